Source: an optimization exercise on an open RTL-to-GDS flow (aim: small area and a short achievable clock period). Production flows keep margins and buffers that such runs may drop. Where RTL was checked, it was by simulation tests only, not by an equivalence proof against the original. Order is by start time. A run may have started before the one above it ended, and the first run may already hold edits. The series may have gaps, and a smaller design here may also do less where the tests do not look. No functional check of the RTL was part of runs 1 to 3. No activity file was given, so power comes from the tool's default toggle rates.

File: flow/config.mk
export PLATFORM = sky130hd
export DESIGN_NAME = sahinatilkan
export DESIGN_NICKNAME = sahinatilkan
export VERILOG_FILES = /design/flow/design.v
export SDC_FILE = /design/flow/constraint.sdc
export NUM_CORES = 4
export LEC_CHECK = 0
export CAP_MARGIN = 20
export CORE_MARGIN = 2
export CORE_UTILIZATION = 40
export SETUP_SLACK_MARGIN = 0.2
export SLEW_MARGIN = 20
File: flow/constraint.sdc
create_clock -name core_clock -period 12.0 [get_ports {clk}]
set_input_delay 2.4000 -clock core_clock [delete_from_list [all_inputs] [get_ports {clk}]]
set_output_delay 2.4000 -clock core_clock [all_outputs]
set_load 0.01 [all_outputs]
File: flow/design.v
module lab7_g7_p1(
    input  logic   [31:0]   komut,
    output logic    [6:0]   opcode,
    output logic    [3:0]   aluop,
    output logic    [4:0]   rs1, rs2, rd,
    output logic   [31:0]   imm,
    output logic            hata
);
parameter R = 7'b0000001;
parameter I = 7'b0000011;
parameter U = 7'b0000111;
parameter B = 7'b0001111;
logic [3:0] funct;
logic [6:0] code;
assign opcode = komut [6:0];
assign aluop   = funct;
always_comb begin
    case(opcode)
        R:
            begin
            rd      = komut [11: 7];
            rs1     = komut [19:15];
            rs2     = komut [24:20];
            imm     = 32'b0;
            {funct[3],funct[2:0]}   = {komut[30],komut [14:12]};
            hata      = 1'b0;
            end
        I:
            begin
            rd       = komut [11: 7] ;
            rs1      = komut [19:15] ;
            imm      = {20'b0,  komut [31:20]};
            {funct[3],funct [2:0]}    = {1'b0,komut[14:12]};
            rs2       = 5'b0;
            hata      = 1'b0;
            end
        U:
            begin
            rd        = komut [11: 7];
            imm       = komut [31:12];
            funct     = 4'b0;
            rs1       = 5'b0;
            rs2       = 5'b0;
            hata      = 1'b0;
            end
        B:
            begin
            {funct[3],funct [2:0]}       = {1'b0,komut[14:12]};
            rs1         = komut [19:15];
            rs2         = komut [24:20];
            imm         = {18'b0,komut [31:25],komut [11:7],1'b0};
            rd          = 5'b0;
            hata        = 1'b0;
            end
    default:
            begin
            funct       = 4'b0;
            rs1         = 5'b0;
            rs2         = 5'b0;
            imm         = 32'b0;
            rd          = 5'b0;
            hata        = 1'b1;
			end
endcase
end
endmodule
module lab7_g7_p2(input logic clk, reset,
input logic we,
input logic [4:0] waddr,
input logic [31:0] wbdata,
input logic [4:0] rs1,
input logic [4:0] rs2,
output logic [31:0] rs1_data,
output logic [31:0] rs2_data);
logic [31:0] mem[0:9];
integer i;
always_ff @(posedge clk)
    if(!reset)
    for (i=0; i<10; i=i+1)
    mem[i] <= 32'b0;
    else if(we && waddr < 5'd10)
        mem[waddr] <= wbdata;
always_comb begin
    rs1_data = (rs1 < 5'd10) ? mem[rs1] : 32'b0;
    rs2_data = (rs2 < 5'd10) ? mem[rs2] : 32'b0;
end
endmodule
module lab7_g7_p3(input logic clk, reset,
input logic [31:0] komut,
output logic [6:0] opcode,
output logic [3:0] aluop,
output logic [31:0] rs1_data,
output logic [31:0] rs2_data,
output logic [31:0] imm,
output logic hata,
input logic we,
input logic [31:0] rd_data);
logic [4:0] rd_kablo;
logic [4:0] rs1_kablo;
logic [4:0] rs2_kablo;
lab7_g7_p1 inst0(.komut(komut), .rd(rd_kablo), .rs1(rs1_kablo), .rs2(rs2_kablo),
.opcode(opcode), .aluop(aluop), .imm(imm), .hata(hata));
lab7_g7_p2 inst1(.clk(clk), .reset(reset), .we(we), .wbdata(rd_data),
.waddr(rd_kablo), .rs1(rs1_kablo), .rs2(rs2_kablo),.rs1_data(rs1_data),
.rs2_data(rs2_data));
endmodule
module lab8_g7_p1(input logic clk, reset, output logic [31:0]pc,
                  input logic pc_update, input logic [31:0] pc_new);
logic [31:0] pc1;
always_ff @(posedge clk) begin
if(!reset)
pc <= 32'b0;
else
pc <= pc1;
end
always_comb
begin
    if(pc_update)
    pc1 = pc_new;
    else
    pc1 = pc + 4;
end
endmodule
module lab8_g7_p3
(
input logic [31:0] rs1_data, rs2_data,
input logic [31:0] imm,
input logic [6:0] opcode,
input logic [3:0] func,
output logic [31:0] sonuc,
output logic pc_update,
output logic we,
output logic hata
);
parameter R = 7'b0000001;
parameter I = 7'b0000011;
parameter U = 7'b0000111;
parameter B = 7'b0001111;
always_comb begin
    case(opcode)
            R:
            begin
            if(func == 4'b0) begin
            sonuc = $signed(rs1_data) + $signed(rs2_data);
            hata = 0;
            pc_update = 0;
            we = 1;
            end
            else if(func == 4'b1000) begin
            sonuc = $signed(rs1_data) - $signed(rs2_data);
            hata = 0;
            pc_update = 0;
            we = 1;
            end
            else if(func == 4'b0111) begin
            sonuc = $signed(rs1_data) && $signed(rs2_data);
            hata = 0;
            pc_update = 0;
            we = 1;
            end
            else if(func == 4'b0110) begin
            sonuc = $signed(rs1_data) || $signed(rs2_data);
            hata = 0;
            pc_update = 0;
            we = 1;
            end
            else if(func == 4'b0100) begin
            sonuc = $signed(rs1_data) ^ $signed(rs2_data);
            hata = 0;
            pc_update = 0;
            we = 1;
            end
            else if(func == 4'b0001) begin
            sonuc = rs1_data << rs2_data;
            hata = 0;
            pc_update = 0;
            we = 1;
            end
            else if(func == 4'b0101) begin
            sonuc = $signed(rs1_data) >> $signed(rs2_data);
            hata = 0;
            pc_update = 0;
            we = 1;
            end
            else if(func == 4'b1101) begin
            sonuc = $signed(rs1_data) >>> $signed(rs2_data);
            hata = 0;
            pc_update = 0;
            we = 1;
            end
            else begin
            sonuc = 32'bx;
            hata = 1;
            pc_update = 0;
            we = 0;
            end
            end
            I:
            begin
            if(func == 4'b0) begin
            sonuc = $signed(rs1_data) + $signed(imm);
            hata = 0;
            pc_update = 0;
            we = 1;
            end
            else if(func == 4'b0111) begin
            sonuc = $signed(rs1_data) & $signed(imm);
            hata = 0;
            pc_update = 0;
            we = 1;
            end
            else if(func == 4'b0110) begin
            sonuc = $signed(rs1_data) | $signed(imm);
            hata = 0;
            pc_update = 0;
            we = 1;
            end
            else if(func == 4'b0100) begin
            sonuc = $signed(rs1_data) ^ $signed(imm);
            hata = 0;
            pc_update = 0;
            we = 1;
            end
            else if(func == 4'b0001) begin
            sonuc = rs1_data << imm;
            hata = 0;
            pc_update = 0;
            we = 1;
            end
            else if(func == 4'b0101) begin
            sonuc = rs1_data >> imm;
            hata = 0;
            pc_update = 0;
            we = 1;
            end
            else begin
            sonuc = 32'bx;
            hata = 1;
            pc_update = 0;
            we = 0;
            end
            end
            U:
            begin
            sonuc = imm;
            hata = 0;
            pc_update = 0;
            we = 1;
            end
            B:
            begin
            if(func == 4'b0011)begin
            pc_update = 1;
            sonuc = $signed(imm);
            hata = 0;
            we = 0;
            end
            else if(func == 4'b0000) begin
                if($signed(rs1_data) == $signed(rs2_data)) begin
                pc_update = 1;
                sonuc = $signed(imm);
                hata = 0;
                we = 0;
                end
                else begin
                pc_update = 0;
                sonuc = 32'bx;
                hata = 0;
                we = 0;
                end
            end
            else if(func == 4'b0001) begin
                if($signed(rs1_data) != $signed(rs2_data)) begin
                pc_update = 1;
                sonuc = $signed(imm);
                hata = 0;
                we = 0;
                end
                else begin
                pc_update = 0;
                sonuc = 32'bx;
                hata = 0;
                we = 0;
                end
            end
            else if(func == 4'b0100) begin
                if($signed(rs1_data) < $signed(rs2_data)) begin
                pc_update = 1;
                sonuc = $signed(imm);
                hata = 0;
                we = 0;
                end
                else begin
                pc_update = 0;
                sonuc = 32'bx;
                hata = 0;
                we = 0;
                end
            end
            else if(func == 4'b0101) begin
                if($signed(rs1_data) >= $signed(rs2_data)) begin
                pc_update = 1;
                sonuc = $signed(imm);
                hata = 0;
                we = 0;
                end
                else begin
                pc_update = 0;
                sonuc = 32'bx;
                hata = 0;
                we = 0;
                end
            end
            else if(func == 4'b0110) begin
                if(rs1_data < rs2_data) begin
                pc_update = 1;
                sonuc = imm;
                hata = 0;
                we = 0;
                end
                else begin
                pc_update = 0;
                sonuc = 32'bx;
                hata = 0;
                we = 0;
                end
            end
            else if(func == 4'b0111) begin
                if(rs1_data >= rs2_data) begin
                pc_update = 1;
                sonuc = imm;
                hata = 0;
                we = 0;
                end
                else begin
                pc_update = 0;
                sonuc = 32'bx;
                hata = 0;
                we = 0;
                end
            end
            else begin
            pc_update = 0;
            sonuc = 32'bx;
            hata = 1;
            we = 0;
            end
            end
            default: begin
            pc_update = 0;
            sonuc = 32'bx;
            hata = 1;
            we = 0;
            end
            endcase
end
endmodule
module sahinatilkan
(
input logic clk,reset,
input logic [31:0] komut,
output logic [31:0] pc,
output logic hata
);
logic [31:0]    rs1_data,rs2_data,imm;
logic [3:0]     aluop;
logic [6:0]     opcode;
logic           we,hataDecoder,hataExecute;
logic           pc_update;
logic [31:0]    pc_new;
lab7_g7_p3 Decoder(.clk(clk),.reset(reset),.komut(komut),.hata(hataDecoder),.rs1_data(rs1_data),
.rs2_data(rs2_data),.imm(imm),.aluop(aluop),.opcode(opcode),.rd_data(pc_new),.we(we));
lab8_g7_p3 Execute(.rs1_data(rs1_data),.rs2_data(rs2_data),.imm(imm),.func(aluop),.opcode(opcode),
.pc_update(pc_update),.sonuc(pc_new),.we(we),.hata(hataExecute));
lab8_g7_p1 Fetc(.clk(clk),.reset(reset),.pc(pc),.pc_update(pc_update),.pc_new(pc_new));
assign hata = hataDecoder | hataExecute;
endmodule
File: flow/run.sh
#!/bin/bash
# synth_recipe.tcl (not shown) runs the flow's synth.tcl, then flattens the netlist and writes it again
# the make line also repeats each setting of config.mk as NAME=value (left out here)
make -C /OpenROAD-flow-scripts/flow DESIGN_CONFIG=/design/flow/config.mk WORK_HOME=/design/flow/orfs CLKGATE_MAP_FILE= SYNTH_SCRIPT=/design/flow/synth_recipe.tcl finish
==> reports/results.tsv, run 1 <==
metric	value	unit
outcome	finished clean	
leakage	14.6	nW
criticalPathCategory	input port to flop	
vdd.ir_drop.worst	0.112	mV
postCtsSetupBuffers	0	
worstHoldPathType	flop to flop	
detail-route-antenna-nets	0	
yosys_most_used_dff	edfxtp_1	
drt_pass1_iterations	25	
grt_busiest_layer	met2	
drv_slew	0	
design_area	39900	um2
grt_pass1_wl	323000	um
core_area	88500	um2
synth-seq-cells	352	
fin_crit_sh	90.1	%
final.min_clock_period	10.82	ns
postRouteWirelength	236000	um
cts_tree	done	
ctsResizeCount	0	
num_rows	109	
grt_pass1_vias	39300	
antenna_found_initial	21	
rsz0062_at_grt	no	
synth_edf_count	320	
finalHoldViolations	0	
io_pins	67	
die_area	91700	um2
viasPerCell	7.54	
htreeDepth	2	
routedWlPerCell	41.5	um
grt_use_met1	63.6	%
fp.dieH	303	um
use_met3	19.3	%
globalplace.congestion	1.07	
cp_max_fo	14	
cp.required	12.28	ns
synth_common_cells	639 x nor2_1, 415 x a21oi_1, 381 x nand2_1	
grt.met2_usage	69.1	%
yosysSeqAreaShare	28.7	%
place_hpwl	176000	um
cts-root-buf	clkbuf_16	
grt.overflow.total	0	
yosys_warnings	4	
rr_worst_depth	23	
netlist_area	35700	um2
arrival	11.10	ns
setup_viol	0	
hold_buffers	0	
clk-insertion-delay-late	0.60	ns
synth_area_leaders	edfxtp_1 27%, nor2_1 6.7%, a21oi_1 5.8%, mux2i_1 4.1%, nand2_1 4.0%	
globalRouteTotalUtil	50.1	%
setup_tns	0	ns
io_buffers	66	
whs_path_depth	2	
syn-instance-count	4489	
clock-sinks	352	
start_util	40.4	%
syn_avg_cell_area	7.96	um2
synth_nets	4630	
clockBufferDepth	3	
synth_top_area_share	26.9	%
grt_max_degree	55	
synth_cell_types	106	
syn2layout_area_growth	11.7	%
max_cap_violations	0	
route.vias.total	42900	
clk_pin_slew	0.06	ns
detail_route.iter0.violations	8538	
yosysTopAreaCell	edfxtp_1	
dpl_cell_area	38600	um2
fmax	0.0924	GHz
fin_util	45.1	%
drive_gt1_share	12.9	%
worstSetupEndpointType	flop	
route.detailed.drc	0	
powerDensity	91.8	nW/um2
synthArstFlopShare	0	%
start_kind	input port	
die_w	303	um
post-synth-top-count-cell	nor2_1	
numCtsBuffers	37	
worstMarginPinSlew	1.34	ns
finish.net_count	4631	
max_slew_margin	10.1	%
reg2reg_slack	4.60	ns
skew	0.0328	ns
-- worst max-delay path, cell delays in order --
cell and delay [ns]:
clkdlybuf4s50_1 0.86, nand3_1 0.45, buf_4 0.32, buf_4 0.18, a2111oi_1 1.02, buf_4 0.30
o221ai_1 0.15, o311ai_1 0.16, buf_4 0.27, nand2_1 0.21, inv_1 0.29, ha_1 0.24
nand2b_1 0.12, a21oi_1 0.10, or3_1 0.36, a211o_1 0.32, a21oi_1 0.28, o21ai_0 0.26
a2111oi_0 0.44, buf_4 0.20, o21ai_0 0.17, a41oi_1 0.35, mux2i_1 0.22, o311ai_0 0.20
buf_4 0.21, a21oi_1 0.88, nor2_1 0.11
-- state kept, by name (all words and copies together) (netlist names) --
| signal | flops |
|---|---|
| Fetc.pc | 32 |
| Decoder.inst1.mem | 320 |
-- where the power goes --
group          switching [mW]  leakage (nW)  internal (mW)
Combinational           0.781          10.5          0.306
Clock                   0.532         0.565          0.642
Sequential             0.0294          3.56           1.37
Total                    1.34          14.6           2.32
-- path summary, 6_finish.rpt --
kind	start	endpoint
worst min-delay path	Fetc.pc[1]	Fetc.pc[1]
worst max register to register	Decoder.inst1.mem[1][2]	Decoder.inst1.mem[8][30]
worst max-delay path	komut[1]	Decoder.inst1.mem[8][30]
worst min register to register	Fetc.pc[1]	Fetc.pc[1]
-- cells by family (layout without fill, tap and decap cells) --
group | after synthesis | after routing | synth area share, %
xor gates and xnor gates | 71 | 71 | 1.74
buffers and inverters | 529 | 555 | 5.98
other | 0 | 8 | 0
adders and majority gates | 107 | 107 | 3.81
and+or+nand+nor | 1564 | 1564 | 19.9
DFF | 352 | 352 | 28.7
muxes | 269 | 269 | 8.82
AOI/OAI and AO/OA | 1597 | 1597 | 31.1
-- cell type report --
cell class,count,area (um2)
Clock buffer,48,967
Antenna cell,8,20.0
Clock inverter,16,203
Timing Repair Buffer,335,2700
Inverter,156,586
Fill cell,8902,48600
Tap cell,1165,1460
Multi-Input combinational cell,3608,23700
Sequential cell,352,10200
-- through the flow --
step           power [mW]  setup WS (ns)  std cells  hold slack [ns]
6_report             3.66           1.18       5688            0.498
5_1_grt              3.71           1.10       5681            0.525
4_1_cts              3.58           1.65       5677            0.497
3_5_place_dp         2.43           1.10       5613            0.485
3_3_place_gp         2.44          0.840       5612            0.485
2_1_floorplan        1.97           3.26       4489            0.494
-- layer usage --
metal  vias to the layer above  wire [um]
met3                      1014      36200
met2                      4072      91900
met1                     20600      85900
met4                        18      21800
met5                         -        158
li1                      17200          -
-- layout by cell type, fill, tap and decap left out, types with 50 or more instances in the layout --
| cell type | instances |
|---|---|
| mux2_2 | 94 |
| nor2b_1 | 71 |
| o22ai_1 | 64 |
| ha_1 | 104 |
| buf_4 | 267 |
| a221oi_1 | 63 |
| o221ai_1 | 67 |
| inv_1 | 148 |
| edfxtp_1 | 320 |
| o21ai_0 | 221 |
| clkdlybuf4s50_1 | 61 |
| a31oi_1 | 53 |
| a211oi_1 | 124 |
| nand3_1 | 83 |
| o211ai_1 | 58 |
| nor3_1 | 119 |
| mux2i_1 | 146 |
| xnor2_1 | 50 |
| nor2_1 | 631 |
| a21oi_1 | 411 |
| nand2_1 | 371 |
==> inputs of run 2 (changes only) <==
==> flow/design.v (replaced) <==
module sahinatilkan
(
input  logic        clk, reset,
input  logic [31:0] komut,
output logic [31:0] pc,
output logic        hata
);
logic [6:0] op;
logic [4:0] rd, rs1, rs2;
logic [2:0] f3;
logic [3:0] f;
assign op  = komut[6:0];
assign rd  = komut[11:7];
assign f3  = komut[14:12];
assign rs1 = komut[19:15];
assign rs2 = komut[24:20];
assign f   = {komut[30], f3};
logic isR, isI, isU, isB;
assign isR = (op == 7'b0000001);
assign isI = (op == 7'b0000011);
assign isU = (op == 7'b0000111);
assign isB = (op == 7'b0001111);
logic r_add, r_sub, r_and, r_or, r_xor, r_sll, r_srl, r_sra, r_ok;
assign r_add = isR & (f == 4'd0);
assign r_sub = isR & (f == 4'd8);
assign r_and = isR & (f == 4'd7);
assign r_or  = isR & (f == 4'd6);
assign r_xor = isR & (f == 4'd4);
assign r_sll = isR & (f == 4'd1);
assign r_srl = isR & (f == 4'd5);
assign r_sra = isR & (f == 4'd13);
assign r_ok  = r_add | r_sub | r_and | r_or | r_xor | r_sll | r_srl | r_sra;
logic i_add, i_and, i_or, i_xor, i_sll, i_srl, i_ok;
assign i_add = isI & (f3 == 3'd0);
assign i_and = isI & (f3 == 3'd7);
assign i_or  = isI & (f3 == 3'd6);
assign i_xor = isI & (f3 == 3'd4);
assign i_sll = isI & (f3 == 3'd1);
assign i_srl = isI & (f3 == 3'd5);
assign i_ok  = i_add | i_and | i_or | i_xor | i_sll | i_srl;
assign hata = ~(r_ok | i_ok | isU | (isB & (f3 != 3'd2)));
logic s_add, s_xor, s_and, s_or, s_land, s_lor, s_sl, s_sr, s_u, sub, left, arith;
assign s_add  = reset & (r_add | r_sub | i_add);
assign s_xor  = reset & (r_xor | i_xor);
assign s_and  = reset & i_and;
assign s_or   = reset & i_or;
assign s_land = reset & r_and;
assign s_lor  = reset & r_or;
assign s_sl   = reset & (r_sll | i_sll);
assign s_sr   = reset & (r_srl | r_sra | i_srl);
assign s_u    = reset & isU;
assign sub    = r_sub | isB;
assign left   = r_sll | i_sll;
assign arith  = r_sra;
logic wr;
assign wr = r_ok | i_ok | isU;
logic [31:0] x [0:9];
logic [31:0] res;
logic [31:0] a, b;
always_comb begin
    a = 32'b0;
    b = isI ? {20'b0, komut[31:20]} : 32'b0;
    for (int k = 0; k < 10; k++) begin
        if (rs1 == k) a = a | x[k];
        if (!isI && rs2 == k) b = b | x[k];
    end
end
genvar g;
generate
for (g = 0; g < 10; g++) begin : rf
    always_ff @(posedge clk)
        if (!reset || (wr && rd == g))
            x[g] <= res;
end
endgenerate
logic [32:0] sum;
logic [31:0] bop;
assign bop = b ^ {32{sub}};
assign sum = {1'b0, a} + {1'b0, bop} + {32'b0, sub};
logic [31:0] ax;
assign ax = a ^ b;
logic eq, ult, slt;
assign eq  = (ax == 32'b0);
assign ult = ~sum[32];
assign slt = (a[31] ^ b[31]) ? a[31] : ~sum[32];
logic anz, bnz;
assign anz = |a;
assign bnz = |b;
logic [31:0] src, shr, rsh;
logic        fill, over;
always_comb
    for (int i = 0; i < 32; i++) src[i] = left ? a[31 - i] : a[i];
assign fill = arith & a[31];
assign over = |b[31:5];
assign shr  = over ? {32{fill}} : 32'($signed({fill, src}) >>> b[4:0]);
always_comb
    for (int i = 0; i < 32; i++) rsh[i] = shr[31 - i];
assign res = ({32{s_add}} & sum[31:0])
           | ({32{s_xor}} & ax)
           | ({32{s_and}} & (a & b))
           | ({32{s_or}}  & (a | b))
           | {31'b0, s_land & anz & bnz}
           | {31'b0, s_lor & (anz | bnz)}
           | ({32{s_sl}}  & rsh)
           | ({32{s_sr}}  & shr)
           | ({32{s_u}}   & {12'b0, komut[31:12]});
logic taken;
always_comb
    case (f3)
        3'd0: taken = eq;
        3'd1: taken = ~eq;
        3'd3: taken = 1'b1;
        3'd4: taken = slt;
        3'd5: taken = ~slt;
        3'd6: taken = ult;
        3'd7: taken = ~ult;
        default: taken = 1'b0;
    endcase
logic [31:1] pcr;
always_ff @(posedge clk)
    if (!reset)
        pcr <= 31'b0;
    else if (isB && taken)
        pcr <= {19'b0, komut[31:25], komut[11:8], komut[7]};
    else
        pcr <= {pcr[31:2] + 30'd1, pcr[1]};
assign pc = {pcr, 1'b0};
endmodule
==> reports/results.tsv, run 2 <==
metric	value	unit	change
swShare	28.2	%	-8.4 points
fin_crit_sh	79.4	%	-11 points
htreeDepth	2		unchanged
antenna_found_initial	6		-71%
reg_top3	x x320, pcr x31		
fmax	0.105	GHz	+14%
synth_cell_types	92		-13%
yosysTopAreaCell	edfxtp_1		
die_area	60700	um2	-34%
max_slew_margin	10.3	%	+0.18 points
finalHoldViolations	0		unchanged
fp.dieH	246	um	-19%
postCtsSetupBuffers	0		unchanged
r2r_end	pcr[26]		
vdd.ir_drop.worst	0.125	mV	+12%
syn2layout_area_growth	13.6	%	
worstSetupEndpoint	pcr[26]		
drv_slew	0		unchanged
criticalPathCategory	input port to flop		
worstHoldPathType	flop to flop		
hold_buffers	0		unchanged
final.min_clock_period	9.52	ns	-1.29 ns
grt_pass1_wl	152000	um	-53%
detail-route-antenna-nets	0		unchanged
globalplace.congestion	1.12		+4.1%
numCtsBuffers	39		+5.4%
rr_worst_depth	16		-30%
clock-sinks	351		-0.28%
arrival	10.00	ns	-1.10 ns
detail_route.iter0.violations	3729		-56%
clkPwrFrac	39.4	%	+7.4 points
final_common_cell	edfxtp_1		
synth_top_area_share	40.9	%	+14 points
clk-insertion-delay-late	0.57	ns	-0.03 ns
powerDensity	117	nW/um2	+28%
routedWlPerCell	34.2	um	-18%
route.detailed.drc	0		unchanged
start_kind	input port		
drive_gt1_share	12.6	%	-0.28 points
postRouteWirelength	107000	um	-54%
die_w	246	um	-19%
largest_register	x		
clk_pin_slew	0.06	ns	about the same
critPathSlowestCell	nor2_2		
yosysSeqAreaShare	43.5	%	+15 points
viasPerCell	7.00		-7.2%
r2r_start	x[7][7]		
yosys_most_used_dff	edfxtp_1		
worstSetupEndpointType	flop		
cp.required	12.47	ns	+0.19 ns
leakage	10.3	nW	-30%
syn_avg_cell_area	10.2	um2	+28%
syn-instance-count	2316		-48%
cts_tree	done		
max_cap_violations	0		unchanged
synth_area_leaders	edfxtp_1 41%, ha_1 5.1%, a22oi_1 3.9%, and3_1 3.8%, mux2i_1 3.0%		
start_util	40.6	%	+0.23 points
post-synth-top-count-cell	edfxtp_1		
netlist_area	23500	um2	-34%
hold_slack	0.478	ns	-0.0197 ns
net-switching-power	0.883	mW	-34%
route.vias.total	22000		-49%
worstMarginPinSlew	1.33	ns	-0.00772 ns
synth_edf_count	320		unchanged
synth-seq-cells	351		-0.28%
num_rows	88		-19%
io_pins	67		unchanged
yosys_warnings	2		-2
io_buffers	65		-1.5%
grt_pass1_vias	20900		-47%
outcome	finished clean		
ctsResizeCount	0		unchanged
pwr-share-comb	16.0	%	-14 points
grt.overflow.total	0		unchanged
worstPathCellList	clkdlybuf4s50_1 -> or3_1 -> nor2_2 -> buf_4 -> nand2_1 -> o21a_1 -> and4_1 -> buf_4 -> xnor2_1 -> fa_1 -> a21o_1 -> a21oi_1 -> o21ai_0 -> a21oi_1 -> nor4_1 -> o41ai_1 -> o31a_1 -> or4_1 -> a21o_1 -> nand2_1 -> nor2_1		
setup_viol	0		unchanged
synthArstFlopShare	0	%	unchanged
setup_tns	0	ns	unchanged
globalRouteTotalUtil	34.8	%	-15 points
p_int	2.25	mW	-3.2%
place_hpwl	75400	um	-57%
grt_max_degree	45		-18%
drt_pass1_iterations	9		-64%
min-delay-start	pcr[1]		
clockBufferDepth	3		unchanged
critPathMaxStageDelay	0.83	ns	-0.19 ns
cp_max_fo	25		+11
skew	0.0257	ns	-0.00712 ns
reg2reg_slack	5.77	ns	+1.17 ns
synth_nets	2447		-47%
finish.net_count	2472		-47%
largest_register_ffs	320		unchanged
core_area	57900	um2	-35%
synth_common_cells	320 x edfxtp_1, 159 x nand2_1, 144 x and3_1		
layout_common_cells	320 x edfxtp_1, 159 x nand2_1, 144 x and3_1		
rsz0062_at_grt	no		
startpoint	komut[23]		
pwr-share-seq	44.7	%	+6.4 points
cts-root-buf	clkbuf_16		
-- run 2: worst min path at each step --
stage                   to  slack (ns)  cells past startpoint
finish              pcr[1]        0.48                      2
CTS                 pcr[1]        0.49                      2
global placement    pcr[1]        0.47                      2
detailed placement  pcr[1]        0.48                      2
global route        pcr[1]        0.52                      2
floorplan           pcr[1]        0.49                      2
-- run 2: per-layer routing --
metal / global-route usage, % / share of wire [%] / vias up
met1: 44.5 / 37 / 10700
met4: 20.5 / 6.9 / 2
li1: - / - / 9121
met2: 50.8 / 42 / 1750
met5: 0 / 0.017 / -
met3: 11.8 / 14 / 416
-- run 2: critical path, delay by kind of cell --
| family | cells | cell delay (ns) |
|---|---|---|
| compound gates | 8 | 2.48 |
| fa+ha+maj | 1 | 0.48 |
| simple gates | 8 | 2.96 |
| xor+xnor | 1 | 0.20 |
| buf+inv | 3 | 1.43 |
-- run 2: layout make-up --
cell class              count  area, um2
repair buffers            164       1390
fillers                  5418      31200
inverters                  81        307
multi-input cells        1704      12500
well taps                 765        957
flip-flops and latches    351      10200
clock buffers              47       1040
diodes                      2       5.00
clock inverters            25        283
-- run 2: kinds of logic after synthesis --
kind of cell | after synthesis | synth area share (%)
adder cells (fa/ha/maj) | 98 | 5.24
XOR/XNOR | 86 | 3.20
other | 1 | 0.0160
AND/OR/NAND/NOR | 736 | 17.0
multiplexers | 112 | 5.56
AO/OA/AOI/OAI | 671 | 20.7
buffers and inverters | 261 | 4.77
flip-flops | 351 | 43.5
-- run 2: metrics by stage --
| step | total power [mW] | setup WS, ns | cells | util [%] | area, um2 |
|---|---|---|---|---|---|
| after floorplan | 1.69 | 4.16 | 2316 | - | 23500 |
| after global placement | 1.90 | 2.34 | 3063 | 43.7 | 25300 |
| after detailed placement | 1.90 | 2.18 | 3063 | 43.7 | 25300 |
| after CTS | 3.12 | 2.74 | 3135 | 46.0 | 26700 |
| after global routing | 3.21 | 2.20 | 3137 | 46.1 | 26700 |
| final | 3.13 | 2.48 | 3139 | 46.1 | 26700 |
-- run 2: power by group through the flow --
| stage | combinational [mW] | clock (mW) | sequential [mW] |
|---|---|---|---|
| finish | 0.500 | 1.23 | 1.40 |
| global route | 0.518 | 1.29 | 1.40 |
| CTS | 0.479 | 1.24 | 1.40 |
| detailed placement | 0.477 | 0 | 1.42 |
| global placement | 0.477 | 0 | 1.42 |
| floorplan | 0.278 | 0 | 1.41 |
==> inputs of run 3 (changes only) <==
--- a/flow/config.mk
+++ b/flow/config.mk
@@ -9,4 +9,4 @@
 export CORE_MARGIN = 2
 export CORE_UTILIZATION = 40
-export SETUP_SLACK_MARGIN = 0.2
+export SETUP_SLACK_MARGIN = 5
 export SLEW_MARGIN = 20
==> reports/results.tsv, run 3 <==
metric	value	unit	change
postRouteWirelength	117000	um	+9.0%
viasPerCell	7.16		+2.4%
die_area	60700	um2	unchanged
cts_tree	done		
max_cap_violations	0		unchanged
grt_max_degree	49		+8.9%
hold_slack	0.487	ns	+0.00872 ns
clockBufferDepth	3		unchanged
critPathTopFamily	compound AO/OA/AOI/OAI gates		
post-synth-top-count-cell	edfxtp_1		
detail-route-antenna-nets	0		unchanged
globalRouteTotalUtil	37.3	%	+2.5 points
placedCellCount	3059		-0.13%
htreeDepth	2		unchanged
synthArstFlopShare	0	%	unchanged
setup_tns	0	ns	unchanged
cp.required	12.22	ns	-0.25 ns
clk_pin_slew	0.06	ns	about the same
arrival	7.29	ns	-2.71 ns
finish.net_count	2590		+4.8%
largest_register_ffs	320		unchanged
final_common_cell	edfxtp_1		
num_rows	88		unchanged
design_area	29200	um2	+9.2%
worstMarginPinSlew	1.07	ns	-0.261 ns
synth_cell_types	92		unchanged
yosysTopAreaCell	edfxtp_1		
rsz0062_at_grt	yes		
path_buf_inv	3		unchanged
outcome	finished clean		
total_power	3.31	mW	+5.7%
antenna_found_initial	3		-3
cts-root-buf	clkbuf_16		
yosysSeqAreaShare	43.5	%	unchanged
synth_edf_count	320		unchanged
grt.overflow.total	0		unchanged
fin_ws	4.93	ns	+2.45 ns
worstPathCellList	clkdlybuf4s15_2 -> or3_4 -> buf_6 -> nor2_1 -> buf_4 -> a22oi_1 -> nand4_1 -> mux2_2 -> mux2i_1 -> a211oi_1 -> mux2i_1 -> o221ai_1 -> a22oi_1 -> o221ai_4		
io_pins	67		unchanged
dpl_cell_area	25300	um2	-0.12%
io_buffers	65		unchanged
clock-sinks	351		unchanged
finalNonFillerCells	3256		+3.7%
syn2layout_area_growth	24.0	%	
start_util	40.6	%	unchanged
critPathMaxStageDelay	0.70	ns	-0.13 ns
grt_pass1_wl	161000	um	+6.1%
min-delay-start	pcr[1]		
synth_top_area_share	40.9	%	unchanged
synth_compound_area_share	20.7	%	unchanged
detail_route.iter0.violations	4277		+15%
synth_adder_area_share	5.24	%	unchanged
fin_crit_sh	58.9	%	-20 points
final.min_clock_period	7.07	ns	-2.45 ns
r2r_start	x[5][0]		
max_slew_margin	28.6	%	+18 points
route.detailed.drc	0		unchanged
drt_pass1_iterations	8		-1
die_w	246	um	unchanged
powerDensity	114	nW/um2	-3.2%
synthXorXnorAreaFrac	3.20	%	unchanged
startpoint	komut[19]		
vdd.ir_drop.worst	0.111	mV	-11%
synth_mux_area_share	5.56	%	unchanged
yosys_warnings	2		unchanged
layout_common_cells	320 x edfxtp_1, 151 x nand2_1, 148 x buf_4		
routedWlPerCell	36.0	um	+5.1%
route.vias.total	23300		+6.2%
reg_top3	x x320, pcr x31		
syn-instance-count	2316		unchanged
drv_slew	0		unchanged
numCtsBuffers	40		+2.6%
drive_gt1_share	22.1	%	+9.5 points
fill_cells	5244		-3.2%
synth_area_leaders	edfxtp_1 41%, ha_1 5.1%, a22oi_1 3.9%, and3_1 3.8%, mux2i_1 3.0%		
synth_common_cells	320 x edfxtp_1, 159 x nand2_1, 144 x and3_1		
syn_avg_cell_area	10.2	um2	unchanged
grt_pass1_vias	21700		+3.8%
synth-seq-cells	351		unchanged
fin_util	50.3	%	+4.2 points
place_hpwl	76500	um	+1.4%
place_ws	2.30	ns	+0.117 ns
synthSimpleGateAreaFrac	17.0	%	unchanged
yosys_most_used_dff	edfxtp_1		
clk-insertion-delay-late	0.60	ns	+0.03 ns
finalHoldViolations	0		unchanged
cp_max_fo	11		-56%
worstHoldPathType	flop to flop		
leakage	11.4	nW	+11%
worstSetupEndpointType	flop		
critPathSlowestCell	a22oi_1		
synth_top_family_by_area	compound AO/OA/AOI/OAI gates		
netlist_area	23500	um2	unchanged
fp.dieH	246	um	unchanged
globalplace.congestion	1.04		-7.1%
core_area	57900	um2	unchanged
skew	0.0522	ns	+0.0265 ns
fmax	0.141	GHz	+35%
setup_viol	0		unchanged
start_kind	input port		
synth_nets	2447		unchanged
largest_register	x		
criticalPathCategory	input port to flop		
run 3: where the power goes:
group          switching (mW)  internal, mW
Clock                   0.515         0.803
Combinational           0.403         0.190
Sequential             0.0266          1.37
Total                   0.945          2.37
run 3: worst min-delay path, delay by kind of cell, from the launching register on:
kind	cells	cell delay [ns]
DFF	1	0.31
AOI/OAI and AO/OA	1	0.06
and+or+nand+nor	1	0.06
run 3: final timing paths:
| kind | depth (start not counted) | slack [ns] | end |
|---|---|---|---|
| min | 2 | 0.49 | pcr[1] |
| max reg2reg | 20 | 7.26 | x[0][30] |
| max | 14 | 4.93 | x[8][20] |
| min reg2reg | 2 | 0.49 | pcr[1] |
run 3: cell families after synthesis:
logic type / count (synthesis)
and+or+nand+nor: 736
AOI/OAI and AO/OA: 671
DFF: 351
buffers and inverters: 261
muxes: 112
adders and majority gates: 98
xor gates and xnor gates: 86
other: 1
run 3: final cells by class:
type | instances | area [um2] | area share (%)
inverter | 81 | 309 | 1.06
antenna | 2 | 5.00 | 0.0172
clock buffer | 49 | 1060 | 3.62
tap | 765 | 957 | 3.28
multi-input combinational | 1712 | 13500 | 46.4
clock inverter | 23 | 342 | 1.17
sequential | 351 | 10200 | 35.1
timing repair buffer | 273 | 2730 | 9.38
run 3: layer usage:
metal | wire [um] | global-route usage [%] | share of wire, % | vias to the layer above
met1 | 43000 | 48.4 | 37 | 11300
li1 | - | - | - | 9385
met4 | 9090 | 24.0 | 7.8 | 2
met2 | 48500 | 53.4 | 41 | 2065
met3 | 16500 | 11.8 | 14 | 530
met5 | 13 | 0 | 0.011 | -
run 3: timing repair:
item	4_1_cts	5_1_grt
endpoints found under the setup margin	352	312
setup buffers	67	40
pin swaps	52	14
gates resized for setup	211	122
gates cloned	6	10
hold buffers	0	0
==> inputs of run 4 (changes only) <==
--- a/flow/design.v
+++ b/flow/design.v
@@ -75,7 +75,26 @@
 endgenerate
 logic [32:0] sum;
-logic [31:0] bop;
+logic [31:0] bop, gg, pp;
+logic [31:0] G [0:5];
+logic [31:0] P [0:5];
 assign bop = b ^ {32{sub}};
-assign sum = {1'b0, a} + {1'b0, bop} + {32'b0, sub};
+assign gg  = a & bop;
+assign pp  = a | bop;
+always_comb begin
+    G[0] = gg;
+    P[0] = pp;
+    G[0][0] = gg[0] | (pp[0] & sub);
+    for (int l = 0; l < 5; l++)
+        for (int i = 0; i < 32; i++)
+            if (i >= (1 << l)) begin
+                G[l+1][i] = G[l][i] | (P[l][i] & G[l][i - (1 << l)]);
+                P[l+1][i] = P[l][i] & P[l][i - (1 << l)];
+            end else begin
+                G[l+1][i] = G[l][i];
+                P[l+1][i] = P[l][i];
+            end
+end
+assign sum[32]   = G[5][31];
+assign sum[31:0] = (a ^ b) ^ ({G[5][30:0], sub} ^ {32{sub}});
 logic [31:0] ax;
 assign ax = a ^ b;
@@ -98,6 +117,6 @@
 assign res = ({32{s_add}} & sum[31:0])
            | ({32{s_xor}} & ax)
-           | ({32{s_and}} & (a & b))
-           | ({32{s_or}}  & (a | b))
+           | ({32{s_and}} & (a & {20'b0, komut[31:20]}))
+           | ({32{s_or}}  & (a | {20'b0, komut[31:20]}))
            | {31'b0, s_land & anz & bnz}
            | {31'b0, s_lor & (anz | bnz)}
@@ -118,4 +137,18 @@
     endcase
 logic [31:1] pcr;
+logic [29:0] pcinc, ones;
+logic [7:0]  grp;
+always_comb begin
+    for (int k = 0; k < 8; k++) begin
+        grp[k] = 1'b1;
+        for (int j = 4 * k; j < 4 * k + 4 && j < 30; j++) grp[k] = grp[k] & pcr[j + 2];
+    end
+    for (int i = 0; i < 30; i++) begin
+        ones[i] = 1'b1;
+        for (int k = 0; k < i / 4; k++) ones[i] = ones[i] & grp[k];
+        for (int j = 4 * (i / 4); j < i; j++) ones[i] = ones[i] & pcr[j + 2];
+        pcinc[i] = pcr[i + 2] ^ ones[i];
+    end
+end
 always_ff @(posedge clk)
     if (!reset)
@@ -124,5 +157,5 @@
         pcr <= {19'b0, komut[31:25], komut[11:8], komut[7]};
     else
-        pcr <= {pcr[31:2] + 30'd1, pcr[1]};
+        pcr <= {pcinc, pcr[1]};
 assign pc = {pcr, 1'b0};
 endmodule
==> reports/results.tsv, run 4 <==
metric	value	unit	change
io_buffers	65		unchanged
critPathSlowestCell	or4b_4		
worstSetupEndpointType	flop		
worstHoldPathType	flop to flop		
swShare	28.2	%	-0.35 points
grt_pass1_wl	147000	um	-8.5%
synth_cell_types	101		+9.8%
min_to	pcr[1]		
r2r_start	x[9][4]		
clk_pin_slew	0.06	ns	about the same
place_hpwl	63500	um	-17%
p_int	2.28	mW	-3.7%
antenna_cells	0		-2
grt_max_degree	59		+20%
clock-sinks	351		unchanged
reg_top3	x x320, pcr x31		
synth_nets	2312		-5.5%
drv_slew	0		unchanged
die_w	242	um	-1.7%
powerDensity	111	nW/um2	-2.5%
pwr-share-seq	44.1	%	+1.8 points
reg2reg_slack	6.86	ns	-0.40 ns
yosys_warnings	4		+2
yosysTopAreaCell	edfxtp_1		
synth_top_area_share	42.4	%	+1.5 points
synth_area_leaders	edfxtp_1 42%, a22oi_1 5.5%, mux2i_1 5.0%, xnor2_1 4.2%, nand2_1 2.9%		
setup_tns	0	ns	unchanged
r2r_end	x[3][17]		
clk-insertion-delay-late	0.59	ns	about the same
leakage	10.2	nW	-10%
worstPathCellList	buf_6 -> or4b_4 -> buf_12 -> o211a_4 -> buf_12 -> a221o_1 -> a211oi_4 -> xnor2_1 -> maj3_2 -> o211a_4 -> o21a_4 -> o32a_1 -> nand3_4 -> o21ai_4 -> o32a_1 -> buf_4 -> a21oi_4 -> o21bai_1 -> a21oi_2 -> mux2i_4 -> buf_6 -> o21ai_4		
finalHoldViolations	0		unchanged
finish.net_count	2474		-4.5%
min-delay-start	pcr[1]		
critPathTopFamily	compound AO/OA/AOI/OAI gates		
yosys_most_used_dff	edfxtp_1		
synth_edf_count	320		unchanged
fmax	0.143	GHz	+1.0%
synthArstFlopShare	0	%	unchanged
syn2layout_area_growth	26.3	%	
final.min_clock_period	7.00	ns	-0.0722 ns
fp.dieH	242	um	-1.7%
max_cap_violations	0		unchanged
arrival	7.29	ns	about the same
path_buf_inv	5		+2
skew	0.0212	ns	-0.0310 ns
numCtsBuffers	40		unchanged
fin_crit_sh	58.3	%	-0.60 points
layout_common_cells	320 x edfxtp_1, 175 x buf_4, 167 x nand2_1		
detail_route.iter0.violations	4019		-6.0%
rsz0062_at_grt	yes		
routedWlPerCell	32.6	um	-9.4%
largest_register	x		
critPathMaxStageDelay	0.55	ns	-0.15 ns
pwr-share-comb	17.4	%	-0.5 points
start_kind	input port		
net-switching-power	0.894	mW	-5.4%
synth-seq-cells	351		unchanged
drive_gt1_share	22.7	%	+0.58 points
start_util	40.3	%	-0.29 points
cp_max_fo	6		-5
route.vias.total	22500		-3.7%
syn-instance-count	2256		-2.6%
die_area	58600	um2	-3.5%
yosysSeqAreaShare	45.1	%	+1.6 points
cp.required	12.29	ns	+0.07 ns
synth_common_cells	320 x edfxtp_1, 177 x nand2_1, 166 x a22oi_1		
detail-route-antenna-nets	0		unchanged
total_power	3.17	mW	-4.2%
criticalPathCategory	input port to flop		
post-synth-top-count-cell	edfxtp_1		
globalplace.congestion	1.04		+0.43%
netlist_area	22700	um2	-3.5%
core_area	56300	um2	-2.8%
setup_viol	0		unchanged
syn_avg_cell_area	10.1	um2	-0.95%
globalRouteTotalUtil	34.0	%	-3.3 points
grt.overflow.total	0		unchanged
io_pins	67		unchanged
antenna_found_initial	3		unchanged
clkPwrFrac	38.6	%	-1.2 points
cts-root-buf	clkbuf_16		
clockBufferDepth	3		unchanged
max_slew_margin	14.5	%	-14 points
whs_path_depth	2		unchanged
postRouteWirelength	104000	um	-11%
grt_pass1_vias	20900		-3.8%
worstMarginPinSlew	1.28	ns	+0.208 ns
drt_pass1_iterations	9		+1
htreeDepth	2		unchanged
largest_register_ffs	320		unchanged
rr_worst_depth	18		-10%
num_rows	87		-1.1%
viasPerCell	7.01		-2.1%
final_common_cell	edfxtp_1		
cts_tree	done		
vdd.ir_drop.worst	0.118	mV	+6.0%
route.detailed.drc	0		unchanged
outcome	finished clean		
==> run 4: cell count changes in the layout (fill, tap and decap cells not counted), sizes merged, moves of 45 or more <==
| cell | before | now |
|---|---|---|
| inv | 83 | 25 |
| xnor2 | 63 | 110 |
| a22oi | 122 | 167 |
| nor2 | 117 | 163 |
| and3 | 145 | 33 |
| ha | 96 | 22 |
==> run 4: cell families (layout without fill, tap and decap cells) <==
family / count (synthesis) / after routing / share of synthesized area (%)
AND/OR/NAND/NOR: 663 / 664 / 14.6
multiplexers: 135 / 135 / 6.27
flip-flops: 351 / 351 / 45.1
XOR/XNOR: 124 / 124 / 4.79
AO/OA/AOI/OAI: 724 / 728 / 23.1
other: 1 / 1 / 0.0165
buffers and inverters: 219 / 405 / 4.12
adder cells (fa/ha/maj): 39 / 39 / 1.97
==> run 4: how the worst max path moves through the flow <==
stage	start	endpoint	slack, ns	cells past startpoint
3_3_place_gp	komut[1]	pcr[26]	2.16	18
2_1_floorplan	komut[23]	x[0][17]	5.00	22
4_1_cts	komut[1]	x[8][31]	5.00	24
5_1_grt	komut[22]	x[2][31]	4.82	23
6_report	komut[5]	x[2][31]	5.00	22
3_5_place_dp	komut[1]	pcr[20]	2.10	18
==> run 4: final cells by class <==
class	instances	area [um2]
inverter	26	101
tap	756	946
fill	5019	27600
clock inverter	19	209
clock buffer	52	1100
timing repair buffer	308	3220
sequential	351	10200
multi-input combinational	1691	12800
==> run 4: worst register-to-register path, delay by kind of cell, from the launching register on <==
kind	cells	cell delay [ns]
mux	1	0.48
flops	1	0.45
fa+ha+maj	1	0.28
compound gates	8	1.93
simple gates	8	1.65
==> run 4: timing repair <==
action	in CTS	in global routing
hold buffers	0	0
gates cloned	16	3
endpoints found under the setup margin	352	341
gates resized for setup	261	113
pin swaps	65	52
buffers inserted	107	37
==> run 4: power groups by stage <==
stage	clock network (mW)	registers [mW]	logic, mW
after floorplan	0	1.41	0.279
after global placement	0	1.42	0.444
after detailed placement	0	1.42	0.444
after CTS	1.23	1.40	0.507
after global routing	1.28	1.40	0.567
final	1.22	1.40	0.551
==> run 4: routing by layer <==
layer / track usage, % / up-vias / routed length [um]
met3: 9.33 / 426 / 14800
met2: 49.7 / 1889 / 43800
li1: - / 9168 / -
met4: 18.2 / 4 / 6630
met5: 0 / - / 24
met1: 45.8 / 11000 / 39100
==> run 4: stage by stage <==
step | std cells | instance area [um2] | hold slack [ns] | utilization, % | setup slack, ns
2_1_floorplan | 2256 | 22700 | 0.480 | - | 5.00
3_3_place_gp | 2969 | 24300 | 0.463 | 43.3 | 2.16
3_5_place_dp | 2969 | 24300 | 0.471 | 43.3 | 2.10
4_1_cts | 3163 | 27900 | 0.478 | 49.6 | 5.00
5_1_grt | 3203 | 28700 | 0.503 | 50.9 | 4.82
6_report | 3203 | 28700 | 0.482 | 50.9 | 5.00
==> inputs of run 5 (changes only) <==
==> flow/flow/run.sh (new file) <==
#!/bin/bash
# Standard ORFS layout of this design with the make variables listed in
# flow/settings.txt (one VAR=VALUE per line) given on the make command line.
set -euo pipefail
W=$PWD
mapfile -t SETTINGS < <(grep -v '^\s*#' flow/settings.txt | grep '=')
make -C "$FLOW_HOME" DESIGN_CONFIG="$W/config.mk" WORK_HOME="$W/orfs" CLKGATE_MAP_FILE= \
  SYNTH_SCRIPT="$W/synth_recipe.tcl" "${SETTINGS[@]}" finish > "$W/make_finish.log" 2>&1
: # left out here: write the final layout as DEF
==> flow/flow/settings.txt (new file) <==
CAP_MARGIN=20
CORE_MARGIN=2
CORE_UTILIZATION=40
SLEW_MARGIN=20
SETUP_SLACK_MARGIN=6
==> flow/standard.sh (new file) <==
#!/bin/bash
# synth_recipe.tcl (not shown) runs the flow's synth.tcl, then flattens the netlist and writes it again
# the make line also repeats each setting of config.mk as NAME=value (left out here)
make -C /OpenROAD-flow-scripts/flow DESIGN_CONFIG=/design/flow/config.mk WORK_HOME=/design/flow/orfs CLKGATE_MAP_FILE= SYNTH_SCRIPT=/design/flow/synth_recipe.tcl "${@:-finish}"
--- a/flow/config.mk
+++ b/flow/config.mk
@@ -9,4 +9,4 @@
 export CORE_MARGIN = 2
 export CORE_UTILIZATION = 40
-export SETUP_SLACK_MARGIN = 5
+export SETUP_SLACK_MARGIN = 0.2
 export SLEW_MARGIN = 20
removed: flow/run.sh
==> reports/results.tsv, run 5 <==
metric	value	unit	change
outcome	finished clean		
synth_common_cells	320 x edfxtp_1, 177 x nand2_1, 166 x a22oi_1		
core_area	56300	um2	unchanged
io_buffers	65		unchanged
finalHoldViolations	0		unchanged
die_w	242	um	unchanged
syn-instance-count	2256		unchanged
p_int	2.29	mW	+0.45%
route.detailed.drc	0		unchanged
vdd.ir_drop.worst	0.122	mV	+3.1%
grt_busiest_layer	met2		
max_cap_violations	0		unchanged
hold_slack	0.471	ns	-0.0113 ns
dpl_cell_area	24800	um2	+1.7%
criticalPathCategory	input port to flop		
detail_route.iter0.violations	3958		-1.5%
die_area	58600	um2	unchanged
grt_pass1_wl	150000	um	+2.2%
start_util	40.3	%	unchanged
finalNonFillerCells	3241		+1.2%
cts_tree	done		
total_power	3.23	mW	+1.8%
clk_pin_slew	0.06	ns	about the same
detail-route-antenna-nets	0		unchanged
globalRouteTotalUtil	34.8	%	+0.79 points
num_rows	87		unchanged
synth_area_leaders	edfxtp_1 42%, a22oi_1 5.5%, mux2i_1 5.0%, xnor2_1 4.2%, nand2_1 2.9%		
yosysSeqAreaShare	45.1	%	unchanged
cp_max_fo	13		+7
post-synth-top-count-cell	edfxtp_1		
worstMarginPinSlew	1.07	ns	-0.208 ns
routedWlPerCell	33.2	um	+1.9%
grt.met2_usage	50.3	%	+0.63 points
arrival	7.38	ns	+0.09 ns
antenna_found_initial	1		-2
yosys_most_used_dff	edfxtp_1		
finish.net_count	2509		+1.4%
synth_edf_count	320		unchanged
drive_gt1_share	27.3	%	+4.6 points
layout_common_cells	320 x edfxtp_1, 167 x buf_4, 161 x a22oi_1		
net-switching-power	0.940	mW	+5.1%
pwr-share-comb	18.7	%	+1.3 points
viasPerCell	7.07		+0.90%
synthArstFlopShare	0	%	unchanged
yosys_warnings	4		unchanged
rsz0062_at_grt	yes		
synth_nets	2312		unchanged
largest_register_ffs	320		unchanged
synth_cell_types	101		unchanged
yosysTopAreaCell	edfxtp_1		
clk-insertion-delay-late	0.58	ns	about the same
fp.dieH	242	um	unchanged
htreeDepth	2		unchanged
drt_pass1_iterations	9		unchanged
io_pins	67		unchanged
postRouteWirelength	108000	um	+3.1%
design_area	30000	um2	+4.7%
fmax	0.141	GHz	-1.5%
worstHoldPathType	flop to flop		
skew	0.0190	ns	-0.00215 ns
reg_top3	x x320, pcr x31		
syn_avg_cell_area	10.1	um2	unchanged
globalplace.congestion	1.03		-1.5%
start_kind	input port		
synth_top_area_share	42.4	%	unchanged
clock-sinks	351		unchanged
synth-seq-cells	351		unchanged
grt_pass1_vias	21600		+3.3%
cp.required	12.28	ns	about the same
drv_slew	0		unchanged
pwr-share-seq	43.3	%	-0.8 points
setup_viol	0		unchanged
place_hpwl	63300	um	-0.33%
grt_max_degree	59		unchanged
netlist_area	22700	um2	unchanged
cts-root-buf	clkbuf_16		
use_met3	10.9	%	+1.6 points
max_slew_margin	27.9	%	+13 points
leakage	10.6	nW	+3.6%
final.min_clock_period	7.10	ns	+0.104 ns
grt.overflow.total	0		unchanged
fin_crit_sh	59.2	%	+0.86 points
grt_use_met1	45.1	%	-0.76 points
worstSetupEndpointType	flop		
clockBufferDepth	3		unchanged
setup_tns	0	ns	unchanged
clkPwrFrac	37.9	%	-0.7 points
numCtsBuffers	38		-5.0%
final_common_cell	edfxtp_1		
powerDensity	108	nW/um2	-2.8%
placedCellCount	2958		-0.37%
largest_register	x		
route.vias.total	22900		+2.1%
syn2layout_area_growth	32.2	%	
swShare	29.1	%	+0.93 points
## run 5: metal layers
| layer | routed length, um | part of all wire [%] |
|---|---|---|
| met3 | 15700 | 15 |
| met2 | 44400 | 41 |
| met5 | 0 | 0 |
| met4 | 8170 | 7.6 |
| met1 | 39400 | 37 |
## run 5: path summary, 6_finish.rpt
path | start | end | slack, ns | depth (start not counted)
worst max register to register | x[7][3] | x[3][31] | 6.78 | 20
worst max-delay path | komut[6] | x[3][31] | 4.90 | 20
worst min register to register | pcr[1] | pcr[1] | 0.47 | 2
worst min-delay path | pcr[1] | pcr[1] | 0.47 | 2
## run 5: final cells by class
cell class	count	area [um2]
Clock inverter	23	288
Tap cell	756	946
Multi-Input combinational cell	1700	13700
Timing Repair Buffer	336	3690
Inverter	26	97.6
Clock buffer	46	991
Antenna cell	3	7.51
Fill cell	4824	26300
Sequential cell	351	10200
## run 5: power groups by stage
| stage | Clock, mW | Sequential, mW | Combinational, mW |
|---|---|---|---|
| 3_3_place_gp | 0 | 1.42 | 0.452 |
| 5_1_grt | 1.28 | 1.40 | 0.619 |
| 6_report | 1.22 | 1.40 | 0.605 |
| 2_1_floorplan | 0 | 1.41 | 0.297 |
| 4_1_cts | 1.24 | 1.40 | 0.548 |
| 3_5_place_dp | 0 | 1.42 | 0.453 |
## run 5: kinds of logic (layout without fill, tap and decap cells)
group	after synthesis	in the layout	share of synthesized area, %
buffers and inverters	219	431	4.12
multiplexers	135	135	6.27
AND/OR/NAND/NOR	663	666	14.6
AO/OA/AOI/OAI	724	735	23.1
flip-flops	351	351	45.1
XOR/XNOR	124	124	4.79
other	1	4	0.0165
adder cells (fa/ha/maj)	39	39	1.97
## run 5: worst max-delay path, cell delays in order
cell and delay [ns]:
buf_6 0.10, or4b_4 0.65, nor2_4 0.19, buf_4 0.28, a21oi_1 0.11, a21oi_1 0.56, or2_2 0.44, o21ai_0 0.24
o211a_4 0.21, o21a_4 0.23, o32a_1 0.31, nand3_2 0.12, o21ai_2 0.10, o32a_1 0.33, a21oi_2 0.22, o21bai_1 0.10
a21oi_2 0.23, mux2i_4 0.33, buf_12 0.15, o21ai_4 0.07
## run 5: per-stage QoR
step                      utilization [%]  setup slack, ns
after floorplan                         -             5.25
after CTS                            51.7             5.11
after global routing                 53.3             4.89
after detailed placement             44.0             2.98
after global placement               44.0             3.02
final                                53.3             4.90
## run 5: timing repair
action	in CTS	in global routing
hold buffers	0	0
gates resized for setup	336	101
setup endpoints to repair	352	352
cloned	26	5
setup buffers	142	36
pin swaps	97	74
==> inputs of run 6 (changes only) <==
==> flow/flow/run.sh (replaced) <==
#!/bin/bash
# ORFS layout of this design: the standard flow's synthesis script with Yosys's abc call
# given flow/abc.script instead of ORFS's speed script, then the standard ORFS
# steps with the make variables listed in flow/settings.txt (one VAR=VALUE per
# line). Each tool's output goes to the ORFS logs and to make_*.log here.
set -euo pipefail
W=$PWD
# synthesis script: synth_recipe.tcl with abc's -script argument replaced
{
  echo 'proc abc {args} {'
  echo '  set i [lsearch -exact $args -script]'
  echo "  if {\$i >= 0} { lset args [expr {\$i + 1}] {$W/flow/abc.script} }"
  echo '  yosys abc {*}$args'
  echo '}'
  cat "$W/synth_recipe.tcl"
} > "$W/my_synth.tcl"
mapfile -t SETTINGS < <(grep -v '^\s*#' flow/settings.txt | grep '=')
make -C "$FLOW_HOME" DESIGN_CONFIG="$W/config.mk" WORK_HOME="$W/orfs" CLKGATE_MAP_FILE= \
  SYNTH_SCRIPT="$W/my_synth.tcl" "${SETTINGS[@]}" finish > "$W/make_finish.log" 2>&1
: # left out here: write the final layout as DEF
==> flow/flow/abc.script (new file) <==
&get -n
&st
&dch
&nf
&put
buffer -c
topo
stime -c
upsize -c
dnsize -c
==> flow/flow/settings.txt (replaced) <==
CAP_MARGIN=20
CORE_MARGIN=2
CORE_UTILIZATION=40
SLEW_MARGIN=20
SETUP_SLACK_MARGIN=5.5
==> reports/results.tsv, run 6 <==
metric	value	unit	change
outcome	finished clean		
viasPerCell	6.86		-3.0%
syn_avg_cell_area	9.81	um2	-2.4%
detail_route.iter0.violations	3560		-10%
io_pins	67		unchanged
synth_edf_count	320		unchanged
clock-sinks	351		unchanged
worstSetupEndpointType	flop		
total_power	3.06	mW	-5.1%
globalplace.congestion	1.09		+6.0%
worstHoldPathType	flop to flop		
drv_slew	0		unchanged
clockBufferDepth	3		unchanged
multi_input_area	11800	um2	-14%
die_w	237	um	-2.1%
max_slew_margin	14.7	%	-13 points
finish.net_count	2400		-4.3%
grt_max_degree	64		+8.5%
cp_max_fo	12		-1
io_buffers	65		unchanged
finalHoldViolations	0		unchanged
synth-seq-cells	351		unchanged
clk-insertion-delay-late	0.58	ns	about the same
reg_top3	x x320, pcr x31		
synth_nets	2269		-1.9%
setup_viol	0		unchanged
worstPathCellList	buf_4 -> and4bb_4 -> buf_12 -> a211oi_4 -> buf_4 -> buf_12 -> a222oi_1 -> nand4_1 -> a221oi_2 -> buf_4 -> and4_4 -> mux2i_1 -> mux2_2 -> mux2i_1 -> a21oi_1 -> nor2_1 -> nor3_1 -> a211o_1		
final_common_cell	edfxtp_1		
yosys_most_used_dff	edfxtp_1		
critPathSlowestCell	nor3_1		
postRouteWirelength	96200	um	-11%
grt.overflow.total	0		unchanged
max_cap_violations	0		unchanged
vdd.ir_drop.worst	0.0946	mV	-22%
globalRouteTotalUtil	31.8	%	-3.0 points
rsz0062_at_grt	no		
clk_pin_slew	0.06	ns	about the same
powerDensity	115	nW/um2	+6.8%
synth_top_area_share	44.2	%	+1.9 points
drive_gt1_share	21.0	%	-6.2 points
antenna_cells	0		-3
place_hpwl	60400	um	-4.6%
worstMarginPinSlew	1.28	ns	+0.204 ns
arrival	6.83	ns	-0.55 ns
synth_common_cells	333 x nand2_1, 320 x edfxtp_1, 144 x nor2_1		
cts-root-buf	clkbuf_16		
fp.dieH	237	um	-2.1%
grt_pass1_vias	19300		-11%
yosysTopAreaCell	edfxtp_1		
fmax	0.153	GHz	+8.9%
regArea	10200	um2	unchanged
numCtsBuffers	40		+5.3%
synth_cell_types	93		-7.9%
criticalPathCategory	input port to flop		
route.vias.total	21100		-8.1%
route.detailed.drc	0		unchanged
synthArstFlopShare	0	%	unchanged
num_rows	85		-2.3%
syn-instance-count	2213		-1.9%
start_kind	input port		
cts_tree	done		
synth_area_leaders	edfxtp_1 44%, nand2_1 5.8%, a22oi_1 3.4%, a222oi_1 3.2%, mux2i_1 3.0%		
die_area	56200	um2	-4.2%
reg2reg_slack	7.85	ns	+1.07 ns
cp.required	12.31	ns	+0.03 ns
grt_pass1_wl	131000	um	-13%
yosysSeqAreaShare	47.1	%	+2.0 points
largest_register	x		
detail-route-antenna-nets	0		unchanged
routedWlPerCell	31.3	um	-5.7%
leakage	9.50	nW	-10%
layout_common_cells	320 x edfxtp_1, 309 x nand2_1, 123 x buf_4		
yosys_warnings	4		unchanged
htreeDepth	2		unchanged
fin_util	49.6	%	-3.7 points
post-synth-top-count-cell	nand2_1		
syn2layout_area_growth	22.7	%	
antenna_found_initial	3		+2
critPathMaxStageDelay	0.56	ns	-0.09 ns
finalNonFillerCells	3072		-5.2%
drt_pass1_iterations	10		+1
hold_buffers	0		unchanged
setup_tns	0	ns	unchanged
final.min_clock_period	6.52	ns	-0.579 ns
placedCellCount	2886		-2.4%
netlist_area	21700	um2	-4.2%
skew	0.0152	ns	-0.00383 ns
fill_cells	4827		+0.062%
start_util	40.4	%	+0.13 points
core_area	53700	um2	-4.6%
fin_crit_sh	54.4	%	-4.8 points
crit_path_frequent_cell	buf_4		
largest_register_ffs	320		unchanged
-- run 6: through the flow --
step	setup WS, ns	area [um2]	hold WS, ns
2_1_floorplan	4.45	21700	0.478
3_3_place_gp	3.23	23200	0.452
3_5_place_dp	3.04	23200	0.453
4_1_cts	5.49	25400	0.462
5_1_grt	5.49	26600	0.495
6_report	5.48	26600	0.460
-- run 6: kinds of logic (layout without fill, tap and decap cells) --
family | count (synthesis) | after routing | synth area share [%]
AO/OA/AOI/OAI | 607 | 611 | 20.6
XOR/XNOR | 84 | 84 | 3.42
flip-flops | 351 | 351 | 47.1
AND/OR/NAND/NOR | 887 | 891 | 20.0
multiplexers | 80 | 80 | 3.77
other | 1 | 1 | 0.0173
buffers and inverters | 179 | 334 | 3.68
adder cells (fa/ha/maj) | 24 | 24 | 1.36
-- run 6: repair_timing --
item	4_1_cts	5_1_grt
gates resized for setup	196	184
pin swaps	22	53
gates cloned	5	12
buffers inserted	27	68
endpoints found under the setup margin	352	352
-- run 6: per-layer routing --
layer / wire, um / track usage, %
met5: 19 / 0
met4: 5990 / 16.7
met3: 11500 / 6.60
met2: 42000 / 49.1
met1: 36700 / 42.2
-- run 6: cell type report --
class	instances	area share [%]
Sequential cell	351	38.4
Timing Repair Buffer	234	8.75
Tap cell	696	3.27
Inverter	26	0.366
Clock buffer	47	3.93
Multi-Input combinational cell	1691	44.5
Clock inverter	27	0.831
-- run 6: path summary, 6_finish.rpt --
check	from	to	depth (start not counted)
setup / recovery	komut[3]	x[9][11]	18
hold / removal	pcr[1]	pcr[1]	2
setup reg to reg	x[0][6]	x[4][25]	16
hold reg to reg	pcr[1]	pcr[1]	2
-- run 6: critical path, delay by kind of cell --
family	cells	cell delay [ns]
buffers and inverters	5	0.75
and+or+nand+nor	5	1.55
muxes	3	0.55
AOI/OAI and AO/OA	5	1.55
-- run 6: where the power goes --
group | switching, mW | internal (mW)
Clock | 0.519 | 0.676
Sequential | 0.0242 | 1.37
Combinational | 0.323 | 0.149
Total | 0.866 | 2.20
==> inputs of run 7 (changes only) <==
--- a/flow/design.v
+++ b/flow/design.v
@@ -40,17 +40,19 @@
 assign i_ok  = i_add | i_and | i_or | i_xor | i_sll | i_srl;
 assign hata = ~(r_ok | i_ok | isU | (isB & (f3 != 3'd2)));
-logic s_add, s_xor, s_and, s_or, s_land, s_lor, s_sl, s_sr, s_u, sub, left, arith;
-assign s_add  = reset & (r_add | r_sub | i_add);
-assign s_xor  = reset & (r_xor | i_xor);
-assign s_and  = reset & i_and;
-assign s_or   = reset & i_or;
-assign s_land = reset & r_and;
-assign s_lor  = reset & r_or;
-assign s_sl   = reset & (r_sll | i_sll);
-assign s_sr   = reset & (r_srl | r_sra | i_srl);
-assign s_u    = reset & isU;
-assign sub    = r_sub | isB;
-assign left   = r_sll | i_sll;
-assign arith  = r_sra;
+logic s_add, s_xor, s_and, s_or, s_land, s_lor, s_sl, s_sr, s_u, nu, sub, left, arith, useimm;
+assign nu     = reset & ~op[2];
+assign s_u    = reset & op[2];
+assign s_add  = nu & (f3 == 3'd0);
+assign s_xor  = nu & (f3 == 3'd4);
+assign s_and  = nu & op[1] & (f3 == 3'd7);
+assign s_or   = nu & op[1] & (f3 == 3'd6);
+assign s_land = nu & ~op[1] & (f3 == 3'd7);
+assign s_lor  = nu & ~op[1] & (f3 == 3'd6);
+assign s_sl   = nu & (f3 == 3'd1);
+assign s_sr   = nu & (f3 == 3'd5);
+assign sub    = op[3] | (~op[1] & komut[30]);
+assign left   = (f3 == 3'd1);
+assign arith  = ~op[1] & komut[30];
+assign useimm = op[1] & ~op[2];
 logic wr;
 assign wr = r_ok | i_ok | isU;
@@ -60,8 +62,8 @@
 always_comb begin
     a = 32'b0;
-    b = isI ? {20'b0, komut[31:20]} : 32'b0;
+    b = useimm ? {20'b0, komut[31:20]} : 32'b0;
     for (int k = 0; k < 10; k++) begin
         if (rs1 == k) a = a | x[k];
-        if (!isI && rs2 == k) b = b | x[k];
+        if (!useimm && rs2 == k) b = b | x[k];
     end
 end
==> flow/flow/settings.txt (replaced) <==
CAP_MARGIN=20
CORE_MARGIN=2
CORE_UTILIZATION=65
SLEW_MARGIN=20
SETUP_SLACK_MARGIN=5.5
CTS_CLUSTER_SIZE=30
CTS_CLUSTER_DIAMETER=60
==> reports/results.tsv, run 7 <==
metric	value	unit	change
outcome	finished clean		
detail-route-antenna-nets	0		unchanged
clk-insertion-delay-late	0.59	ns	about the same
total_power	3.16	mW	+3.1%
syn-instance-count	2195		-0.81%
synth_top_family_by_area	simple AND/OR/NAND/NOR gates		
criticalPathCategory	input port to flop		
finish.net_count	2355		-1.9%
clockBufferDepth	3		unchanged
worstSetupEndpointType	flop		
post-synth-top-count-cell	edfxtp_1		
yosysTopAreaCell	edfxtp_1		
grt_pass1_wl	126000	um	-4.1%
synth_top_area_share	43.9	%	-0.31 points
use_met3	17.8	%	+11 points
largest_register_ffs	320		unchanged
final_common_cell	edfxtp_1		
max_slew_margin	8.89	%	-5.8 points
routedWlPerCell	32.8	um	+4.8%
worstHoldPathType	flop to flop		
setup_tns	0	ns	unchanged
synth_mux_area_share	3.59	%	-0.18 points
yosys_most_used_dff	edfxtp_1		
antenna_found_initial	2		-1
route.vias.total	21600		+2.7%
p_int	2.09	mW	-4.7%
worstMarginPinSlew	1.36	ns	+0.0859 ns
io_buffers	65		unchanged
synthXorXnorAreaFrac	4.70	%	+1.3 points
vdd.ir_drop.worst	0.149	mV	+58%
largest_register	x		
finalHoldViolations	0		unchanged
yosysSeqAreaShare	46.8	%	-0.33 points
setup_viol	0		unchanged
grt_busiest_layer	met2		
num_rows	67		-21%
synthArstFlopShare	0	%	unchanged
synth-seq-cells	351		unchanged
synth_edf_count	320		unchanged
postRouteWirelength	90900	um	-5.6%
finalNonFillerCells	2767		-9.9%
grt_pass1_vias	20300		+4.9%
cp_max_fo	16		+4
start_kind	input port		
fin_crit_sh	54.8	%	+0.48 points
globalRouteTotalUtil	48.0	%	+16 points
reg_top3	x x320, pcr x31		
htreeDepth	1		-1
viasPerCell	7.82		+14%
synth_area_leaders	edfxtp_1 44%, nand2_1 5.1%, a222oi_1 4.0%, xnor2_1 3.7%, mux2i_1 3.4%		
pwr-share-seq	46.3	%	+0.7 points
synth_nets	2251		-0.79%
placedCellCount	2610		-9.6%
net-switching-power	1.06	mW	+23%
drt_pass1_iterations	13		+3
core_area	33400	um2	-38%
clock-sinks	351		unchanged
multi_input_area	11600	um2	-2.0%
grt_use_met1	62.4	%	+20 points
yosys_warnings	4		unchanged
design_area	25800	um2	-3.1%
synth_cell_types	107		+15%
die_area	35100	um2	-37%
cp.required	12.28	ns	-0.03 ns
io_pins	67		unchanged
swShare	33.7	%	+5.4 points
final.min_clock_period	6.58	ns	+0.0578 ns
synthSimpleGateAreaFrac	20.7	%	+0.65 points
pwr-share-comb	24.8	%	+9.4 points
start_util	65.6	%	+25 points
leakage	9.45	nW	-0.53%
netlist_area	21900	um2	+0.71%
die_w	187	um	-21%
skew	0.0300	ns	+0.0148 ns
reg2reg_slack	7.74	ns	-0.11 ns
fill_cells	2207		-54%
grt.met2_usage	68.4	%	+19 points
dpl_cell_area	22900	um2	-1.5%
fp.dieH	187	um	-21%
cts_tree	done		
synth_compound_area_share	18.6	%	-2.1 points
grt.overflow.total	0		unchanged
powerDensity	122	nW/um2	+6.4%
clk_pin_slew	0.09	ns	+0.03 ns
rsz0062_at_grt	no		
regArea	10200	um2	unchanged
numCtsBuffers	24		-40%
syn2layout_area_growth	18.0	%	
synth_adder_area_share	1.72	%	+0.36 points
place_hpwl	55000	um	-8.8%
drive_gt1_share	18.3	%	-2.8 points
synth_common_cells	320 x edfxtp_1, 300 x nand2_1, 154 x nor2_1		
globalplace.congestion	1.12		+3.0%
drv_slew	0		unchanged
cts-root-buf	clkbuf_16		
grt_max_degree	77		+20%
detail_route.iter0.violations	5216		+47%
route.detailed.drc	0		unchanged
layout_common_cells	320 x edfxtp_1, 287 x nand2_1, 145 x nor2_1		
clkPwrFrac	28.9	%	-10 points
fmax	0.152	GHz	-0.88%
arrival	6.86	ns	+0.03 ns
syn_avg_cell_area	9.97	um2	+1.5%
max_cap_violations	0		unchanged
## run 7: changes by cell type after synthesis, moves of 14 or more
| cell | delta |
|---|---|
| nand3_1 | +27 |
| nand2_1 | -33 |
| nor3_1 | -19 |
| buf_2 | +29 |
| o21ai_0 | +16 |
| a211oi_1 | -17 |
| a222oi_1 | +18 |
| clkbuf_1 | -36 |
| xnor2_1 | +29 |
| a311oi_1 | -14 |
## run 7: worst paths after layout
path | from | to | cells after the start
setup / recovery | komut[26] | x[0][27] | 15
setup reg to reg | x[0][6] | x[0][27] | 14
hold / removal | pcr[2] | pcr[2] | 1
hold reg to reg | pcr[2] | pcr[2] | 1
## run 7: layout make-up
type,instances,share of cell area [%]
flip-flops and latches,351,39.6
inverters,19,0.291
diodes,2,0.0194
repair buffers,230,9.57
clock inverters,20,1.05
clock buffers,24,2.33
well taps,448,2.17
multi-input cells,1673,45.0
## run 7: kinds of logic (layout without fill, tap and decap cells)
| family | count (synthesis) | in the layout |
|---|---|---|
| and+or+nand+nor | 879 | 880 |
| AOI/OAI and AO/OA | 567 | 569 |
| DFF | 351 | 351 |
| buffers and inverters | 174 | 293 |
| xor gates and xnor gates | 113 | 113 |
| muxes | 78 | 78 |
| adders and majority gates | 32 | 32 |
| other | 1 | 3 |
## run 7: per-stage QoR
step | setup WS, ns | util [%] | hold slack [ns]
floorplan | 5.69 | - | 0.479
global placement | 2.98 | 68.6 | 0.469
detailed placement | 2.94 | 68.6 | 0.484
CTS | 5.50 | 74.5 | 0.503
global route | 5.45 | 77.4 | 0.512
finish | 5.42 | 77.4 | 0.510
## run 7: critical path, cell delays in order
cell             delay [ns]
clkdlybuf4s50_1        0.67
nand3b_1               0.30
o41ai_1                0.11
a2111oi_1              0.40
nand4_1                0.12
and4b_4                0.52
nand4_1                0.16
or4_4                  0.48
nor2_4                 0.16
and2b_4                0.29
nor2_2                 0.19
a21oi_1                0.29
o21ai_0                0.11
a21oi_1                0.38
nand2_2                0.25
## run 7: power groups by stage
stage / Clock, mW / Combinational [mW] / Sequential, mW
after global placement: 0 / 0.621 / 1.48
after detailed placement: 0 / 0.624 / 1.48
after floorplan: 0 / 0.417 / 1.48
after global routing: 0.943 / 0.798 / 1.47
after CTS: 0.896 / 0.683 / 1.46
final: 0.912 / 0.783 / 1.46
## run 7: what timing repair did
item | in CTS | in global routing
resized for setup | 170 | 116
setup endpoints to repair | 352 | 352
hold buffers | 0 | 0
cloned | 5 | 10
setup buffers | 50 | 46
pin swaps | 17 | 20
## run 7: metal layers
metal | part of all wire [%] | up-vias
li1 | - | 8695
met1 | 32 | 9980
met2 | 41 | 2398
met3 | 19 | 570
met4 | 7.6 | 4
met5 | 0.035 | -
==> inputs of run 8 (changes only) <==
--- a/flow/design.v
+++ b/flow/design.v
@@ -89,7 +89,7 @@
     for (int l = 0; l < 5; l++)
         for (int i = 0; i < 32; i++)
-            if (i >= (1 << l)) begin
-                G[l+1][i] = G[l][i] | (P[l][i] & G[l][i - (1 << l)]);
-                P[l+1][i] = P[l][i] & P[l][i - (1 << l)];
+            if ((i >> l) % 2 == 1) begin
+                G[l+1][i] = G[l][i] | (P[l][i] & G[l][((i >> l) << l) - 1]);
+                P[l+1][i] = P[l][i] & P[l][((i >> l) << l) - 1];
             end else begin
                 G[l+1][i] = G[l][i];
@@ -119,6 +119,6 @@
 assign res = ({32{s_add}} & sum[31:0])
            | ({32{s_xor}} & ax)
-           | ({32{s_and}} & (a & {20'b0, komut[31:20]}))
-           | ({32{s_or}}  & (a | {20'b0, komut[31:20]}))
+           | ({32{s_and}} & gg)
+           | ({32{s_or}}  & pp)
            | {31'b0, s_land & anz & bnz}
            | {31'b0, s_lor & (anz | bnz)}
==> flow/flow/abc.script (replaced) <==
&get -n
&st
&dch
&nf -p -R 10
&put
buffer -c
topo
stime -c
upsize -c
dnsize -c
==> flow/flow/settings.txt (replaced) <==
CAP_MARGIN=20
CORE_MARGIN=2
CORE_UTILIZATION=55
SLEW_MARGIN=20
SETUP_SLACK_MARGIN=5.5
CTS_CLUSTER_SIZE=30
CTS_CLUSTER_DIAMETER=60
==> reports/results.tsv, run 8 <==
metric	value	unit	change
outcome	finished clean		
criticalPathCategory	input port to flop		
worstHoldPathType	flop to flop		
synthArstFlopShare	0	%	unchanged
detail-route-antenna-nets	0		unchanged
detail_route.iter0.violations	4245		-19%
viasPerCell	7.57		-3.3%
powerDensity	126	nW/um2	+3.0%
synth_top_area_share	46.8	%	+2.9 points
yosys_most_used_dff	edfxtp_1		
yosys_warnings	4		unchanged
die_area	38900	um2	+11%
syn2layout_area_growth	25.6	%	
postRouteWirelength	89200	um	-1.8%
max_slew_margin	11.0	%	+2.1 points
r2r_start	x[0][16]		
htreeDepth	1		unchanged
post-synth-top-count-cell	edfxtp_1		
min-delay-start	pcr[31]		
max_cap_violations	0		unchanged
cts-root-buf	clkbuf_16		
synth_common_cells	320 x edfxtp_1, 230 x nand2_1, 170 x nor2_1		
grt_pass1_wl	124000	um	-1.4%
fp.dieH	197	um	+5.2%
syn_avg_cell_area	10.4	um2	+4.3%
hold_buffers	0		unchanged
yosysSeqAreaShare	49.8	%	+3.1 points
clkPwrFrac	33.0	%	+4.1 points
yosysTopAreaCell	edfxtp_1		
pwr-share-comb	21.8	%	-3.0 points
synth-seq-cells	351		unchanged
critPathSlowestCell	a21boi_1		
reg2reg_slack	7.62	ns	-0.12 ns
cp_max_fo	17		+1
r2r_end	pcr[2]		
rr_worst_depth	18		+4
globalRouteTotalUtil	44.3	%	-3.7 points
place_hpwl	53700	um	-2.4%
num_rows	70		+4.5%
largest_register_ffs	320		unchanged
setup_viol	0		unchanged
critPathMaxStageDelay	0.73	ns	+0.06 ns
clk-insertion-delay-late	0.64	ns	+0.05 ns
fin_util	70.2	%	-7.2 points
leakage	9.34	nW	-1.1%
start_util	55.9	%	-9.6 points
net-switching-power	1.04	mW	-2.4%
pwr-share-seq	45.3	%	-1.0 points
skew	0.0518	ns	+0.0218 ns
finalHoldViolations	0		unchanged
setup_tns	0	ns	unchanged
die_w	197	um	+5.2%
antenna_found_initial	2		unchanged
arrival	7.11	ns	+0.25 ns
whs_path_depth	2		+1
grt.overflow.total	0		unchanged
clockBufferDepth	3		unchanged
vdd.ir_drop.worst	0.142	mV	-4.7%
cts_tree	done		
drv_slew	0		unchanged
layout_common_cells	320 x edfxtp_1, 216 x nand2_1, 140 x nor2_1		
min_to	pcr[31]		
start_kind	input port		
clk_pin_slew	0.08	ns	about the same
synth_cell_types	89		-17%
io_pins	67		unchanged
netlist_area	20500	um2	-6.2%
reg_top3	x x320, pcr x31		
numCtsBuffers	28		+17%
globalplace.congestion	1.04		-6.9%
fill_cells	2736		+24%
rsz0062_at_grt	yes		
drive_gt1_share	22.4	%	+4.1 points
grt_max_degree	43		-44%
drt_pass1_iterations	10		-3
p_int	2.21	mW	+5.4%
largest_register	x		
final.min_clock_period	6.61	ns	+0.0347 ns
route.detailed.drc	0		unchanged
routedWlPerCell	33.9	um	+3.1%
synth_edf_count	320		unchanged
final_common_cell	edfxtp_1		
placedCellCount	2436		-6.7%
core_area	36700	um2	+10%
finalNonFillerCells	2635		-4.8%
fmax	0.151	GHz	-0.52%
swShare	32.0	%	-1.7 points
synth_area_leaders	edfxtp_1 47%, a222oi_1 5.1%, nand2_1 4.2%, xnor2_1 3.5%, mux2i_1 3.2%		
io_buffers	65		unchanged
worstPathCellList	buf_2 -> nand2b_1 -> nor2_4 -> buf_4 -> a222oi_1 -> a21boi_1 -> nand2_1 -> xnor2_1 -> nor4_1 -> nand4_1 -> nor3_2 -> o221ai_1 -> nor3b_4 -> buf_6 -> a31oi_4 -> buf_12 -> o21ai_0 -> a21oi_1		
cp.required	12.49	ns	+0.21 ns
route.vias.total	19900		-7.9%
worstSetupEndpointType	flop		
synth_nets	2030		-9.8%
finish.net_count	2199		-6.6%
worstMarginPinSlew	1.33	ns	-0.0287 ns
syn-instance-count	1974		-10%
clock-sinks	351		unchanged
grt_pass1_vias	18500		-8.6%
fin_crit_sh	55.1	%	+0.29 points
[run 8: what timing repair did]
action	4_1_cts	5_1_grt
gates resized for setup	257	126
gates cloned	18	9
setup buffers	70	47
setup endpoints to repair	352	351
pin swaps	35	60
[run 8: power by group through the flow]
stage	Clock (mW)	Sequential (mW)	Combinational (mW)
2_1_floorplan	0	1.48	0.353
3_3_place_gp	0	1.49	0.542
3_5_place_dp	0	1.49	0.545
4_1_cts	1.07	1.46	0.625
5_1_grt	1.12	1.47	0.728
6_report	1.07	1.47	0.706
[run 8: area by class of cell]
type                    count  area, um2  area share (%)
clock inverters            24        398            1.54
inverters                  16       60.1           0.233
multi-input cells        1489      11000            42.6
clock buffers              28        701            2.72
flip-flops and latches    351      10200            39.7
well taps                 468        586            2.27
diodes                      2       5.00          0.0194
repair buffers            257       2800            10.9
[run 8: per-layer routing]
metal  track usage (%)  wire length [um]  share of wire, %  vias up
li1                  -                 -                 -     8129
met1              58.8             31300                35     9568
met2              62.5             36000                40     1858
met3              14.3             15000                17      383
met4              28.4              6880               7.7        2
met5             0.128                11             0.012        -
[run 8: worst max-delay path: cells and delay by family]
family          cells  cell delay, ns
xor+xnor            1            0.29
simple gates        7            1.95
buf+inv             4            0.88
compound gates      6            1.56
[run 8: worst max-delay path by stage]
stage	from	end	slack, ns
after floorplan	komut[3]	x[0][0]	5.16
after global placement	komut[2]	pcr[25]	2.80
after detailed placement	komut[2]	pcr[13]	2.55
after CTS	komut[2]	x[4][26]	5.47
after global routing	komut[1]	x[0][11]	5.45
final	komut[15]	pcr[2]	5.39
[run 8: cell families after synthesis]
logic type / after synthesis / synth area share, %
AND/OR/NAND/NOR: 710 / 17.1
AO/OA/AOI/OAI: 566 / 20.3
flip-flops: 351 / 49.8
buffers and inverters: 142 / 3.00
XOR/XNOR: 98 / 4.25
multiplexers: 79 / 3.93
adder cells (fa/ha/maj): 27 / 1.59
other: 1 / 0.0183
[run 8: through the flow]
stage	area [um2]	hold slack (ns)	total power [mW]	setup slack [ns]
finish	25800	0.527	3.24	5.39
global route	25800	0.569	3.32	5.45
CTS	24700	0.537	3.16	5.47
detailed placement	21900	0.503	2.04	2.55
global placement	21900	0.499	2.03	2.80
floorplan	20500	0.538	1.83	5.16
==> inputs of run 9 (changes only) <==
--- a/flow/flow/settings.txt
+++ b/flow/flow/settings.txt
@@ -6,2 +6,3 @@
 CTS_CLUSTER_SIZE=30
 CTS_CLUSTER_DIAMETER=60
+BUFFER_PORTS_ARGS=-buffer_cell sky130_fd_sc_hd__buf_4
==> reports/results.tsv, run 9 <==
metric	value	unit	change
critPathMaxStageDelay	0.44	ns	-0.29 ns
outcome	finished clean		
yosys_most_used_dff	edfxtp_1		
skew	0.0344	ns	-0.0174 ns
min-delay-start	pcr[31]		
globalplace.congestion	1.07		+3.1%
grt_pass1_wl	119000	um	-3.7%
worstPathCellList	buf_12 -> nor2b_4 -> buf_12 -> buf_4 -> nor4_4 -> buf_4 -> buf_6 -> a222oi_1 -> nand3_1 -> or2_2 -> nor3b_2 -> nand4_1 -> buf_4 -> nor4_4 -> buf_6 -> nor3_1 -> clkbuf_8 -> a21oi_4 -> o221ai_4 -> a221o_2		
vdd.ir_drop.worst	0.170	mV	+19%
cp.required	12.29	ns	-0.20 ns
critPathTopFamily	simple AND/OR/NAND/NOR gates		
arrival	6.85	ns	-0.26 ns
grt_pass1_vias	17900		-3.2%
largest_register	x		
core_area	36700	um2	unchanged
htreeDepth	1		unchanged
synth_area_leaders	edfxtp_1 47%, a222oi_1 5.1%, nand2_1 4.2%, xnor2_1 3.5%, mux2i_1 3.2%		
cts-root-buf	clkbuf_16		
setup_viol	0		unchanged
synth-seq-cells	351		unchanged
regArea	10200	um2	unchanged
antenna_found_initial	0		-2
clock-sinks	351		unchanged
globalRouteTotalUtil	42.6	%	-1.7 points
largest_register_ffs	320		unchanged
route.detailed.drc	0		unchanged
setup_tns	0	ns	unchanged
leakage	9.07	nW	-2.9%
criticalPathCategory	input port to flop		
r2r_start	x[0][5]		
reg_top3	x x320, pcr x31		
finalHoldViolations	0		unchanged
synth_edf_count	320		unchanged
postRouteWirelength	89900	um	+0.74%
syn-instance-count	1974		unchanged
place_hpwl	52800	um	-1.6%
clockBufferDepth	3		unchanged
cp_max_fo	15		-2
synthArstFlopShare	0	%	unchanged
powerDensity	128	nW/um2	+1.3%
io_buffers	65		unchanged
synth_nets	2030		unchanged
synth_top_area_share	46.8	%	unchanged
max_slew_margin	16.4	%	+5.4 points
fp.dieH	197	um	unchanged
netlist_area	20500	um2	unchanged
die_area	38900	um2	unchanged
fill_cells	2823		+3.2%
cts_tree	done		
finish.net_count	2148		-2.3%
start_kind	input port		
die_w	197	um	unchanged
clk-insertion-delay-late	0.59	ns	-0.05 ns
grt_max_degree	46		+7.0%
fmax	0.153	GHz	+0.88%
syn2layout_area_growth	21.3	%	
detail-route-antenna-nets	0		unchanged
worstMarginPinSlew	1.25	ns	-0.0788 ns
yosys_warnings	4		unchanged
grt.overflow.total	0		unchanged
max_cap_violations	0		unchanged
worstHoldPathType	flop to flop		
rsz0062_at_grt	yes		
final.min_clock_period	6.56	ns	-0.0578 ns
multi_input_area	10900	um2	-1.1%
startpoint	komut[2]		
yosysTopAreaCell	edfxtp_1		
drive_gt1_share	22.3	%	-0.15 points
post-synth-top-count-cell	edfxtp_1		
clk_pin_slew	0.08	ns	about the same
crit_path_frequent_cell	buf_4		
syn_avg_cell_area	10.4	um2	unchanged
final_common_cell	edfxtp_1		
yosysSeqAreaShare	49.8	%	unchanged
hold_buffers	0		unchanged
synth_common_cells	320 x edfxtp_1, 230 x nand2_1, 170 x nor2_1		
start_util	55.9	%	unchanged
critPathSlowestCell	a221o_2		
detail_route.iter0.violations	4191		-1.3%
synth_cell_types	89		unchanged
layout_common_cells	320 x edfxtp_1, 217 x nand2_1, 157 x buf_4		
drv_slew	0		unchanged
route.vias.total	19800		-0.69%
numCtsBuffers	26		-7.1%
viasPerCell	7.67		+1.4%
routedWlPerCell	34.8	um	+2.8%
fin_crit_sh	54.6	%	-0.48 points
io_pins	67		unchanged
path_buf_inv	8		+4
drt_pass1_iterations	7		-3
worstSetupEndpointType	flop		
fin_util	67.8	%	-2.4 points
num_rows	70		unchanged
[run 9: cell count changes in the layout (fill, tap and decap cells not counted), sizes merged, moves of 2 or more]
cell | previous run | this run
buf | 190 | 195
bufbuf | 4 | 1
clkbuf | 37 | 40
clkdlybuf4s50 | 47 | 0
clkinv | 11 | 4
dlygate4sd2 | 6 | 0
inv | 26 | 29
nand2 | 230 | 232
[run 9: final cells by class]
| cell class | count | area share [%] |
|---|---|---|
| Timing Repair Buffer | 209 | 8.51 |
| Tap cell | 468 | 2.35 |
| Antenna cell | 1 | 0.0101 |
| Inverter | 16 | 0.241 |
| Clock inverter | 21 | 1.44 |
| Clock buffer | 27 | 2.71 |
| Multi-Input combinational cell | 1488 | 43.6 |
| Sequential cell | 351 | 41.1 |
[run 9: final timing paths]
kind | slack [ns] | end | depth (start not counted)
setup reg to reg | 7.58 | x[7][30] | 12
hold reg to reg | 0.53 | pcr[31] | 2
setup / recovery | 5.44 | x[0][10] | 20
hold / removal | 0.53 | pcr[31] | 2
[run 9: worst min-delay path, stage by stage (launching register included)]
cell and delay [ns]:
dfxtp_1 0.35, xnor2_1 0.07, nor2_1 0.08
[run 9: report_power, final]
group	switching [mW]	internal, mW
sequential	0.0426	1.42
combinational	0.455	0.223
clock	0.511	0.519
total	1.01	2.17
[run 9: cell families after synthesis]
kind of cell             after synthesis  synth area share [%]
XOR/XNOR                              98                  4.25
AND/OR/NAND/NOR                      710                  17.1
flip-flops                           351                  49.8
AO/OA/AOI/OAI                        566                  20.3
other                                  1                0.0183
adder cells (fa/ha/maj)               27                  1.59
multiplexers                          79                  3.93
buffers and inverters                142                  3.00
[run 9: routing by layer]
layer | GRT usage [%] | vias up | part of all wire [%]
met3 | 11.3 | 417 | 17
met5 | 0 | - | 0
met4 | 26.7 | 0 | 7.4
li1 | - | 8023 | -
met2 | 60.9 | 1901 | 40
met1 | 57.9 | 9461 | 36
[run 9: through the flow]
step | hold slack [ns] | setup WS, ns | power [mW] | area [um2] | std cells
floorplan | 0.538 | 5.16 | 1.83 | 20500 | 1974
global placement | 0.499 | 3.23 | 2.03 | 21700 | 2433
detailed placement | 0.513 | 3.31 | 2.03 | 21700 | 2434
CTS | 0.537 | 5.45 | 3.07 | 23500 | 2507
global route | 0.567 | 5.38 | 3.25 | 24900 | 2580
finish | 0.527 | 5.44 | 3.17 | 24900 | 2581
[run 9: what timing repair did]
item                       CTS  global route
setup endpoints to repair  351           341
cloned                       4            19
resized for setup          122           163
pin swaps                   15            44
setup buffers               21            54
==> inputs of run 10 (changes only) <==
==> flow/flow/settings.txt (replaced) <==
CAP_MARGIN=20
CORE_MARGIN=2
CORE_UTILIZATION=55
SLEW_MARGIN=20
SETUP_SLACK_MARGIN=5.75
CTS_CLUSTER_SIZE=30
CTS_CLUSTER_DIAMETER=60
BUFFER_PORTS_ARGS=-buffer_cell sky130_fd_sc_hd__buf_4
==> reports/results.tsv, run 10 <==
metric	value	unit	change
postRouteWirelength	91500	um	+1.8%
route.vias.total	20400		+3.3%
core_area	36700	um2	unchanged
yosysTopAreaCell	edfxtp_1		
synth_cell_types	89		unchanged
synth_adder_area_share	1.59	%	unchanged
grt_pass1_wl	123000	um	+3.3%
design_area	26500	um2	+6.4%
htreeDepth	1		unchanged
start_util	55.9	%	unchanged
synth_mux_area_share	3.93	%	unchanged
r2r_end	pcr[10]		
place_hpwl	54600	um	+3.2%
netlist_area	20500	um2	unchanged
viasPerCell	7.66		-0.21%
pwr-share-seq	46.6	%	+0.4 points
fmax	0.154	GHz	+1.1%
reg2reg_slack	7.68	ns	+0.10 ns
drt_pass1_iterations	13		+6
fin_crit_sh	54.1	%	-0.57 points
syn_avg_cell_area	10.4	um2	unchanged
clkPwrFrac	28.5	%	-4.0 points
powerDensity	119	nW/um2	-6.6%
globalRouteTotalUtil	44.0	%	+1.4 points
synth_area_leaders	edfxtp_1 47%, a222oi_1 5.1%, nand2_1 4.2%, xnor2_1 3.5%, mux2i_1 3.2%		
rsz0062_at_grt	yes		
arrival	6.95	ns	+0.10 ns
die_w	197	um	unchanged
cp.required	12.47	ns	+0.18 ns
synth_nets	2030		unchanged
synth_common_cells	320 x edfxtp_1, 230 x nand2_1, 170 x nor2_1		
met1Wirelength	31500	um	-1.4%
grt_max_degree	46		unchanged
layout_common_cells	320 x edfxtp_1, 217 x nand2_1, 191 x buf_4		
clk_pin_slew	0.08	ns	about the same
synth_compound_area_share	20.3	%	unchanged
whs_path_depth	2		unchanged
fin_util	72.2	%	+4.3 points
antenna_found_initial	1		+1
skew	0.0285	ns	-0.00592 ns
grt_pass1_vias	18300		+2.3%
min_to	pcr[31]		
fin_ws	5.51	ns	+0.0690 ns
synth_top_area_share	46.8	%	unchanged
r2r_start	x[0][16]		
fill_cells	2607		-7.7%
synthSimpleGateAreaFrac	17.1	%	unchanged
globalplace.congestion	1.09		+1.5%
largest_register_ffs	320		unchanged
final.min_clock_period	6.49	ns	-0.0690 ns
max_slew_margin	-1.17	%	-18 points
synth-seq-cells	351		unchanged
setup_viol	0		unchanged
min-delay-start	pcr[31]		
die_area	38900	um2	unchanged
dpl_cell_area	21800	um2	+0.45%
final_common_cell	edfxtp_1		
routedWlPerCell	34.2	um	-1.7%
drv_slew	18		+18
grt.overflow.total	0		unchanged
synthArstFlopShare	0	%	unchanged
cp_max_fo	20		+5
cts_tree	done		
clk-insertion-delay-late	0.58	ns	about the same
place_ws	3.28	ns	-0.0362 ns
yosysSeqAreaShare	49.8	%	unchanged
net-switching-power	1.04	mW	+3.2%
synth_edf_count	320		unchanged
swShare	33.0	%	+1.2 points
finalHoldViolations	0		unchanged
start_kind	input port		
cts-root-buf	clkbuf_16		
top_layer	met5		
pwr-share-comb	24.9	%	+3.5 points
numCtsBuffers	25		-3.8%
fp.dieH	197	um	unchanged
startpoint	komut[19]		
worstSetupEndpointType	flop		
p_int	2.11	mW	-2.4%
hold_buffers	0		unchanged
worstHoldPathType	flop to flop		
syn2layout_area_growth	29.1	%	
detail-route-antenna-nets	0		unchanged
leakage	9.68	nW	+6.7%
criticalPathCategory	input port to flop		
vdd.ir_drop.worst	0.135	mV	-21%
met3_length	16100	um	+6.0%
syn-instance-count	1974		unchanged
synth_top_family_by_area	compound AO/OA/AOI/OAI gates		
worstMarginPinSlew	1.52	ns	+0.262 ns
reg_top3	x x320, pcr x31		
clock-sinks	351		unchanged
outcome	failed layout checks		
max_cap_violations	1		+1
drive_gt1_share	29.7	%	+7.4 points
synthXorXnorAreaFrac	4.25	%	unchanged
io_buffers	65		unchanged
failed_checks	max-capacitance violations, max-slew violations		
route.detailed.drc	0		unchanged
rr_worst_depth	17		+5
clockBufferDepth	3		unchanged
num_rows	70		unchanged
io_pins	67		unchanged
detail_route.iter0.violations	4287		+2.3%
yosys_warnings	4		unchanged
setup_tns	0	ns	unchanged
post-synth-top-count-cell	edfxtp_1		
yosys_most_used_dff	edfxtp_1		
finish.net_count	2239		+4.2%
route.met2.wl	37000	um	+2.7%
largest_register	x		
[run 10: cell counts after synthesis]
Identical to the previous run, type by type.
[run 10: per-layer routing]
layer / up-vias / track usage (%)
li1: 8226 / -
met1: 9683 / 56.6
met2: 2094 / 62.4
met3: 444 / 16.9
met4: 2 / 27.5
met5: - / 0
[run 10: power by group through the flow]
stage | logic (mW) | clock network, mW | registers, mW
after floorplan | 0.357 | 0 | 1.48
final | 0.785 | 0.900 | 1.47
after detailed placement | 0.547 | 0 | 1.49
after global routing | 0.802 | 0.948 | 1.48
after global placement | 0.546 | 0 | 1.49
after CTS | 0.640 | 0.897 | 1.47
[run 10: critical path, stage by stage]
cell      delay, ns
buf_4          0.16
or3_4          0.44
nor3_4         0.37
buf_8          0.27
a22oi_1        0.13
and3_1         0.23
nand2_1        0.32
xnor2_1        0.18
nor4_2         0.52
nand4_1        0.33
nor3_4         0.34
o221ai_1       0.18
nor3b_2        0.33
a31oi_4        0.18
buf_6          0.18
o21ai_0        0.26
a21oi_2        0.06
[run 10: layout make-up]
| class | instances | area [um2] | share of cell area [%] |
|---|---|---|---|
| antenna | 2 | 5.00 | 0.0189 |
| multi-input combinational | 1506 | 11900 | 44.9 |
| clock buffer | 26 | 629 | 2.38 |
| tap | 468 | 586 | 2.21 |
| timing repair buffer | 283 | 2860 | 10.8 |
| sequential | 351 | 10200 | 38.6 |
| clock inverter | 19 | 225 | 0.850 |
| inverter | 16 | 60.1 | 0.227 |
[run 10: kinds of logic (layout without fill, tap and decap cells)]
kind of cell             Yosys count  in the layout
flip-flops                       351            351
AND/OR/NAND/NOR                  710            720
buffers and inverters            142            344
AO/OA/AOI/OAI                    566            581
adder cells (fa/ha/maj)           27             27
XOR/XNOR                          98             98
other                              1              3
multiplexers                      79             79
[run 10: worst max path at each step]
stage	slack (ns)	to	cells after the start
final	5.51	pcr[1]	17
after global routing	5.47	x[3][14]	25
after CTS	5.68	x[6][30]	17
after detailed placement	3.28	pcr[17]	21
after global placement	3.46	pcr[13]	19
after floorplan	5.16	x[0][0]	5
[run 10: through the flow]
stage	power, mW	cells	hold WS [ns]
6_report	3.16	2671	0.515
5_1_grt	3.22	2669	0.540
4_1_cts	3.00	2573	0.523
3_5_place_dp	2.04	2437	0.498
3_3_place_gp	2.04	2437	0.499
2_1_floorplan	1.84	1974	0.538
[run 10: timing repair]
action | CTS | global route
setup endpoints to repair | 351 | 352
gates cloned | 15 | 24
pin swaps | 63 | 81
gates resized for setup | 254 | 235
buffers inserted | 76 | 72
==> inputs of run 11 (changes only) <==
==> flow/flow/settings.txt (replaced) <==
CAP_MARGIN=20
CORE_MARGIN=2
CORE_UTILIZATION=55
SLEW_MARGIN=20
SETUP_SLACK_MARGIN=5.5
CTS_CLUSTER_SIZE=30
CTS_CLUSTER_DIAMETER=60
BUFFER_PORTS_ARGS=-buffer_cell sky130_fd_sc_hd__buf_2
==> reports/results.tsv, run 11 <==
metric	value	unit	change
num_rows	70		unchanged
post-synth-top-count-cell	edfxtp_1		
skew	0.0479	ns	+0.0194 ns
globalplace.congestion	1.13		+3.8%
setup_viol	0		unchanged
multi_input_area	10800	um2	-9.0%
place_ws	3.42	ns	+0.145 ns
hold_slack	0.542	ns	+0.0268 ns
route.vias.total	19400		-5.1%
route.detailed.drc	0		unchanged
yosys_warnings	4		unchanged
fp.dieH	197	um	unchanged
synth_cell_types	89		unchanged
die_area	38900	um2	unchanged
worstMarginPinSlew	1.36	ns	-0.154 ns
clockBufferDepth	3		unchanged
detail-route-antenna-nets	0		unchanged
worstPathCellList	buf_2 -> or4b_4 -> nor3_4 -> buf_4 -> clkbuf_16 -> a222oi_1 -> nand2_1 -> a221o_1 -> a221oi_4 -> nand4_1 -> nor2_1 -> nand4_1 -> nor4_4 -> buf_6 -> o21ai_0 -> nor2_1 -> nor2_1 -> a221oi_4 -> nand3_2		
synth_top_area_share	46.8	%	unchanged
yosys_most_used_dff	edfxtp_1		
placedCellCount	2432		-0.21%
worstSetupEndpointType	flop		
critPathTopFamily	simple AND/OR/NAND/NOR gates		
dpl_cell_area	21600	um2	-1.2%
finalHoldViolations	0		unchanged
leakage	8.81	nW	-9.0%
powerDensity	127	nW/um2	+6.9%
start_kind	input port		
grt.overflow.total	0		unchanged
fmax	0.149	GHz	-3.5%
critPathSlowestCell	a221oi_4		
clk_pin_slew	0.08	ns	about the same
viasPerCell	7.60		-0.72%
io_pins	67		unchanged
met1Wirelength	30400	um	-3.5%
syn-instance-count	1974		unchanged
yosysSeqAreaShare	49.8	%	unchanged
fin_ws	5.27	ns	-0.238 ns
criticalPathCategory	input port to flop		
syn2layout_area_growth	17.9	%	
reg_top3	x x320, pcr x31		
drv_slew	0		-18
cp_max_fo	16		-20%
place_hpwl	52100	um	-4.6%
routedWlPerCell	32.8	um	-4.1%
regArea	10200	um2	unchanged
design_area	24200	um2	-8.6%
synth_nets	2030		unchanged
final.min_clock_period	6.73	ns	+0.238 ns
vdd.ir_drop.worst	0.146	mV	+8.3%
arrival	7.02	ns	+0.07 ns
synth_edf_count	320		unchanged
layout_common_cells	320 x edfxtp_1, 220 x nand2_1, 150 x nor2_1		
clk-insertion-delay-late	0.63	ns	+0.05 ns
max_slew_margin	9.09	%	+10 points
outcome	finished clean		
top_layer	met5		
max_cap_violations	0		-1
finalNonFillerCells	2554		-4.4%
reg2reg_slack	7.61	ns	-0.07 ns
final_common_cell	edfxtp_1		
io_buffers	65		unchanged
largest_register_ffs	320		unchanged
cts_tree	done		
synth-seq-cells	351		unchanged
syn_avg_cell_area	10.4	um2	unchanged
critPathMaxStageDelay	0.43	ns	-0.09 ns
grt_pass1_wl	116000	um	-5.6%
synth_area_leaders	edfxtp_1 47%, a222oi_1 5.1%, nand2_1 4.2%, xnor2_1 3.5%, mux2i_1 3.2%		
fin_crit_sh	56.1	%	+2.0 points
crit_path_frequent_cell	nor2_1		
drt_pass1_iterations	9		-4
route.met2.wl	33800	um	-8.7%
path_buf_inv	4		+1
clock-sinks	351		unchanged
grt_pass1_vias	17600		-3.9%
finish.net_count	2121		-5.3%
total_power	3.08	mW	-2.3%
yosysTopAreaCell	edfxtp_1		
core_area	36700	um2	unchanged
numCtsBuffers	26		+4.0%
drive_gt1_share	21.0	%	-8.7 points
worstHoldPathType	flop to flop		
start_util	55.9	%	unchanged
grt_max_degree	43		-6.5%
die_w	197	um	unchanged
synthArstFlopShare	0	%	unchanged
cts-root-buf	clkbuf_16		
rsz0062_at_grt	yes		
fin_util	66.0	%	-6.2 points
netlist_area	20500	um2	unchanged
fill_cells	2838		+8.9%
setup_tns	0	ns	unchanged
postRouteWirelength	83800	um	-8.3%
globalRouteTotalUtil	41.1	%	-2.8 points
met3_length	13600	um	-16%
synth_common_cells	320 x edfxtp_1, 230 x nand2_1, 170 x nor2_1		
detail_route.iter0.violations	3978		-7.2%
cp.required	12.30	ns	-0.17 ns
antenna_found_initial	2		+1
largest_register	x		
htreeDepth	1		unchanged
==> run 11: final timing paths <==
path,cells after the start,to,startpoint
worst max-delay path,19,x[0][11],komut[22]
worst min-delay path,2,pcr[1],pcr[1]
worst max register to register,16,x[0][11],x[0][16]
worst min register to register,2,pcr[1],pcr[1]
==> run 11: area by class of cell <==
class	instances	share of cell area, %
Clock buffer	26	2.69
Inverter	16	0.248
Multi-Input combinational cell	1489	44.7
Sequential cell	351	42.3
Tap cell	468	2.42
Timing Repair Buffer	181	6.34
Clock inverter	22	1.31
Antenna cell	1	0.0103
==> run 11: routing by layer <==
| layer | vias up | GRT usage, % |
|---|---|---|
| met5 | - | 0 |
| met4 | 4 | 22.9 |
| met2 | 1820 | 58.2 |
| met1 | 9230 | 56.1 |
| met3 | 395 | 12.9 |
| li1 | 7963 | - |
==> run 11: power by group <==
group / switching (mW) / internal (mW) / total [mW]
clock: 0.508 / 0.459 / 0.967
combinational: 0.436 / 0.212 / 0.648
sequential: 0.0432 / 1.42 / 1.47
==> run 11: repair_timing <==
action / 4_1_cts / 5_1_grt
pin swaps: 12 / 34
gates cloned: 5 / 12
resized for setup: 101 / 146
hold buffers: 0 / 0
setup buffers: 13 / 43
endpoints found under the setup margin: 351 / 351
==> run 11: cell families after synthesis <==
family / share of synthesized area, %
AND/OR/NAND/NOR: 17.1
AO/OA/AOI/OAI: 20.3
flip-flops: 49.8
buffers and inverters: 3.00
XOR/XNOR: 4.25
multiplexers: 3.93
adder cells (fa/ha/maj): 1.59
other: 0.0183
==> run 11: tightest hold or removal path, stage by stage, from the launching register on <==
cell and delay, ns:
dfxtp_1 0.33, o21ai_0 0.08, a21oi_1 0.10
==> inputs of run 12 (changes only) <==
--- a/flow/design.v
+++ b/flow/design.v
@@ -138,5 +138,8 @@
         default: taken = 1'b0;
     endcase
-logic [31:1] pcr;
+logic [31:1] pcr, pcn;
+logic [12:1] pct;
+logic        tkn;
+assign pcr = tkn ? {19'b0, pct} : pcn;
 logic [29:0] pcinc, ones;
 logic [7:0]  grp;
@@ -153,11 +156,14 @@
     end
 end
-always_ff @(posedge clk)
-    if (!reset)
-        pcr <= 31'b0;
-    else if (isB && taken)
-        pcr <= {19'b0, komut[31:25], komut[11:8], komut[7]};
-    else
-        pcr <= {pcinc, pcr[1]};
+always_ff @(posedge clk) begin
+    pct <= {komut[31:25], komut[11:7]};
+    if (!reset) begin
+        pcn <= 31'b0;
+        tkn <= 1'b0;
+    end else begin
+        pcn <= {pcinc, pcr[1]};
+        tkn <= isB & taken;
+    end
+end
 assign pc = {pcr, 1'b0};
 endmodule
==> reports/results.tsv, run 12 <==
metric	value	unit	change
htreeDepth	1		unchanged
swShare	31.2	%	-0.81 points
syn-instance-count	2075		+5.1%
grt_pass1_wl	118000	um	+1.3%
fmax	0.151	GHz	+1.6%
outcome	finished clean		
finish.net_count	2190		+3.3%
p_int	2.15	mW	+2.8%
yosysTopAreaCell	edfxtp_1		
numCtsBuffers	27		+3.8%
clk-insertion-delay-late	0.61	ns	-0.02 ns
leakage	8.79	nW	-0.16%
yosys_most_used_dff	edfxtp_1		
yosys_warnings	4		unchanged
design_area	24400	um2	+0.99%
cts-root-buf	clkbuf_16		
cp.required	12.45	ns	+0.15 ns
postRouteWirelength	83000	um	-0.96%
start_util	55.7	%	-0.24 points
reg_top3	x x320, pcn x31, pct x12		
criticalPathCategory	input port to flop		
fp.dieH	202	um	+2.2%
final.min_clock_period	6.62	ns	-0.104 ns
synth_nets	2131		+5.0%
synth-seq-cells	364		+3.7%
synth_area_leaders	edfxtp_1 45%, nand2_1 5.1%, dfxtp_1 4.1%, a222oi_1 4.0%, mux2i_1 3.6%		
rsz0062_at_grt	yes		
netlist_area	21500	um2	+4.6%
detail_route.iter0.violations	3421		-14%
grt_pass1_vias	17900		+1.5%
detail-route-antenna-nets	0		unchanged
vdd.ir_drop.worst	0.146	mV	+0.31%
total_power	3.13	mW	+1.6%
yosysSeqAreaShare	48.9	%	-0.99 points
clock-sinks	364		+3.7%
dpl_cell_area	22400	um2	+3.9%
largest_register_ffs	320		unchanged
antenna_cells	0		-1
final_common_cell	edfxtp_1		
largest_register	x		
place_hpwl	53700	um	+3.2%
setup_viol	0		unchanged
synth_common_cells	320 x edfxtp_1, 290 x nand2_1, 140 x nor2_1		
syn2layout_area_growth	13.9	%	
start_kind	input port		
pwr-share-comb	20.3	%	-0.7 points
skew	0.0277	ns	-0.0202 ns
worstSetupEndpointType	flop		
die_w	202	um	+2.2%
drv_slew	0		unchanged
syn_avg_cell_area	10.3	um2	-0.48%
io_buffers	65		unchanged
die_area	40600	um2	+4.5%
io_pins	67		unchanged
fin_crit_sh	55.2	%	-0.86 points
powerDensity	128	nW/um2	+0.61%
synth_cell_types	91		+2.2%
grt.overflow.total	0		unchanged
clkPwrFrac	31.4	%	about the same
cp_max_fo	26		+10
synthArstFlopShare	0	%	unchanged
routedWlPerCell	31.1	um	-5.3%
worstMarginPinSlew	1.09	ns	-0.276 ns
setup_tns	0	ns	unchanged
layout_common_cells	320 x edfxtp_1, 282 x nand2_1, 122 x nor2_1		
net-switching-power	0.978	mW	-0.96%
drt_pass1_iterations	12		+3
synth_top_area_share	44.8	%	-2.1 points
hold_buffers	0		unchanged
grt_max_degree	62		+44%
cts_tree	done		
clk_pin_slew	0.08	ns	about the same
finalHoldViolations	0		unchanged
clockBufferDepth	3		unchanged
max_slew_margin	27.5	%	+18 points
core_area	38600	um2	+5.1%
globalRouteTotalUtil	39.6	%	-1.6 points
route.detailed.drc	0		unchanged
drive_gt1_share	18.3	%	-2.7 points
antenna_found_initial	1		-1
worstHoldPathType	flop to flop		
globalplace.congestion	1.05		-7.1%
pwr-share-seq	48.3	%	+0.7 points
max_cap_violations	0		unchanged
num_rows	72		+2.9%
viasPerCell	7.18		-5.5%
synth_edf_count	320		unchanged
route.vias.total	19200		-1.2%
arrival	7.07	ns	+0.05 ns
post-synth-top-count-cell	edfxtp_1		
## run 12: kinds of logic (layout without fill, tap and decap cells)
group                    Yosys count  count (layout)  synth area share (%)
flip-flops                       364             364                  48.9
other                              1               1                0.0175
AND/OR/NAND/NOR                  825             826                  19.8
AO/OA/AOI/OAI                    491             492                  16.7
XOR/XNOR                          98              98                  4.10
adder cells (fa/ha/maj)           27              27                  1.52
buffers and inverters            155             232                  3.48
multiplexers                     114             114                  5.53
## run 12: worst paths after layout
check / start / endpoint / slack (ns) / cells after the start
worst min register to register: pcn[2] / pcn[2] / 0.56 / 2
worst min-delay path: pcn[2] / pcn[2] / 0.56 / 2
worst max register to register: x[0][3] / x[6][26] / 7.65 / 16
worst max-delay path: komut[18] / x[0][6] / 5.38 / 17
## run 12: area by class of cell
cell class                      instances  area (um2)
Clock inverter                         20         293
Timing Repair Buffer                  170        1410
Multi-Input combinational cell       1558       10900
Fill cell                            3127       14100
Inverter                               13        48.8
Tap cell                              518         648
Sequential cell                       364       10500
Clock buffer                           29         683
## run 12: what timing repair did
| item | 4_1_cts | 5_1_grt |
|---|---|---|
| pin swaps | 10 | 11 |
| endpoints found under the setup margin | 321 | 321 |
| endpoints found under the hold margin | 0 | 0 |
| buffers inserted | 15 | 28 |
| cloned | 4 | 2 |
| gates resized for setup | 71 | 78 |
## run 12: power groups by stage
stage	registers, mW	clock network (mW)	logic, mW
floorplan	1.53	0	0.363
global placement	1.54	0	0.544
detailed placement	1.54	0	0.544
CTS	1.51	0.993	0.580
global route	1.52	1.04	0.663
finish	1.51	0.983	0.637
## run 12: per-layer routing
metal,up-vias,part of all wire [%],track usage [%]
li1,8132,-,-
met1,9207,38,54.8
met2,1556,42,57.2
met3,289,15,11.3
met4,2,5.5,19.1
met5,-,0.12,0
## run 12: worst max-delay path: stages
cell	delay, ns
buf_2	0.16
or3b_2	0.62
nor2_4	0.29
buf_6	0.36
a222oi_1	0.18
and3_1	0.26
nand2_1	0.34
mux2_2	0.28
mux2i_1	0.09
mux2i_1	0.20
o21ai_0	0.16
mux2i_1	0.48
o21ai_0	0.17
a21oi_1	0.41
a21oi_1	0.21
o21ai_0	0.18
buf_4	0.23
## run 12: metrics by stage
stage | utilization (%) | setup slack [ns] | cells | hold WS (ns)
final | 63.4 | 5.38 | 2672 | 0.561
after global routing | 63.4 | 5.39 | 2672 | 0.594
after CTS | 61.9 | 5.51 | 2642 | 0.566
after detailed placement | 58.1 | 3.05 | 2574 | 0.553
after global placement | 58.1 | 3.15 | 2574 | 0.545
after floorplan | - | 5.53 | 2075 | 0.567
==> inputs of run 13 (changes only) <==
--- a/flow/design.v
+++ b/flow/design.v
@@ -138,8 +138,5 @@
         default: taken = 1'b0;
     endcase
-logic [31:1] pcr, pcn;
-logic [12:1] pct;
-logic        tkn;
-assign pcr = tkn ? {19'b0, pct} : pcn;
+logic [31:1] pcr;
 logic [29:0] pcinc, ones;
 logic [7:0]  grp;
@@ -156,14 +153,11 @@
     end
 end
-always_ff @(posedge clk) begin
-    pct <= {komut[31:25], komut[11:7]};
-    if (!reset) begin
-        pcn <= 31'b0;
-        tkn <= 1'b0;
-    end else begin
-        pcn <= {pcinc, pcr[1]};
-        tkn <= isB & taken;
-    end
-end
+always_ff @(posedge clk)
+    if (!reset)
+        pcr <= 31'b0;
+    else if (isB && taken)
+        pcr <= {19'b0, komut[31:25], komut[11:8], komut[7]};
+    else
+        pcr <= {pcinc, pcr[1]};
 assign pc = {pcr, 1'b0};
 endmodule
==> flow/flow/settings.txt (replaced) <==
CAP_MARGIN=20
CORE_MARGIN=2
CORE_UTILIZATION=60
SLEW_MARGIN=20
SETUP_SLACK_MARGIN=5.5
CTS_CLUSTER_SIZE=30
CTS_CLUSTER_DIAMETER=60
BUFFER_PORTS_ARGS=-buffer_cell sky130_fd_sc_hd__buf_2
==> reports/results.tsv, run 13 <==
metric	value	unit	change
finalHoldViolations	0		unchanged
htreeDepth	1		unchanged
place_hpwl	52500	um	-2.3%
arrival	7.11	ns	+0.04 ns
synth_nets	2030		-4.7%
io_buffers	65		unchanged
critPathSlowestCell	nor4_2		
grt_pass1_vias	18200		+1.7%
worstSetupEndpointType	flop		
hold_slack	0.518	ns	-0.0430 ns
max_cap_violations	0		unchanged
outcome	finished clean		
largest_register_ffs	320		unchanged
rsz0062_at_grt	yes		
multi_input_area	10700	um2	-1.3%
globalRouteTotalUtil	44.7	%	+5.1 points
path_buf_inv	3		unchanged
powerDensity	125	nW/um2	-2.7%
post-synth-top-count-cell	edfxtp_1		
final.min_clock_period	6.60	ns	-0.0261 ns
synth_area_leaders	edfxtp_1 47%, a222oi_1 5.1%, nand2_1 4.2%, xnor2_1 3.5%, mux2i_1 3.2%		
reg_top3	x x320, pcr x31		
viasPerCell	7.86		+9.4%
largest_register	x		
clk_pin_slew	0.08	ns	about the same
worstMarginPinSlew	1.20	ns	+0.109 ns
yosys_warnings	4		unchanged
core_area	33600	um2	-13%
antenna_found_initial	2		+1
grt.overflow.total	0		unchanged
synth-seq-cells	351		-3.6%
clk-insertion-delay-late	0.60	ns	about the same
netlist_area	20500	um2	-4.4%
globalplace.congestion	1.11		+5.9%
detail_route.iter0.violations	4291		+25%
clock-sinks	351		-3.6%
startpoint	komut[19]		
worstHoldPathType	flop to flop		
start_util	61.0	%	+5.4 points
route.vias.total	19900		+3.8%
max_slew_margin	20.3	%	-7.2 points
critPathMaxStageDelay	0.56	ns	-0.06 ns
yosys_most_used_dff	edfxtp_1		
grt_use_met1	59.4	%	+4.6 points
synth_cell_types	89		-2.2%
layout_common_cells	320 x edfxtp_1, 220 x nand2_1, 151 x nor2_1		
final_common_cell	edfxtp_1		
worstSetupEndpoint	pcr[23]		
min-delay-start	pcr[31]		
grt_pass1_wl	117000	um	-0.66%
cts-root-buf	clkbuf_16		
synth_edf_count	320		unchanged
grt_max_degree	43		-31%
num_rows	67		-6.9%
postRouteWirelength	86700	um	+4.4%
clockBufferDepth	3		unchanged
die_w	189	um	-6.3%
hold_buffers	0		unchanged
synthArstFlopShare	0	%	unchanged
syn2layout_area_growth	17.7	%	
cp_num_cells	17		unchanged
route.detailed.drc	0		unchanged
drive_gt1_share	20.4	%	+2.1 points
critPathTopFamily	simple AND/OR/NAND/NOR gates		
finish.net_count	2122		-3.1%
yosysTopAreaCell	edfxtp_1		
rr_worst_depth	16		unchanged
use_met3	14.7	%	+3.4 points
grt.met2_usage	63.9	%	+6.7 points
setup_tns	0	ns	unchanged
synth_top_area_share	46.8	%	+2.1 points
cp_max_fo	15		-42%
setup_viol	0		unchanged
leakage	8.80	nW	+0.10%
reg2reg_slack	7.58	ns	-0.07 ns
syn_avg_cell_area	10.4	um2	+0.48%
io_pins	67		unchanged
vdd.ir_drop.worst	0.165	mV	+13%
fill_cells	2403		-23%
detail-route-antenna-nets	0		unchanged
cp.required	12.52	ns	+0.07 ns
drt_pass1_iterations	13		+1
r2r_end	x[1][22]		
cts_tree	done		
fp.dieH	189	um	-6.3%
grt_busiest_layer	met2		
routedWlPerCell	34.2	um	+10%
syn-instance-count	1974		-4.9%
drv_slew	0		unchanged
r2r_start	x[0][11]		
fmax	0.152	GHz	+0.40%
fin_crit_sh	55.0	%	-0.22 points
skew	0.0295	ns	+0.00178 ns
worstPathCellList	buf_2 -> or3b_4 -> nor2_4 -> buf_4 -> a222oi_1 -> and3_1 -> nand2_1 -> xnor2_1 -> nor4_2 -> nand4_1 -> nor3_1 -> o221ai_1 -> nor3b_2 -> a31oi_4 -> buf_8 -> nand2b_2 -> nor2b_1		
criticalPathCategory	input port to flop		
regArea	10200	um2	-2.5%
start_kind	input port		
yosysSeqAreaShare	49.8	%	+0.99 points
die_area	35700	um2	-12%
synth_common_cells	320 x edfxtp_1, 230 x nand2_1, 170 x nor2_1		
numCtsBuffers	24		-11%
[run 13: power breakdown]
part / switching [mW] / internal [mW]
clock: 0.485 / 0.406
combinational: 0.442 / 0.208
sequential: 0.0477 / 1.42
total: 0.974 / 2.04
[run 13: cells by family after synthesis]
kind of cell             share of synthesized area, %
AO/OA/AOI/OAI                                    20.3
XOR/XNOR                                         4.25
adder cells (fa/ha/maj)                          1.59
buffers and inverters                            3.00
flip-flops                                       49.8
multiplexers                                     3.93
other                                          0.0183
AND/OR/NAND/NOR                                  17.1
[run 13: timing repair]
action,in CTS,in global routing
setup buffers,24,36
setup endpoints to repair,351,341
pin swaps,13,36
cloned,3,15
gates resized for setup,95,166
[run 13: worst min path at each step]
stage	end	slack [ns]	cells past startpoint
floorplan	pcr[31]	0.54	2
global placement	pcr[31]	0.49	2
detailed placement	pcr[31]	0.50	2
CTS	pcr[31]	0.53	2
global route	pcr[31]	0.56	2
finish	pcr[31]	0.52	2
[run 13: layer usage]
metal / vias up / share of wire, %
met3: 544 / 18
li1: 7954 / -
met4: 0 / 8.7
met2: 2130 / 40
met5: - / 0
met1: 9281 / 33
[run 13: through the flow]
stage	worst slack (ns)	cells	power (mW)	utilization [%]	cell area, um2
2_1_floorplan	5.16	1974	1.83	-	20500
3_3_place_gp	3.71	2410	2.02	64.0	21500
3_5_place_dp	3.62	2410	2.02	64.0	21500
4_1_cts	5.50	2481	2.92	68.3	22900
5_1_grt	5.43	2532	3.08	71.8	24100
6_report	5.40	2534	3.01	71.9	24200
[run 13: final cells by class]
cell class	count	area share, %
timing repair buffer	187	7.07
inverter	16	0.249
tap	448	2.32
antenna	2	0.0207
clock buffer	25	2.50
clock inverter	19	1.06
sequential	351	42.4
multi-input combinational	1486	44.4
[run 13: worst min-delay path: cells and delay by family (launching register included)]
family	cells	cell delay [ns]
DFF	1	0.35
xor gates and xnor gates	1	0.07
and+or+nand+nor	1	0.07
==> inputs of run 14 (changes only) <==
--- a/flow/design.v
+++ b/flow/design.v
@@ -138,5 +138,8 @@
         default: taken = 1'b0;
     endcase
-logic [31:1] pcr;
+logic [31:1] pcr, pcn;
+logic [12:1] pct;
+logic        tkn;
+assign pcr = tkn ? {19'b0, pct} : pcn;
 logic [29:0] pcinc, ones;
 logic [7:0]  grp;
@@ -153,11 +156,14 @@
     end
 end
-always_ff @(posedge clk)
-    if (!reset)
-        pcr <= 31'b0;
-    else if (isB && taken)
-        pcr <= {19'b0, komut[31:25], komut[11:8], komut[7]};
-    else
-        pcr <= {pcinc, pcr[1]};
+always_ff @(posedge clk) begin
+    pct <= {komut[31:25], komut[11:7]};
+    if (!reset) begin
+        pcn <= 31'b0;
+        tkn <= 1'b0;
+    end else begin
+        pcn <= {pcinc, pcr[1]};
+        tkn <= isB & taken;
+    end
+end
 assign pc = {pcr, 1'b0};
 endmodule
==> reports/results.tsv, run 14 <==
metric	value	unit	change
synth-seq-cells	364		+3.7%
drive_gt1_share	19.6	%	-0.76 points
powerDensity	132	nW/um2	+6.2%
r2r_start	x[0][5]		
clockBufferDepth	3		unchanged
core_area	35400	um2	+5.3%
skew	0.0341	ns	+0.00459 ns
critPathTopFamily	simple AND/OR/NAND/NOR gates		
pwr-share-seq	46.2	%	-2.7 points
fin_crit_sh	54.4	%	-0.60 points
dpl_cell_area	22300	um2	+3.6%
largest_register_ffs	320		unchanged
criticalPathCategory	input port to flop		
place_hpwl	53900	um	+2.7%
die_area	37300	um2	+4.5%
synthXorXnorAreaFrac	4.10	%	-0.15 points
synth_top_family_by_area	simple AND/OR/NAND/NOR gates		
max_cap_violations	0		unchanged
grt_pass1_vias	18300		+0.90%
detail_route.iter0.violations	3571		-17%
finish.net_count	2204		+3.9%
fmax	0.153	GHz	+1.1%
outcome	finished clean		
detail-route-antenna-nets	0		unchanged
rsz0062_at_grt	no		
grt_pass1_wl	120000	um	+2.4%
setup_viol	0		unchanged
cp_max_fo	24		+9
swShare	31.3	%	-1.0 points
synth_edf_count	320		unchanged
synth_adder_area_share	1.52	%	-0.070 points
start_kind	input port		
globalRouteTotalUtil	44.6	%	-0.068 points
layout_common_cells	320 x edfxtp_1, 284 x nand2_1, 121 x nor2_1		
globalplace.congestion	1.04		-6.7%
drt_pass1_iterations	10		-3
num_rows	69		+3.0%
cts_tree	done		
fp.dieH	193	um	+2.2%
worstHoldPathType	flop to flop		
arrival	6.87	ns	-0.24 ns
min-delay-start	pcn[31]		
start_util	60.7	%	-0.39 points
syn-instance-count	2075		+5.1%
io_pins	67		unchanged
fill_cells	2639		+9.8%
drv_slew	0		unchanged
worstSetupEndpointType	flop		
largest_register	x		
leakage	8.92	nW	+1.3%
net-switching-power	1.02	mW	+5.1%
io_buffers	65		unchanged
clk_pin_slew	0.07	ns	about the same
final_common_cell	edfxtp_1		
antenna_found_initial	3		+1
yosys_most_used_dff	edfxtp_1		
postRouteWirelength	84300	um	-2.7%
design_area	24700	um2	+2.3%
synthArstFlopShare	0	%	unchanged
cts-root-buf	clkbuf_16		
p_int	2.25	mW	+10%
reg_top3	x x320, pcn x31, pct x12		
post-synth-top-count-cell	edfxtp_1		
syn2layout_area_growth	15.1	%	
die_w	193	um	+2.2%
multi_input_area	11000	um2	+2.4%
routedWlPerCell	32.0	um	-6.4%
fin_util	69.8	%	-2.1 points
synth_cell_types	91		+2.2%
grt.overflow.total	0		unchanged
clkPwrFrac	33.8	%	+4.2 points
max_slew_margin	28.7	%	+8.4 points
yosysSeqAreaShare	48.9	%	-0.99 points
finalHoldViolations	0		unchanged
regArea	10500	um2	+2.6%
worstMarginPinSlew	1.07	ns	-0.126 ns
htreeDepth	1		unchanged
route.detailed.drc	0		unchanged
yosysTopAreaCell	edfxtp_1		
setup_tns	0	ns	unchanged
synth_common_cells	320 x edfxtp_1, 290 x nand2_1, 140 x nor2_1		
pwr-share-comb	19.9	%	-1.7 points
grt_max_degree	62		+44%
hold_slack	0.599	ns	+0.0811 ns
critPathSlowestCell	or3b_2		
startpoint	komut[19]		
yosys_warnings	4		unchanged
synth_nets	2131		+5.0%
cp.required	12.35	ns	-0.17 ns
crit_path_frequent_cell	mux2i_1		
synth_mux_area_share	5.53	%	+1.6 points
synth_area_leaders	edfxtp_1 45%, nand2_1 5.1%, dfxtp_1 4.1%, a222oi_1 4.0%, mux2i_1 3.6%		
synth_compound_area_share	16.7	%	-3.6 points
vdd.ir_drop.worst	0.135	mV	-18%
worstPathCellList	buf_2 -> or3b_2 -> nor2_4 -> buf_6 -> a222oi_1 -> and3_1 -> nand2_1 -> mux2_2 -> mux2i_1 -> mux2i_1 -> mux2i_1 -> mux2i_2 -> o21ai_0 -> a21oi_1 -> a21oi_1 -> o21ai_2		
clk-insertion-delay-late	0.61	ns	about the same
synth_top_area_share	44.8	%	-2.1 points
final.min_clock_period	6.53	ns	-0.0718 ns
route.vias.total	19700		-0.96%
viasPerCell	7.49		-4.7%
netlist_area	21500	um2	+4.6%
synthSimpleGateAreaFrac	19.8	%	+2.8 points
numCtsBuffers	28		+17%
critPathMaxStageDelay	0.59	ns	+0.03 ns
clock-sinks	364		+3.7%
path_buf_inv	2		-1
syn_avg_cell_area	10.3	um2	-0.48%
run 14: cell types whose count changed after synthesis, moves of 12 or more:
cell       before  now
a221oi_1       25   12
a222oi_1      104   85
nand3_1        52   86
and2_1         14   37
nor2_1        170  140
a22oi_1        85   66
dfxtp_1        31   44
nand2_1       230  290
a2111oi_0       3   15
mux2_2         13   37
run 14: layout make-up:
class / instances / area share (%)
clock buffers: 30 / 3.04
diodes: 3 / 0.0304
flip-flops and latches: 364 / 42.5
inverters: 13 / 0.198
multi-input cells: 1560 / 44.5
repair buffers: 181 / 5.93
well taps: 461 / 2.33
clock inverters: 22 / 1.52
run 14: metrics by stage:
step	power, mW	instances	setup WS, ns
5_1_grt	3.34	2631	5.49
6_report	3.27	2634	5.47
2_1_floorplan	1.89	2075	5.53
3_3_place_gp	2.08	2512	3.17
3_5_place_dp	2.08	2512	3.02
4_1_cts	3.20	2599	5.49
run 14: final timing paths:
path                            endpoint  slack (ns)  cells after the start
worst max register to register       tkn        7.77                     16
worst min-delay path             pcn[31]        0.60                      3
worst min register to register   pcn[31]        0.60                      3
worst max-delay path             x[3][5]        5.47                     16
run 14: power groups by stage:
stage                     clock network [mW]  registers (mW)  logic, mW
after floorplan                            0            1.53      0.363
after global placement                     0            1.53      0.546
after detailed placement                   0            1.54      0.546
after CTS                               1.10            1.51      0.586
after global routing                    1.15            1.52      0.675
final                                   1.11            1.51      0.652
run 14: worst min-delay path, cell delays in order, from the launching register on:
cell     delay [ns]
dfxtp_1        0.29
nor2b_1        0.14
nor2_1         0.08
nor2_1         0.05
run 14: kinds of logic (layout without fill, tap and decap cells):
group                    count (synthesis)  count (layout)
flip-flops                             364             364
buffers and inverters                  155             246
multiplexers                           114             114
other                                    1               4
AO/OA/AOI/OAI                          491             492
AND/OR/NAND/NOR                        825             828
adder cells (fa/ha/maj)                 27              27
XOR/XNOR                                98              98
run 14: layer usage:
metal	part of all wire, %	wire length (um)	GRT usage (%)	vias to the layer above
li1	-	-	-	8156
met1	34	28800	57.2	9249
met2	42	35200	65.0	1862
met3	17	13900	15.7	446
met4	7.5	6310	27.2	4
met5	0.085	72	0	-
run 14: timing repair:
item | in CTS | in global routing
gates cloned | 3 | 2
resized for setup | 103 | 69
setup endpoints to repair | 321 | 321
setup buffers | 32 | 30
hold buffers | 0 | 0
pin swaps | 14 | 22

-- static timing again, ports no longer ideal --
No port has a modelled driver above. Below, the same layouts with a new extraction and two added sets of constraints. Step 1: set_driving_cell puts a clkbuf_16 on clk and a buf_2 on each other input, an assumption about the parent block. Step 2 also shifts input and output timing later by t, the mid clock arrival at the registers, as if the neighbouring blocks saw the same clock. a / b / c = no drivers / after step 1 / after step 2; a / b = the first two.
| run | t (ns) | setup slack, ns | worst setup path at the end | latest minus earliest clock arrival (ns) | slew at the worst register clock pin (ns) |
|---|---|---|---|---|---|
| run 1 | 0.649 | 1.183 / 1.227 / 0.578 | input to register | 0.032 / 0.033 | 0.08 / 0.08 |
| run 2 | 0.619 | 2.477 / 2.512 / 1.894 | input to register | 0.026 / 0.025 | 0.06 / 0.06 |
| run 3 | 0.638 | 4.930 / 4.964 / 4.326 | input to register | 0.052 / 0.052 | 0.08 / 0.08 |
| run 4 | 0.635 | 5.002 / 5.023 / 4.387 | input to register | 0.021 / 0.021 | 0.06 / 0.06 |
| run 5 | 0.631 | 4.899 / 4.928 / 4.298 | input to register | 0.019 / 0.019 | 0.07 / 0.07 |
| run 6 | 0.625 | 5.478 / 5.497 / 4.887 | input to register | 0.016 / 0.015 | 0.07 / 0.07 |
| run 7 | 0.629 | 5.420 / 5.450 / 4.821 | input to register | 0.030 / 0.030 | 0.10 / 0.10 |
| run 8 | 0.669 | 5.385 / 5.423 / 4.754 | input to register | 0.052 / 0.052 | 0.09 / 0.09 |
| run 9 | 0.634 | 5.443 / 5.452 / 4.818 | input to register | 0.035 / 0.034 | 0.10 / 0.10 |
| run 10 | 0.623 | 5.512 / 5.540 / 4.918 | input to register | 0.028 / 0.029 | 0.10 / 0.10 |
| run 11 | 0.657 | 5.273 / 5.296 / 4.639 | input to register | 0.048 / 0.047 | 0.09 / 0.09 |
| run 12 | 0.650 | 5.377 / 5.415 / 4.765 | input to register | 0.028 / 0.028 | 0.09 / 0.09 |
| run 13 | 0.637 | 5.403 / 5.437 / 4.800 | input to register | 0.029 / 0.030 | 0.10 / 0.10 |
| run 14 | 0.651 | 5.475 / 5.509 / 4.858 | input to register | 0.034 / 0.034 | 0.10 / 0.10 |
The setup slack of run 11, which loses most, moves by +0.023 ns with the drivers and by -0.634 ns with both steps.
